What follows belongs to an exercise in optimizing a design on an open flow for small area, a short achievable clock period and few clock cycles per item; a production flow would make more cautious choices.
RTL that was checked went through simulation tests only; none was proved equivalent to the original.
The runs stand in the order in which they began. Some may have run side by side, so a run need not build on the results above it, and the first need not be the original design.
Not every run is shown, and edits may drop behaviour that the tests do not exercise.
Function not checked in run 2: the RTL went through the layout flow alone.

### design/flow/run.sh
#!/bin/bash
# synth_recipe.tcl (not shown) runs the flow's synth.tcl, then flattens the netlist and writes it again
# the make line also repeats each setting of config.mk as NAME=value (left out here)
make -C /OpenROAD-flow-scripts/flow DESIGN_CONFIG=/design/flow/config.mk WORK_HOME=/design/flow/orfs CLKGATE_MAP_FILE= SYNTH_SCRIPT=/design/flow/synth_recipe.tcl finish
### design/flow/config.mk
export PLATFORM = sky130hd
export DESIGN_NAME = bitcoin_hash
export DESIGN_NICKNAME = bitcoin_hash
export VERILOG_FILES = /design/flow/design.v
export SDC_FILE = /design/flow/constraint.sdc
export NUM_CORES = 4
export LEC_CHECK = 0
export CAP_MARGIN = 20
export CORE_MARGIN = 2
export CORE_UTILIZATION = 40
export PLACE_DENSITY = 0.6
export SLEW_MARGIN = 20
### design/flow/constraint.sdc
create_clock -name core_clock -period 12.0 [get_ports {clk}]
set_input_delay 2.4000 -clock core_clock [delete_from_list [all_inputs] [get_ports {clk}]]
set_output_delay 2.4000 -clock core_clock [all_outputs]
set_load 0.01 [all_outputs]
### design/flow/design.v
module bitcoin_hash (input logic clk, reset_n, start, 
                     input logic [15:0] message_addr, output_addr, 
							output logic done, mem_we, 
							output logic [15:0] mem_addr, 
							output logic [31:0] mem_write_data, 
							input logic [31:0] mem_read_data); 
  localparam logic [2047:0] sha256_k = { 
     32'h428a2f98, 32'h71374491, 32'hb5c0fbcf, 32'he9b5dba5, 32'h3956c25b, 32'h59f111f1, 32'h923f82a4, 32'hab1c5ed5, 
	  32'hd807aa98, 32'h12835b01, 32'h243185be, 32'h550c7dc3, 32'h72be5d74, 32'h80deb1fe, 32'h9bdc06a7, 32'hc19bf174, 
	  32'he49b69c1, 32'hefbe4786, 32'h0fc19dc6, 32'h240ca1cc, 32'h2de92c6f, 32'h4a7484aa, 32'h5cb0a9dc, 32'h76f988da, 
	  32'h983e5152, 32'ha831c66d, 32'hb00327c8, 32'hbf597fc7, 32'hc6e00bf3, 32'hd5a79147, 32'h06ca6351, 32'h14292967, 
	  32'h27b70a85, 32'h2e1b2138, 32'h4d2c6dfc, 32'h53380d13, 32'h650a7354, 32'h766a0abb, 32'h81c2c92e, 32'h92722c85, 
	  32'ha2bfe8a1, 32'ha81a664b, 32'hc24b8b70, 32'hc76c51a3, 32'hd192e819, 32'hd6990624, 32'hf40e3585, 32'h106aa070, 
	  32'h19a4c116, 32'h1e376c08, 32'h2748774c, 32'h34b0bcb5, 32'h391c0cb3, 32'h4ed8aa4a, 32'h5b9cca4f, 32'h682e6ff3, 
	  32'h748f82ee, 32'h78a5636f, 32'h84c87814, 32'h8cc70208, 32'h90befffa, 32'ha4506ceb, 32'hbef9a3f7, 32'hc67178f2 
  }; 
  function logic [255:0] sha256_op(input logic [31:0] a, b, c, d, e, f, g, h, w,
                                   input logic [7:0] t);
    logic [31:0] S1, S0, ch, maj, t1, t2;  
  begin
      S1 = rrot(e, 6) ^ rrot(e, 11) ^ rrot(e, 25);
      ch = (e & f) ^ ((~e) & g);
      t1 = h + S1 + ch + sha256_k[(6'd63 - t[5:0])*32 +: 32] + w;
      S0 = rrot(a, 2) ^ rrot(a, 13) ^ rrot(a, 22);
      maj = (a & b) ^ (a & c) ^ (b & c);
      t2 = S0 + maj;
      sha256_op = {t1 + t2, a, b, c, d + t1, e, f, g};
  end
  endfunction
  function logic [31:0] rrot (input logic [31:0] x,
                              input logic [7:0] r);
  begin
    rrot = (x >> r) | (x << (32-r));
  end
  endfunction
  enum logic [3:0] {IDLE=4'b0000, READ0=4'b0001, READ1=4'b0010, COMPUTEFIRSTBLOCK=4'b0011, FIRSTBLOCKCONT=4'b0100, FIRSTBLOCKRESULTS=4'b0101, 
					     READSECOND0=4'b0110, READSECOND1=4'b0111, READSECOND2=4'b1000, SHAUNDER16=4'b1001, SHAOVER16=4'b1010, 
						  FIRSTHASH=4'b1011, WRITE=4'b1100, FINISH=4'b1101} state;
  logic [31:0] w[0:15];
  logic [31:0] H[0:7];
  logic [31:0] end1, end2, end3;
  logic [31:0] nonce;
  logic [31:0] a, b, c, d, e, f, g, h;
  logic [31:0] wtxnew;
  logic [7:0] rc, wc, t, i;
  logic [1:0] isSecond;
	function logic [31:0] wtnew(input logic [31:0] w0, w1, w9, w14);
	  logic [31:0] s0, s1; 
	begin
	  s0 = rrot(w1,7)^rrot(w1,18)^(w1>>3); 
	  s1 = rrot(w14,17)^rrot(w14,19)^(w14>>10); 
	  wtnew = w0 + s0 + w9 + s1; 
	end
	endfunction
  always_ff @(posedge clk)
  begin
    if (!reset_n) begin
		state <= IDLE;
		done <= 0;
		mem_we <= 0;
    end else begin
      mem_we <= 0;
      case (state)
        IDLE:
          if (start) begin
				{H[0], H[1], H[2], H[3], H[4], H[5], H[6], H[7]} <= {32'h6a09e667, 32'hbb67ae85, 32'h3c6ef372, 32'ha54ff53a, 32'h510e527f, 32'h9b05688c, 32'h1f83d9ab, 32'h5be0cd19};
			   mem_addr <= message_addr; 
				mem_we <= 0;
				rc <= 1;
				wc <= 0;
				isSecond <= 0;
				done <= 0;
            state <= READ0;
          end
        READ0: begin
			 mem_addr <= message_addr + rc; 
			 rc <= rc + 1; 
		    state <= READ1;
		  end
		  READ1: begin
		    w[15] <= mem_read_data; 
			 mem_addr <= message_addr + rc; 
			 rc <= rc + 1; 
			 t = 0;
			 a <= H[0]; b <= H[1]; c <= H[2]; d <= H[3]; e <= H[4]; f <= H[5]; g <= H[6]; h <= H[7];
		    state <= COMPUTEFIRSTBLOCK;
		  end
		  COMPUTEFIRSTBLOCK: begin
		    {a, b, c, d, e, f, g, h} <= sha256_op(a, b, c, d, e, f, g, h, w[15], t); 
			 for( i = 0; i < 15; i++ ) w[i] <= w[i+1];
			 if (t < 15 ) w[15] <= mem_read_data;
			 else w[15] <= wtnew(w[0], w[1], w[9], w[14]); 
			 if( rc < 16 ) begin 
			   mem_addr <= message_addr + rc; 
			   rc <= rc + 1; 
			 end
			 t = t + 1;
			 if( t > 62 ) state <= FIRSTBLOCKCONT;
		  end
		  FIRSTBLOCKCONT: begin
		    {a, b, c, d, e, f, g, h} <= sha256_op(a, b, c, d, e, f, g, h, w[15], t);
			 mem_addr <= message_addr + rc;
			 rc <= rc + 1;
			 state <= FIRSTBLOCKRESULTS;
		  end
		  FIRSTBLOCKRESULTS: begin
		    H[0] <= H[0] + a; H[1] <= H[1] + b; H[2] <= H[2] + c; H[3] <= H[3] + d; H[4] <= H[4] + e; H[5] <= H[5] + f; H[6] <= H[6] + g; H[7] <= H[7] + h;
			 t = 0;
			 mem_addr <= message_addr + rc; 
			 rc <= rc + 1;
			 state <= READSECOND0;
		  end
		  READSECOND0: begin
		    a <= H[0]; b <= H[1]; c <= H[2]; d <= H[3]; e <= H[4]; f <= H[5]; g <= H[6]; h <= H[7];
		    mem_addr <= message_addr + rc; 
			 end1 <= mem_read_data;
			 rc <= rc + 1;
			 w[0] <= mem_read_data;
			 state <= READSECOND1;
		  end
		  READSECOND1: begin
		    mem_addr <= message_addr + rc;
			 end2 <= mem_read_data;
			 w[1] <= mem_read_data; 
			 state <= READSECOND2;
		  end
		  READSECOND2: begin
		    end3 <= mem_read_data;
			 w[2] <= mem_read_data;
			 nonce <= 0;
			 w[3] <= 0;
			 w[4] <= 32'h80000000;
			 for (i = 5; i < 15; i++) w[i] <= 32'h00000000;
			 w[15] <= 32'd640;
			 state <= SHAUNDER16;
		  end
		  SHAUNDER16: begin
		    {a, b, c, d, e, f, g, h} <= sha256_op(a, b, c, d, e, f, g, h, w[t], t); 
			 t = t + 1;
			 if( t > 15 ) state <= SHAOVER16;
		  end
		  SHAOVER16: begin  
			 for (i = 0; i < 15; i++) w[i] <= w[i+1];
			 wtxnew = wtnew(w[0], w[1], w[9], w[14]);
			 w[15] <= wtxnew; 
			 {a, b, c, d, e, f, g, h} <= sha256_op(a, b, c, d, e, f, g, h, wtxnew, t);
			 t = t + 1;
			 if( t > 63 ) begin 
			   state <= FIRSTHASH;
				if( isSecond == 1 ) state <= WRITE;
			 end
		  end
		  FIRSTHASH: begin
		    w[0] <= H[0] + a; w[1] <= H[1] + b; w[2] <= H[2] + c; w[3] <= H[3] + d; w[4] <= H[4] + e; w[5] <= H[5] + f; w[6] <= H[6] + g; w[7] <= H[7] + h;
			 w[8] <= 32'h80000000;
			 for (i = 9; i < 15; i++) w[i] <= 32'h00000000;
			 w[15] <= 32'd256;
			 {a,b,c,d,e,f,g,h} <= {32'h6a09e667, 32'hbb67ae85, 32'h3c6ef372, 32'ha54ff53a, 32'h510e527f, 32'h9b05688c, 32'h1f83d9ab, 32'h5be0cd19};
			 t = 0; 
			 isSecond <= 1;
			 state <= SHAUNDER16;
		  end
		  WRITE: begin
			mem_we <= 1;
		   mem_addr <= output_addr + wc;
			wc <= wc + 1;
			mem_write_data <= a + 32'h6a09e667;
			if( nonce == 15 ) state <= FINISH;
			else state <= SHAUNDER16;
			a <= H[0]; b <= H[1]; c <= H[2]; d <= H[3]; e <= H[4]; f <= H[5]; g <= H[6]; h <= H[7];
			w[0] <= end1; w[1] <= end2; w[2] <= end3; 
			w[3] <= nonce + 1;
			w[4] <= 32'h80000000;
			for (i = 5; i < 15; i++) w[i] <= 32'h00000000;
			w[15] <= 32'd640;
			isSecond <= 0;
			nonce <= nonce + 1;
			t = 0;
		  end
		  FINISH: begin
			done <= 1;
			state <= IDLE;
		  end
      endcase
    end
  end
endmodule
==> flow_summary_export.csv, run 1 <==
group,metric,value,unit
sta,finalCritPeriodShare,90.29,%
critical_path,cpPeakStageDelay,620,ps
run,max-cap-violations,0,
final_layout,fillers,18765,
cts,postCtsHoldBufs,0,
yosys,syn_inst,7780,
critical_path,cp-end-kind,"flop",
final_layout,drive_gt1_share,6.541,%
global_route,grt_max_degree,138,
yosys,yosys_warnings,3,
global_route,met1_usage,46.14,%
cts,clkSinkCount,1231,
floorplan,start_util,40.26,%
yosys,seq_area_frac_synth,45.35,%
final_layout,nNetsFinal,8486,
outcome,status,"finished clean",
place,hpwlAfterDp,296000,um
yosys,synth_edf_count,1225,
sta,relSlewSlack,1.115,%
floorplan,core_area,202100,um^2
floorplan,fp.dieH,455.0,um
route,viasPerCell,6.520,
yosys,synth_top_area_share,45.21,%
yosys,syn-num-nets,8481,
cts,ctsResizeCount,0,
min_path,hp-class,"reg2reg",
yosys,synthArstFlopShare,0,%
critical_path,path_class,"reg2reg",
yosys,synth_seq_cells,1231,
final_layout,design_area,90920,um^2
sta,fin_skew,65.61,ps
route,drtPass1Iterations,11,
floorplan,pin_count,117,
sta,rsz0062_at_grt,"no",
global_route,grtUsageTotal,36.56,%
global_route,grt_pass1_wl,525200,um
critical_path,path_depth,44,
route,remaining_drc_errors,0,
route,vias,69054,
cts,clk_latency,850,ps
critical_path,critPathBufInv,4,
sta,worstMarginPinSlew,1483,ps
yosys,synth_ff_type,"edfxtp_1",
cts,cts_setup_buffers,0,
yosys,yosys-top-cells-area,"edfxtp_1, ha_1, xnor2_1",
floorplan,dieWidth,455.0,um
sta,fmax,92.29,MHz
cts,cts-root-buf,"clkbuf_16",
global_route,grt_pass1_vias,65089,
route,ant_nets,0,
place,portBuffers,116,
route,drt_wl_total,387900,um
cts,cts.htree.levels,4,
sta,setup_viol,0,
yosys,syn_area,81370,um^2
critical_path,critPathArrivalTime,11380,ps
global_route,grt_use_met3,11.40,%
route,drt_iter0_markers,10632,
sta,final.setup.tns,0,ps
yosys,synth_cell_types,87,
sta,hold_viol_final,0,
place,place_area,86090,um^2
global_route,gr-total-overflow,0,
final_layout,fin_util,44.98,%
place,dp_cells,10308,
sta,fin_crit,10840,ps
critical_path,required,12540,ps
cts,clk_pin_slew,70,ps
cts,tritoncts,"done",
sta,slew_violations,0,
yosys,avgSynthCellArea,10.46,um^2
final_layout,syn2layout_area_growth,11.73,%
place,gp_congestion,1.077,
critical_path,crit_path_start_kind,"flop",
final_layout,final_cell_count_no_fill,10591,
global_route,grtUsageMet2,53.77,%
cts,numCtsBuffers,147,
critical_path,crit_top_cell,"a21oi_1",
yosys,yosysTopAreaCell,"edfxtp_1",
floorplan,rows,165,
floorplan,die-area,207100,um^2
global_route,grt_antenna_before_repair,32,
critical_path,r2r_cells,44,
critical_path,slowest_stage,"edfxtp_1",
critical_path,cp_max_fo,13,
critical_path,crit_family,"compound AO/OA/AOI/OAI gates",
min_path,worstHoldPathCells,2,
global_route,grt_busiest_layer,"met2",
cts,cts_buffer_depth,3,
route,wire_per_inst,36.63,um
==> worst paths after layout <==
path / start / end / slack [ps]
worst max-delay path: t[0]$_SDFFCE_PN0P_ / e[30]$_DFFE_PP_ / 1160
worst min-delay path: done$_SDFFE_PN0P_ / done$_SDFFE_PN0P_ / 540
worst max register to register: t[0]$_SDFFCE_PN0P_ / e[30]$_DFFE_PP_ / 1160
worst min register to register: done$_SDFFE_PN0P_ / done$_SDFFE_PN0P_ / 540
==> worst reg2reg max path, delay by kind of cell, from the launching register on <==
kind	cells	cell delay (ps)
buf+inv	4	870
xor+xnor	3	570
flops	1	620
compound gates	22	4540
fa+ha+maj	6	2570
simple gates	9	1390
==> cells in the final DEF, fill, tap and decap left out, types with 222 or more instances in the layout <==
master | netlist | routed
edfxtp_1 | 1225 | 1225
nand2_1 | 585 | 581
o21ai_0 | 577 | 574
xnor2_1 | 513 | 513
a21oi_1 | 505 | 499
ha_1 | 494 | 494
nor2_1 | 443 | 433
inv_1 | 382 | 381
and3_1 | 263 | 261
xor2_1 | 240 | 239
a21o_1 | 223 | 222
==> kinds of logic after synthesis <==
logic type / share of synthesized area, %
xor+xnor: 8.152
buf+inv: 3.892
flops: 45.35
compound gates: 19.43
fa+ha+maj: 11.42
simple gates: 10.74
mux: 1.007
==> area by class of cell <==
class / count / area [um^2] / area share, %
Timing Repair Buffer: 315 / 2755 / 3.030
Sequential cell: 1231 / 36910 / 40.59
Antenna cell: 15 / 37.54 / 0.04129
Inverter: 384 / 1441 / 1.585
Clock inverter: 101 / 1011 / 1.112
Multi-Input combinational cell: 5706 / 41650 / 45.81
Tap cell: 2672 / 3343 / 3.677
Clock buffer: 167 / 3775 / 4.152
==> synth_stat cells, drive strengths merged (15+ instances only) <==
cell type	instances
a211o	15
a211oi	35
a21boi	26
a21o	223
a21oi	507
a221o	21
a221oi	47
a222oi	105
a22o	132
a22oi	153
a31oi	59
and2	17
and3	263
buf	42
clkbuf	417
edfxtp	1225
fa	140
ha	494
inv	382
maj3	31
mux2i	56
nand2	585
nand2b	77
nand3	147
nand4	57
nor2	443
nor2b	60
nor3	111
nor4	16
o211ai	35
o21a	53
o21ai	586
o21bai	82
o221ai	26
o22a	106
o22ai	32
o311ai	15
o31ai	22
or3	26
xnor2	514
xor2	240
==> sequential cells by signal, summed over array words and instances (netlist names), 4 cells and up <==
signal	count
h	32
H	256
state	4
d	32
mem_addr	16
w	512
rc	8
mem_write_data	32
end2	32
f	32
c	32
t	8
end1	32
a	32
nonce	32
end3	32
g	32
b	32
wc	8
e	32
==> metal layers <==
metal / vias to the layer above / wire length, um
met2: 4571 / 163600
met3: 985 / 46940
met4: 26 / 31620
met5: - / 280
met1: 34365 / 145500
li1: 29107 / -
==> metrics by stage <==
step	hold slack, ps	setup WS, ps
final	538.2	1165
after global routing	558.6	270.9
after global placement	522.6	1359
after floorplan	517.8	530.3
after CTS	537.6	1353
after detailed placement	525.3	1416
Testbench counts, summed over its fixed seeds: cycles 34,432, jobs 16.
Power of run 1 is left out: the tool's default activity adds up to more than one toggle a clock period on the data nets, which glitch-free logic cannot reach.
==> inputs of run 2 (changes only) <==
==> design/flow/design.v (replaced) <==
module bitcoin_hash (input logic clk, reset_n, start,
                     input logic [15:0] message_addr, output_addr,
                     output logic done, mem_we,
                     output logic [15:0] mem_addr,
                     output logic [31:0] mem_write_data,
                     input logic [31:0] mem_read_data);
  localparam logic [31:0] IV0 = 32'h6a09e667, IV1 = 32'hbb67ae85,
                          IV2 = 32'h3c6ef372, IV3 = 32'ha54ff53a,
                          IV4 = 32'h510e527f, IV5 = 32'h9b05688c,
                          IV6 = 32'h1f83d9ab, IV7 = 32'h5be0cd19;
  localparam logic [2047:0] KTAB = {
    32'h428a2f98, 32'h71374491, 32'hb5c0fbcf, 32'he9b5dba5, 32'h3956c25b, 32'h59f111f1, 32'h923f82a4, 32'hab1c5ed5,
    32'hd807aa98, 32'h12835b01, 32'h243185be, 32'h550c7dc3, 32'h72be5d74, 32'h80deb1fe, 32'h9bdc06a7, 32'hc19bf174,
    32'he49b69c1, 32'hefbe4786, 32'h0fc19dc6, 32'h240ca1cc, 32'h2de92c6f, 32'h4a7484aa, 32'h5cb0a9dc, 32'h76f988da,
    32'h983e5152, 32'ha831c66d, 32'hb00327c8, 32'hbf597fc7, 32'hc6e00bf3, 32'hd5a79147, 32'h06ca6351, 32'h14292967,
    32'h27b70a85, 32'h2e1b2138, 32'h4d2c6dfc, 32'h53380d13, 32'h650a7354, 32'h766a0abb, 32'h81c2c92e, 32'h92722c85,
    32'ha2bfe8a1, 32'ha81a664b, 32'hc24b8b70, 32'hc76c51a3, 32'hd192e819, 32'hd6990624, 32'hf40e3585, 32'h106aa070,
    32'h19a4c116, 32'h1e376c08, 32'h2748774c, 32'h34b0bcb5, 32'h391c0cb3, 32'h4ed8aa4a, 32'h5b9cca4f, 32'h682e6ff3,
    32'h748f82ee, 32'h78a5636f, 32'h84c87814, 32'h8cc70208, 32'h90befffa, 32'ha4506ceb, 32'hbef9a3f7, 32'hc67178f2
  };
  function automatic logic [31:0] rotr(input logic [31:0] x, input int r);
    rotr = (x >> r) | (x << (32 - r));
  endfunction
  function automatic logic [63:0] csa(input logic [31:0] x, y, z);
    logic [31:0] s, c;
    s = x ^ y ^ z;
    c = (x & y) | (x & z) | (y & z);
    csa = {c[30:0], 1'b0, s};
  endfunction
  localparam logic [3:0] IDLE = 4'd0, FILL = 4'd1, LD1 = 4'd2, B1 = 4'd3, FF1 = 4'd4,
                         LD2F = 4'd5, B2 = 4'd6, LD3 = 4'd7, B3 = 4'd8, LD2N = 4'd9,
                         OUTX = 4'd10, OUTY = 4'd11;
  logic [3:0]  ph;
  logic [5:0]  t;
  logic [3:0]  n;
  logic [31:0] a, b, c, d, e, f, g, hkw;
  logic [31:0] W [0:15];
  logic [31:0] ma [0:3];
  logic [31:0] me [0:3];
  wire rnd  = (ph == B1) | (ph == B2) | (ph == B3);
  wire ldiv = (ph == LD1) | (ph == LD3);
  wire ldm  = (ph == LD2F) | (ph == LD2N);
  wire [31:0] S1 = rotr(e, 6) ^ rotr(e, 11) ^ rotr(e, 25);
  wire [31:0] S0 = rotr(a, 2) ^ rotr(a, 13) ^ rotr(a, 22);
  wire [31:0] ch = (e & f) ^ (~e & g);
  wire [31:0] mj = (a & b) | (c & (a | b));
  wire [63:0] pa1 = csa(hkw, ch, mj);
  wire [63:0] pa2 = csa(pa1[31:0], pa1[63:32], S1);
  wire [63:0] pa3 = csa(pa2[31:0], pa2[63:32], S0);
  wire [31:0] a_new = pa3[31:0] + pa3[63:32];
  wire [63:0] pe1 = csa(hkw, ch, d);
  wire [63:0] pe2 = csa(pe1[31:0], pe1[63:32], S1);
  wire [31:0] e_new = pe2[31:0] + pe2[63:32];
  wire [5:0]  kidx = t + 6'd1;
  wire [31:0] kw   = KTAB[(6'd63 - kidx) * 32 +: 32];
  wire [31:0] hx   = ldm ? me[3] : ldiv ? IV7 : g;
  wire [31:0] hy   = (ph == LD3) ? a : W[1];
  wire [31:0] hz   = (ph == LD3) ? ma[3] : 32'd0;
  wire [63:0] ph1  = csa(hx, kw, hy);
  wire [63:0] ph2  = csa(ph1[31:0], ph1[63:32], hz);
  wire [31:0] hkw_new = ph2[31:0] + ph2[63:32];
  wire [31:0] s0w = rotr(W[1], 7) ^ rotr(W[1], 18) ^ (W[1] >> 3);
  wire [31:0] s1w = rotr(W[14], 17) ^ rotr(W[14], 19) ^ (W[14] >> 10);
  wire [63:0] pw1 = csa(W[0], W[9], s0w);
  wire [63:0] pw2 = csa(pw1[31:0], pw1[63:32], s1w);
  wire [31:0] w_new = pw2[31:0] + pw2[63:32];
  wire        useM = (ph == B2) | (ph == LD3);
  wire [1:0]  k    = rnd ? (2'd0 - t[1:0]) : 2'd0;
  logic [31:0] iva, ive;
  always_comb begin
    case (k)
      2'd0: begin iva = IV0; ive = IV4; end
      2'd1: begin iva = IV1; ive = IV5; end
      2'd2: begin iva = IV2; ive = IV6; end
      default: begin iva = IV3; ive = IV7; end
    endcase
  end
  wire [31:0] fa = (useM ? ma[3] : iva) + a;
  wire [31:0] fe = (useM ? me[3] : ive) + e;
  wire ffw  = (t >= 6'd61);
  wire rot  = (rnd & ffw & (ph != B3)) | (ph == FF1) | (ph == LD3);
  wire rld  = (ph == B1) | (ph == FF1);
  wire        inj1 = (ph == B1) & (t >= 6'd50);
  wire        inj3 = (ph == B3) & (t >= 6'd49);
  wire [4:0]  j    = inj1 ? {1'b0, t[3:0]} - 5'd2 : inj3 ? {1'b0, t[3:0]} - 5'd1 :
                     (ph == FF1) ? 5'd14 : 5'd15;
  wire        inj  = inj1 | inj3 | (ph == FF1) | ldm;
  wire [3:0]  nn   = (ph == B1) ? 4'd0 : n + 4'd1;
  wire        c3   = ((ph == B2) & (t >= 6'd57)) | (ph == LD3);
  logic [31:0] w15;
  always_comb begin
    if ((ph == FILL) | (ph == LD1) | (inj & (j < 5'd3))) w15 = mem_read_data;
    else if (inj) begin
      if (j == 5'd3) w15 = {28'd0, nn};
      else if (j == 5'd4) w15 = 32'h80000000;
      else if (j == 5'd15) w15 = 32'd640;
      else w15 = 32'd0;
    end else if (c3) begin
      if (ph == LD3) w15 = 32'd256;
      else if (t == 6'd57) w15 = 32'h80000000;
      else w15 = 32'd0;
    end else w15 = w_new;
  end
  wire        wr_next = (ph == LD2N) | (ph == OUTX) | ((ph == B3) & (t == 6'd63));
  logic [4:0] off;
  always_comb begin
    if (ph == IDLE) off = 5'd0;
    else if (ph == FILL) off = {1'b0, t[3:0]} + 5'd1;
    else if (ph == B1) off = t[4:0] - 5'd0;       
    else off = t[4:0] + 5'd1;                     
  end
  wire [15:0] abase = wr_next ? output_addr : message_addr;
  wire [15:0] aoff  = wr_next ? {12'd0, (ph == OUTX) ? 4'd15 : n} : {11'd0, off};
  integer i;
  always_ff @(posedge clk) begin
    if (ldiv) begin
      a <= IV0; b <= IV1; c <= IV2; d <= IV3; e <= IV4; f <= IV5; g <= IV6;
    end else if (ldm) begin
      a <= ma[0]; b <= ma[1]; c <= ma[2]; d <= ma[3];
      e <= me[0]; f <= me[1]; g <= me[2];
    end else begin
      a <= a_new; b <= a; c <= b; d <= c;
      e <= e_new; f <= e; g <= f;
    end
    hkw <= hkw_new;
    for (i = 0; i < 15; i = i + 1) W[i] <= W[i+1];
    W[15] <= w15;
    if (ph == B2 && t == 6'd61) begin W[6] <= fa; W[10] <= fe; end
    if (ph == B2 && t == 6'd62) begin W[4] <= fa; W[8]  <= fe; end
    if (ph == B2 && t == 6'd63) begin W[2] <= fa; W[6]  <= fe; end
    if (ph == LD3)              begin W[0] <= fa; W[4]  <= fe; end
    if (rot) begin
      ma[1] <= ma[0]; ma[2] <= ma[1]; ma[3] <= ma[2];
      me[1] <= me[0]; me[2] <= me[1]; me[3] <= me[2];
      ma[0] <= rld ? fa : ma[3];
      me[0] <= rld ? fe : me[3];
    end
    mem_write_data <= fa;
    mem_addr <= abase + aoff;
    if (!reset_n) begin
      ph <= IDLE;
      done <= 1'b0;
      mem_we <= 1'b0;
    end else begin
      mem_we <= 1'b0;
      case (ph)
        IDLE: if (start) begin
          done <= 1'b0;
          ph <= FILL;
          t <= 6'd0;
          n <= 4'd0;
        end
        FILL: begin
          t <= t + 6'd1;
          if (t == 6'd15) begin ph <= LD1; t <= 6'd63; end
        end
        LD1: begin ph <= B1; t <= 6'd0; end
        B1: if (t == 6'd63) ph <= FF1; else t <= t + 6'd1;
        FF1: ph <= LD2F;
        LD2F: begin ph <= B2; t <= 6'd0; end
        B2: if (t == 6'd63) ph <= LD3; else t <= t + 6'd1;
        LD3: begin ph <= B3; t <= 6'd0; end
        B3: if (t == 6'd63) ph <= (n == 4'd15) ? OUTX : LD2N; else t <= t + 6'd1;
        LD2N: begin ph <= B2; t <= 6'd0; n <= n + 4'd1; mem_we <= 1'b1; end
        OUTX: begin ph <= OUTY; mem_we <= 1'b1; end
        OUTY: begin ph <= IDLE; done <= 1'b1; end
        default: ph <= IDLE;
      endcase
    end
  end
endmodule
==> run 2 against run 1 <==
- non-clock buffer count down 87
- register-to-register slack better by 2200 ps
- core utilization up 0.37 points
- cell count down 26%
- routed wire length down 47%
==> flow_summary_export.csv, run 2 <==
group,metric,value,unit
outcome,status,"finished clean",
yosys,yosys_warnings,4,
critical_path,crit_top_cell,"o21ai_0",
critical_path,crit_path_start_kind,"flop",
sta,worstMarginPinSlew,1233,ps
route,viasPerCell,5.551,
min_path,worstHoldPathCells,0,
critical_path,crit_family,"compound AO/OA/AOI/OAI gates",
yosys,synth_cell_types,84,
min_path,min_from,"W[12][26]$_DFF_P_",
place,hpwlAfterDp,155900,um
cts,postCtsHoldBufs,0,
critical_path,critPathArrivalTime,9230,ps
cts,cts.htree.levels,3,
run,max-cap-violations,0,
floorplan,rows,137,
global_route,grtUsageTotal,28.64,%
critical_path,cp-end-kind,"flop",
route,ant_nets,0,
floorplan,dieWidth,377.9,um
yosys,avgSynthCellArea,9.537,um^2
yosys,synth_ff_type,"dfxtp_1",
critical_path,path_class,"reg2reg",
min_path,hp-class,"reg2reg",
yosys,yosysTopAreaCell,"dfxtp_1",
critical_path,r2r-end,"hkw[30]$_DFF_P_",
yosys,synth_top_area_share,29.43,%
critical_path,regToRegStartpoint,"t[0]$_DFFE_PP_",
route,wire_per_inst,26.26,um
final_layout,reg_top3,"W (512), ma (128), me (128)",
cts,ctsResizeCount,0,
cts,cts-root-buf,"clkbuf_16",
critical_path,rrSetupSlack,3360,ps
floorplan,start_util,40.17,%
cts,numCtsBuffers,112,
sta,setup_viol,0,
cts,clkSinkCount,1088,
sta,hold_viol_final,0,
place,gp_congestion,0.9644,
floorplan,pin_count,117,
sta,rsz0062_at_grt,"no",
yosys,syn_area,55910,um^2
sta,finalCritPeriodShare,71.98,%
sta,final.setup.tns,0,ps
critical_path,cpPeakStageDelay,840,ps
sta,fmax,115.8,MHz
floorplan,core_area,139200,um^2
final_layout,largest_reg_flops,512,
final_layout,nNetsFinal,6437,
yosys,synth_most_common_cell,"nand2_1",
cts,tritoncts,"done",
global_route,grt_antenna_before_repair,13,
cts,clk_pin_slew,60,ps
yosys,synthArstFlopShare,0,%
yosys,seq_area_frac_synth,43.72,%
yosys,synth_common_cells,"nand2_1, dfxtp_1, inv_1",
min_path,hold_path_end,"W[11][26]$_DFF_P_",
final_layout,syn2layout_area_growth,12.90,%
yosys,syn_inst,5863,
place,portBuffers,116,
sta,slew_violations,0,
sta,relSlewSlack,17.22,%
final_layout,drive_gt1_share,6.488,%
critical_path,r2r_cells,25,
yosys,syn-num-nets,6429,
final_layout,mostFrequentLayoutCell,"nand2_1",
sta,fin_skew,96.85,ps
floorplan,die-area,142800,um^2
route,drt_iter0_markers,4967,
final_layout,top_register,"W",
global_route,gr-total-overflow,0,
critical_path,cp_max_fo,61,
sta,fin_crit,8638,ps
yosys,synth_edf_count,266,
yosys,yosys-top-cells-area,"dfxtp_1, edfxtp_1, fa_1",
cts,clk_latency,760,ps
yosys,synth_seq_cells,1088,
global_route,grt_max_degree,153,
cts,cts_buffer_depth,3,
cts,cts_setup_buffers,0,
final_layout,final_cell_mix,"nand2_1, dfxtp_1, inv_1",
final_layout,fillers,13467,
global_route,grt_pass1_vias,41452,
route,vias,43536,
route,drt_wl_total,205900,um
critical_path,critPathBufInv,4,
route,drtPass1Iterations,6,
critical_path,slowest_stage,"a2111oi_0",
route,remaining_drc_errors,0,
floorplan,fp.dieH,377.9,um
global_route,grt_pass1_wl,295900,um
critical_path,required,12590,ps
==> run 2: cell count changes in the layout (fill, tap and decap cells not counted), moves of 105 or more <==
cell	change
xnor2_1	-187
o21ai_0	-241
and3_1	-229
a22oi_1	-125
a21o_1	-110
nor2_1	-198
a22o_1	-121
nand2_1	+420
dfxtp_1	+816
xor2_1	-130
fa_1	+141
edfxtp_1	-959
a222oi_1	-105
ha_1	-276
==> run 2: layer usage <==
metal | GRT usage, % | up-vias | routed length, um
met2 | 44.32 | 1812 | 91420
li1 | - | 19876 | -
met3 | 4.603 | 353 | 16270
met1 | 40.11 | 21491 | 89510
met5 | 0 | - | 26
met4 | 10.94 | 4 | 8696
==> run 2: per-stage QoR <==
step	hold slack (ps)	util (%)	instance area [um^2]	std cells	setup slack [ps]
floorplan	309.6	-	55930	5863	1361
global placement	309.7	42.53	59200	7632	3640
detailed placement	312.1	42.54	59210	7633	3593
CTS	295.2	45.35	63120	7841	3504
global route	319.3	45.35	63120	7841	2812
finish	304.9	45.36	63130	7843	3362
==> run 2: cell families (layout without fill, tap and decap cells) <==
family | after synthesis | count (layout) | synth area share [%]
compound gates | 1342 | 1342 | 15.07
xor+xnor | 448 | 448 | 7.017
fa+ha+maj | 529 | 529 | 15.48
buf+inv | 740 | 842 | 5.039
flops | 1088 | 1088 | 43.72
mux | 51 | 51 | 1.025
other cells | 0 | 2 | 0
simple gates | 1665 | 1665 | 12.65
==> run 2: final cells by class <==
| cell class | count | area [um^2] | area share [%] |
|---|---|---|---|
| multi-input cells | 4035 | 28890 | 45.76 |
| clock buffers | 158 | 3278 | 5.193 |
| well taps | 1876 | 2347 | 3.718 |
| flip-flops and latches | 1088 | 24440 | 38.72 |
| clock inverters | 50 | 628.1 | 0.9949 |
| repair buffers | 228 | 2014 | 3.191 |
| diodes | 2 | 5.005 | 0.007928 |
| inverters | 406 | 1524 | 2.414 |
==> run 2: worst register-to-register path, delay by kind of cell (launching register included) <==
family	cells	cell delay, ps
compound gates	10	3470
xor+xnor	2	390
fa+ha+maj	3	1210
buf+inv	4	1910
flops	1	320
simple gates	6	1210
==> run 2: worst max-delay path by stage <==
stage,to,depth (start not counted),startpoint
floorplan,ma[0][0]$_DFFE_PP_,7,t[0]$_DFFE_PP_
global placement,hkw[30]$_DFF_P_,25,t[0]$_DFFE_PP_
detailed placement,hkw[30]$_DFF_P_,25,t[0]$_DFFE_PP_
CTS,hkw[30]$_DFF_P_,25,t[0]$_DFFE_PP_
global route,hkw[30]$_DFF_P_,24,t[0]$_DFFE_PP_
finish,hkw[30]$_DFF_P_,25,t[0]$_DFFE_PP_
Power of run 2 is left out for the same reason.
==> inputs of run 3 (changes only) <==
--- a/design/flow/design.v
+++ b/design/flow/design.v
@@ -53,4 +53,4 @@
   wire [31:0] e_new = pe2[31:0] + pe2[63:32];
-  wire [5:0]  kidx = t + 6'd1;
-  wire [31:0] kw   = KTAB[(6'd63 - kidx) * 32 +: 32];
+  wire [2047:0] KNEXT = {KTAB[2015:0], KTAB[2047:2016]};
+  wire [31:0] kw   = KNEXT[(6'd63 - t) * 32 +: 32];
   wire [31:0] hx   = ldm ? me[3] : ldiv ? IV7 : g;
==> run 3 against run 2 <==
- first-iteration DRC count shrank 8.4%
- synthesized area shrank 0.15%
- die area shrank 0.14%
- flip-flop and latch count is the same
- core utilization is essentially flat
- synthesized cell count shrank 0.75%
- sequential share of layout area grew 0.071 points
- highest routed layer unchanged
- via count shrank 0.51%
- worst hold slack lost 9.9 ps
- routed wire length shrank 0.85%
- cell area shrank 0.18%
==> flow_summary_export.csv, run 3 <==
group,metric,value,unit
sta,fin_skew,86.68,ps
final_layout,multiInputGateArea,28770,um^2
cts,clk_pin_slew,60,ps
yosys,yosysTopAreaCell,"dfxtp_1",
floorplan,fp.dieH,377.6,um
global_route,grt_pass1_vias,41338,
yosys,synth_common_cells,"nand2_1, dfxtp_1, inv_1",
cts,cts_setup_buffers,0,
yosys,synth_edf_count,266,
route,wire_per_inst,26.14,um
yosys,syn_inst,5819,
route,drt_wl_total,204200,um
route,drtPass1Iterations,6,
critical_path,required,12590,ps
final_layout,syn2layout_area_growth,12.86,%
sta,setup_viol,0,
critical_path,worstPathCellList,"buf_4 -> clkinv_1 -> ha_1 -> inv_1 -> nor2_1 -> a21oi_1 -> o21ai_0 -> a211oi_1 -> a21oi_1 -> o21ai_0 -> fa_1 -> fa_1 -> inv_1 -> ha_1 -> a21oi_1 -> o21ai_0 -> a311oi_1 -> o32a_1 -> a21oi_1 -> o41ai_1 -> nor2b_1 -> o21a_1 -> o21a_1 -> o311ai_0",
cts,cts-root-buf,"clkbuf_16",
sta,final.setup.tns,0,ps
yosys,avgSynthCellArea,9.595,um^2
floorplan,start_util,40.16,%
critical_path,crit_top_cell,"a21oi_1",
global_route,grt_pass1_wl,293100,um
cts,cts.htree.levels,3,
place,hpwlAfterDp,155300,um
floorplan,pin_count,117,
yosys,seq_area_frac_synth,43.78,%
final_layout,seqCellArea,24440,um^2
outcome,status,"finished clean",
route,remaining_drc_errors,0,
route,ant_nets,0,
critical_path,slowest_stage,"ha_1",
critical_path,crit_path_start_kind,"flop",
floorplan,core_area,139000,um^2
min_path,hp-class,"reg2reg",
sta,rsz0062_at_grt,"no",
sta,hold_viol_final,0,
final_layout,drive_gt1_share,6.393,%
route,vias,43316,
global_route,gr-total-overflow,0,
final_layout,reg_top3,"W (512), ma (128), me (128)",
sta,worstMarginPinSlew,1216,ps
global_route,grtUsageTotal,28.45,%
final_layout,mostFrequentLayoutCell,"nand2_1",
yosys,synth_seq_cells,1088,
yosys,synth_ff_type,"dfxtp_1",
yosys,synth_top_area_share,29.47,%
place,gp_congestion,0.9932,
sta,fmax,133.7,MHz
critical_path,critPathArrivalTime,8070,ps
yosys,synthArstFlopShare,0,%
cts,ctsResizeCount,0,
min_path,worstHoldPathCells,0,
floorplan,die-area,142600,um^2
critical_path,path_class,"reg2reg",
yosys,yosys_warnings,4,
final_layout,final_cell_count_no_fill,7810,
cts,tritoncts,"done",
final_layout,largest_reg_flops,512,
final_layout,top_register,"W",
yosys,yosys-top-cells-area,"dfxtp_1, edfxtp_1, fa_1",
yosys,synth_cell_types,89,
sta,finalCritPeriodShare,62.33,%
cts,clkSinkCount,1088,
critical_path,cp_max_fo,19,
final_layout,final_cell_mix,"nand2_1, dfxtp_1, inv_1",
cts,cts_buffer_depth,3,
global_route,grt_max_degree,161,
critical_path,cp-end-kind,"flop",
critical_path,r2r_cells,24,
final_layout,fillers,13243,
floorplan,dieWidth,377.6,um
final_layout,nNetsFinal,6408,
cts,clk_latency,780,ps
sta,relSlewSlack,17.88,%
run,max-cap-violations,0,
place,portBuffers,116,
sta,fin_crit,7480,ps
route,drt_iter0_markers,4551,
floorplan,rows,137,
yosys,syn-num-nets,6398,
yosys,synth_most_common_cell,"nand2_1",
place,dp_cells,7587,
global_route,grt_antenna_before_repair,17,
cts,postCtsHoldBufs,0,
sta,slew_violations,0,
route,viasPerCell,5.546,
cts,numCtsBuffers,116,
critical_path,cpPeakStageDelay,830,ps
yosys,syn_area,55830,um^2
[run 3: cell types whose count changed in the layout (fill, tap and decap cells not counted), sizes merged, moves of 12 or more]
cell   change
nor2      +26
ha        +13
xnor2     -17
a21o      -26
nand2     -30
a21oi     -24
o21a      +12
[run 3: worst max-delay path, delay by kind of cell, from the launching register on]
kind	cells	cell delay (ps)
AO/OA/AOI/OAI	14	3240
adder cells (fa/ha/maj)	4	2250
buffers and inverters	4	940
flip-flops	1	320
AND/OR/NAND/NOR	2	540
[run 3: layout make-up]
class,instances,area share (%)
Clock buffer,164,5.298
Tap cell,1876,3.725
Antenna cell,6,0.02383
Timing Repair Buffer,218,3.098
Clock inverter,53,1.038
Sequential cell,1088,38.79
Inverter,397,2.365
Multi-Input combinational cell,4008,45.66
[run 3: path summary, 6_finish.rpt]
kind         slack [ps]               from          endpoint
max                4520     t[1]$_DFFE_PP_   hkw[30]$_DFF_P_
min                 290  W[10][22]$_DFF_P_  W[9][22]$_DFF_P_
max reg2reg        4520     t[1]$_DFFE_PP_   hkw[30]$_DFF_P_
min reg2reg         290  W[10][22]$_DFF_P_  W[9][22]$_DFF_P_
[run 3: routing by layer]
layer | share of wire (%) | wire (um) | vias to the layer above | GRT usage, %
met5 | 0.014 | 29 | - | 0
met4 | 4.8 | 9701 | 4 | 12.36
met3 | 9.2 | 18710 | 342 | 5.331
met2 | 44 | 90020 | 1971 | 43.70
met1 | 42 | 85720 | 21242 | 39.04
li1 | - | - | 19757 | -
[run 3: per-stage QoR]
stage                     worst slack [ps]  instance area (um^2)  utilization (%)  hold slack [ps]
after global routing                  4070                 63000            45.32            295.3
after global placement                4739                 58990            42.43            309.6
after CTS                             4631                 63000            45.32            298.2
after floorplan                       1923                 55850                -            309.6
after detailed placement              4730                 59010            42.45            312.1
final                                 4520                 63010            45.33            295.0
[run 3: cell families (layout without fill, tap and decap cells)]
family                     after synthesis  count (layout)  share of synthesized area (%)
buffers and inverters                  723             832                          4.930
AOI/OAI and AO/OA                     1304            1304                          14.69
DFF                                   1088            1088                          43.78
adders and majority gates              542             542                          15.79
xor gates and xnor gates               440             440                          6.902
other                                    0               6                              0
muxes                                   57              57                          1.228
and+or+nand+nor                       1665            1665                          12.68
Testbench counts for the RTL of run 3, summed over its fixed seeds: cycles 34,640, jobs 16.
Power of run 3 is left out for the same reason.
==> inputs of run 4 (changes only) <==
--- a/design/flow/config.mk
+++ b/design/flow/config.mk
@@ -11,2 +11,3 @@
 export PLACE_DENSITY = 0.6
+export SETUP_SLACK_MARGIN = 5
 export SLEW_MARGIN = 20
==> run 4 against run 3 <==
- still clean on timing, DRC and antenna
- flip-flop and latch count did not move
- clock skew rose by 19 ps
- global-route usage fell by 0.094 points
- synthesized cell count unchanged
- cell count about the same
- die area is the same
- core utilization is 0.087 points higher
- first-iteration DRC count rose by 3.8%
- register-to-register slack better by 800 ps
- critical path type unchanged
==> flow_summary_export.csv, run 4 <==
group,metric,value,unit
cts,postCtsHoldBufs,0,
route,vias,43337,
outcome,status,"finished clean",
yosys,synth_top_area_share,29.47,%
sta,finalCritPeriodShare,55.62,%
sta,rsz0062_at_grt,"no",
critical_path,required,12570,ps
route,drt_iter0_markers,4723,
route,remaining_drc_errors,0,
yosys,synth_seq_cells,1088,
yosys,seq_area_frac_synth,43.78,%
yosys,synth_top_family_by_area,"adder cells",
sta,slew_violations,0,
yosys,synthArstFlopShare,0,%
global_route,grt_pass1_wl,294000,um
critical_path,rrSetupSlack,5330,ps
floorplan,core_area,139000,um^2
final_layout,final_cell_mix,"nand2_1, dfxtp_1, inv_1",
final_layout,syn2layout_area_growth,13.08,%
yosys,synth_xor_area_share,6.902,%
sta,relSlewSlack,12.40,%
floorplan,start_util,40.16,%
cts,cts-root-buf,"clkbuf_16",
global_route,grt_pass1_vias,41790,
cts,cts.htree.levels,3,
yosys,synth_edf_count,266,
cts,numCtsBuffers,113,
yosys,synth_common_cells,"nand2_1, dfxtp_1, inv_1",
global_route,grtUsageTotal,28.36,%
yosys,synth_cell_types,89,
yosys,synthSimpleGateAreaFrac,12.68,%
yosys,syn-num-nets,6398,
cts,tritoncts,"done",
floorplan,dieWidth,377.6,um
yosys,synth-compound-area-share,14.69,%
place,dp_cells,7586,
sta,worstMarginPinSlew,1305,ps
floorplan,die-area,142600,um^2
yosys,synth_mux_area_share,1.228,%
sta,hold_viol_final,0,
cts,clk_latency,790,ps
critical_path,path_class,"reg2reg",
critical_path,cp-end-kind,"flop",
yosys,synth_ff_type,"dfxtp_1",
critical_path,critPathArrivalTime,7240,ps
floorplan,fp.dieH,377.6,um
yosys,yosys_warnings,4,
place,gp_congestion,0.9707,
sta,fin_skew,105.8,ps
yosys,syn_area,55830,um^2
route,ant_nets,0,
sta,setup_viol,0,
final_layout,drive_gt1_share,6.814,%
sta,final.setup.tns,0,ps
route,drt_wl_total,204100,um
sta,fmax,149.8,MHz
yosys,synthAdderAreaFrac,15.79,%
global_route,gr-total-overflow,0,
route,viasPerCell,5.550,
min_path,hp-class,"reg2reg",
place,place_area,59060,um^2
global_route,grt_max_degree,176,
yosys,yosysTopAreaCell,"dfxtp_1",
cts,clkSinkCount,1088,
place,portBuffers,116,
yosys,yosys-top-cells-area,"dfxtp_1, edfxtp_1, fa_1",
final_layout,design_area,63140,um^2
final_layout,nNetsFinal,6411,
cts,cts_buffer_depth,3,
global_route,grt_antenna_before_repair,17,
critical_path,crit_path_start_kind,"flop",
final_layout,final_cell_count_no_fill,7809,
final_layout,top_register,"W",
route,drtPass1Iterations,6,
yosys,synth_most_common_cell,"nand2_1",
critical_path,cp_max_fo,22,
final_layout,reg_top3,"W (512), ma (128), me (128)",
floorplan,rows,137,
cts,clk_pin_slew,60,ps
yosys,avgSynthCellArea,9.595,um^2
place,hpwlAfterDp,153900,um
sta,fin_crit,6675,ps
run,max-cap-violations,0,
floorplan,pin_count,117,
final_layout,largest_reg_flops,512,
route,wire_per_inst,26.14,um
final_layout,mostFrequentLayoutCell,"nand2_1",
yosys,syn_inst,5819,
[run 4: cell counts after synthesis]
Identical to the previous run, type by type.
[run 4: worst max-delay path: stages, from the launching register on]
cell and delay [ps]:
edfxtp_1 320, buf_4 320, ha_1 520, inv_1 250, ha_1 390, nor2_1 210
mux2i_1 100, nor2_1 100, a311oi_1 70, a21oi_2 410, fa_1 510, fa_1 500
inv_1 40, ha_1 350, and3_1 210, and3_1 190, a211oi_2 380, o32a_1 310
a21oi_1 130, o41ai_2 350, nor2b_1 90, o21a_1 210, o21a_1 180, o311ai_0 350
[run 4: area by class of cell]
class | instances | area [um^2]
clock inverters | 54 | 716.9
repair buffers | 224 | 2038
fillers | 13285 | 75880
flip-flops and latches | 1088 | 24440
multi-input cells | 4008 | 28860
diodes | 4 | 10.01
clock buffers | 158 | 3217
inverters | 397 | 1504
well taps | 1876 | 2347
[run 4: final timing paths]
| check | startpoint | end | cells past startpoint |
|---|---|---|---|
| hold / removal | W[13][1]$_DFF_P_ | W[12][1]$_DFF_P_ | 0 |
| hold reg to reg | W[13][1]$_DFF_P_ | W[12][1]$_DFF_P_ | 0 |
| setup / recovery | t[0]$_DFFE_PP_ | hkw[30]$_DFF_P_ | 23 |
| setup reg to reg | t[0]$_DFFE_PP_ | hkw[30]$_DFF_P_ | 23 |
[run 4: cell families (layout without fill, tap and decap cells)]
group           Yosys count  count (layout)
simple gates           1665            1665
compound gates         1304            1304
flops                  1088            1088
buf+inv                 723             833
fa+ha+maj               542             542
xor+xnor                440             440
mux                      57              57
other cells               0               4
[run 4: routing by layer]
metal  part of all wire, %  global-route usage (%)  wire (um)
met5                0.0064                       0         13
met4                   4.7                   11.87       9628
met3                   8.2                   4.434      16830
met2                    44                   43.43      89280
met1                    43                   39.76      88360
[run 4: what timing repair did]
item                       in CTS  in global routing
cloned                          0                  1
buffers inserted                0                  6
setup endpoints to repair       1                  7
hold endpoints to repair        0                  0
resized for setup               5                 13
[run 4: stage by stage]
step | utilization [%] | hold WS, ps | worst slack, ps
2_1_floorplan | - | 309.6 | 2106
3_3_place_gp | 42.48 | 309.7 | 5080
3_5_place_dp | 42.48 | 312.1 | 4996
4_1_cts | 45.33 | 272.7 | 5001
5_1_grt | 45.41 | 296.0 | 5000
6_report | 45.42 | 285.1 | 5325
Power of run 4 is left out for the same reason.
==> inputs of run 5 (changes only) <==
--- a/design/flow/design.v
+++ b/design/flow/design.v
@@ -39,5 +39,8 @@
   logic [31:0] me [0:3];
+  logic f_ldiv, f_ldm, f_ld3, f_useM;
+  logic [1:0] f_k;
+  logic [31:0] kr;    
   wire rnd  = (ph == B1) | (ph == B2) | (ph == B3);
-  wire ldiv = (ph == LD1) | (ph == LD3);
-  wire ldm  = (ph == LD2F) | (ph == LD2N);
+  wire ldiv = f_ldiv;
+  wire ldm  = f_ldm;
   wire [31:0] S1 = rotr(e, 6) ^ rotr(e, 11) ^ rotr(e, 25);
@@ -53,10 +56,7 @@
   wire [31:0] e_new = pe2[31:0] + pe2[63:32];
-  wire [2047:0] KNEXT = {KTAB[2015:0], KTAB[2047:2016]};
-  wire [31:0] kw   = KNEXT[(6'd63 - t) * 32 +: 32];
-  wire [31:0] hx   = ldm ? me[3] : ldiv ? IV7 : g;
-  wire [31:0] hy   = (ph == LD3) ? a : W[1];
-  wire [31:0] hz   = (ph == LD3) ? ma[3] : 32'd0;
-  wire [63:0] ph1  = csa(hx, kw, hy);
-  wire [63:0] ph2  = csa(ph1[31:0], ph1[63:32], hz);
-  wire [31:0] hkw_new = ph2[31:0] + ph2[63:32];
+  localparam logic [2047:0] KNEXT = {KTAB[2015:0], KTAB[2047:2016]};
+  wire [31:0] hx   = ldm ? me[3] : f_ld3 ? (IV7 + 32'h428a2f98) : ldiv ? IV7 : g;
+  wire [31:0] hy   = f_ld3 ? a : W[1];
+  wire [63:0] ph1  = csa(hx, kr, hy);
+  wire [31:0] hkw_new = ph1[31:0] + ph1[63:32];
   wire [31:0] s0w = rotr(W[1], 7) ^ rotr(W[1], 18) ^ (W[1] >> 3);
@@ -66,4 +66,4 @@
   wire [31:0] w_new = pw2[31:0] + pw2[63:32];
-  wire        useM = (ph == B2) | (ph == LD3);
-  wire [1:0]  k    = rnd ? (2'd0 - t[1:0]) : 2'd0;
+  wire        useM = f_useM;
+  wire [1:0]  k    = f_k;
   logic [31:0] iva, ive;
@@ -113,2 +113,22 @@
   wire [15:0] aoff  = wr_next ? {12'd0, (ph == OUTX) ? 4'd15 : n} : {11'd0, off};
+  logic [3:0] ph_nx;
+  logic [5:0] t_nx;
+  always_comb begin
+    ph_nx = ph; t_nx = t;
+    case (ph)
+      IDLE: if (start) begin ph_nx = FILL; t_nx = 6'd0; end
+      FILL: if (t == 6'd15) begin ph_nx = LD1; t_nx = 6'd63; end else t_nx = t + 6'd1;
+      LD1:  begin ph_nx = B1; t_nx = 6'd0; end
+      B1:   if (t == 6'd63) ph_nx = FF1; else t_nx = t + 6'd1;
+      FF1:  ph_nx = LD2F;
+      LD2F: begin ph_nx = B2; t_nx = 6'd0; end
+      B2:   if (t == 6'd63) ph_nx = LD3; else t_nx = t + 6'd1;
+      LD3:  begin ph_nx = B3; t_nx = 6'd0; end
+      B3:   if (t == 6'd63) ph_nx = (n == 4'd15) ? OUTX : LD2N; else t_nx = t + 6'd1;
+      LD2N: begin ph_nx = B2; t_nx = 6'd0; end
+      OUTX: ph_nx = OUTY;
+      OUTY: ph_nx = IDLE;
+      default: ph_nx = IDLE;
+    endcase
+  end
   integer i;
@@ -144,27 +164,16 @@
     end else begin
-      mem_we <= 1'b0;
-      case (ph)
-        IDLE: if (start) begin
-          done <= 1'b0;
-          ph <= FILL;
-          t <= 6'd0;
-          n <= 4'd0;
-        end
-        FILL: begin
-          t <= t + 6'd1;
-          if (t == 6'd15) begin ph <= LD1; t <= 6'd63; end
-        end
-        LD1: begin ph <= B1; t <= 6'd0; end
-        B1: if (t == 6'd63) ph <= FF1; else t <= t + 6'd1;
-        FF1: ph <= LD2F;
-        LD2F: begin ph <= B2; t <= 6'd0; end
-        B2: if (t == 6'd63) ph <= LD3; else t <= t + 6'd1;
-        LD3: begin ph <= B3; t <= 6'd0; end
-        B3: if (t == 6'd63) ph <= (n == 4'd15) ? OUTX : LD2N; else t <= t + 6'd1;
-        LD2N: begin ph <= B2; t <= 6'd0; n <= n + 4'd1; mem_we <= 1'b1; end
-        OUTX: begin ph <= OUTY; mem_we <= 1'b1; end
-        OUTY: begin ph <= IDLE; done <= 1'b1; end
-        default: ph <= IDLE;
-      endcase
+      ph <= ph_nx;
+      mem_we <= (ph == LD2N) | (ph == OUTX);
+      if (ph == IDLE && start) done <= 1'b0;
+      if (ph == OUTY) done <= 1'b1;
     end
+    t <= t_nx;
+    if (ph == IDLE) n <= 4'd0;
+    else if (ph == LD2N) n <= n + 4'd1;
+    f_ldiv <= (ph_nx == LD1) | (ph_nx == LD3);
+    f_ldm  <= (ph_nx == LD2F) | (ph_nx == LD2N);
+    f_ld3  <= (ph_nx == LD3);
+    f_useM <= (ph_nx == B2) | (ph_nx == LD3);
+    f_k    <= ((ph_nx == B1) | (ph_nx == B2) | (ph_nx == B3)) ? (2'd0 - t_nx[1:0]) : 2'd0;
+    kr     <= (ph_nx == LD3) ? ma[2] : KNEXT[(6'd63 - t_nx) * 32 +: 32];
   end
==> design/flow/flow/run.sh (new file) <==
#!/bin/bash
# Standard ORFS layout (standard.sh), with the timing repair asked to
# overshoot the clock constraint so the achieved period is as short as it can be.
set -euo pipefail
bash standard.sh SETUP_SLACK_MARGIN=8 finish > flow_make.log 2>&1
==> design/flow/standard.sh (new file) <==
#!/bin/bash
# synth_recipe.tcl (not shown) runs the flow's synth.tcl, then flattens the netlist and writes it again
# the make line also repeats each setting of config.mk as NAME=value (left out here)
make -C /OpenROAD-flow-scripts/flow DESIGN_CONFIG=/design/flow/config.mk WORK_HOME=/design/flow/orfs CLKGATE_MAP_FILE= SYNTH_SCRIPT=/design/flow/synth_recipe.tcl "${@:-finish}"
--- a/design/flow/config.mk
+++ b/design/flow/config.mk
@@ -11,3 +11,2 @@
 export PLACE_DENSITY = 0.6
-export SETUP_SLACK_MARGIN = 5
 export SLEW_MARGIN = 20
removed: design/flow/run.sh
==> run 5 against run 4 <==
- highest routed layer unchanged
- die area is 1.1% higher
- clock-buffer cell count up 4
- sequential share of layout area down 3.9 points
- still clean
- global-route usage increased by 1.2 points
- fmax grew 38%
- first-iteration DRC count rose by 3.6%
- core utilization rose by 6.6 points
- setup slack better by 1800 ps
- flip-flop and latch count increased by 38
- critical endpoint is now a[29]$_SDFF_PP1_
==> flow_summary_export.csv, run 5 <==
group,metric,value,unit
outcome,status,"finished clean",
run,max-cap-violations,0,
cts,numCtsBuffers,121,
yosys,synthArstFlopShare,0,%
final_layout,drive_gt1_share,24.43,%
final_layout,syn2layout_area_growth,28.89,%
critical_path,cp_max_fo,4,
sta,fmax,206.8,MHz
floorplan,rows,137,
cts,tritoncts,"done",
place,hpwlAfterDp,153000,um
yosys,synth_ff_type,"dfxtp_1",
sta,relSlewSlack,10.90,%
place,portBuffers,116,
final_layout,mostFrequentLayoutCell,"dfxtp_1",
global_route,grt_antenna_before_repair,16,
cts,clk_pin_slew,70,ps
floorplan,core_area,139700,um^2
route,ant_nets,0,
final_layout,nNetsFinal,6643,
critical_path,crit_path_start_kind,"flop",
critical_path,slowest_stage,"fa_1",
route,wire_per_inst,27.23,um
critical_path,worstPathCellList,"mux2_4 -> buf_4 -> fa_1 -> inv_1 -> fa_1 -> inv_2 -> fa_1 -> inv_2 -> fa_2 -> nor2b_2 -> o21ai_2 -> a21boi_2 -> o31a_1 -> o21ai_4 -> nand2_4 -> a221o_1 -> a21oi_4 -> nor4b_1 -> or3_1",
min_path,hp-class,"reg2reg",
yosys,yosys-top-cells-area,"dfxtp_1, edfxtp_1, fa_1",
yosys,synth_seq_cells,1126,
final_layout,seqCellArea,25340,um^2
sta,rsz0062_at_grt,"yes",
cts,clkSinkCount,1126,
floorplan,fp.dieH,379.6,um
yosys,yosys_warnings,4,
cts,clk_latency,780,ps
sta,hold_viol_final,0,
floorplan,start_util,40.39,%
sta,worstMarginPinSlew,1323,ps
global_route,met1_usage,38.82,%
route,vias,45743,
place,gp_congestion,0.9938,
cts,cts.htree.levels,3,
yosys,seq_area_frac_synth,44.49,%
final_layout,top_register,"W",
final_layout,multiInputGateArea,32860,um^2
global_route,grt_max_degree,128,
critical_path,cpPeakStageDelay,540,ps
route,drt_iter0_markers,4895,
yosys,syn-num-nets,6268,
yosys,yosysTopAreaCell,"dfxtp_1",
cts,cts-root-buf,"clkbuf_16",
yosys,synth_top_area_share,30.86,%
route,viasPerCell,5.654,
sta,final.setup.tns,0,ps
global_route,grtUsageTotal,29.52,%
route,drtPass1Iterations,5,
route,remaining_drc_errors,0,
critical_path,required,12630,ps
global_route,grt_busiest_layer,"met2",
final_layout,fillers,12323,
global_route,grt_pass1_vias,44298,
sta,fin_skew,53.59,ps
global_route,grtUsageMet2,45.83,%
critical_path,path_class,"reg2reg",
cts,cts_buffer_depth,3,
final_layout,reg_top3,"W (512), ma (128), me (128)",
yosys,synth_edf_count,256,
global_route,grt_use_met3,5.447,%
floorplan,pin_count,117,
global_route,grt_pass1_wl,311900,um
yosys,synth_cell_types,95,
critical_path,cp-end-kind,"flop",
sta,slew_violations,0,
critical_path,critPathArrivalTime,5470,ps
sta,finalCritPeriodShare,40.29,%
critical_path,r2r_cells,19,
final_layout,largest_reg_flops,512,
yosys,syn_inst,5732,
yosys,syn_area,56430,um^2
min_path,worstHoldPathCells,0,
floorplan,die-area,144100,um^2
yosys,avgSynthCellArea,9.845,um^2
floorplan,dieWidth,379.6,um
critical_path,crit_top_cell,"fa_1",
yosys,synth_common_cells,"dfxtp_1, nand2_1, inv_1",
sta,setup_viol,0,
yosys,synth_most_common_cell,"dfxtp_1",
route,drt_wl_total,220300,um
final_layout,final_cell_mix,"dfxtp_1, nand2_1, inv_1",
sta,fin_crit,4835,ps
global_route,gr-total-overflow,0,
[run 5: layout make-up]
type	count	area share, %
Timing Repair inverter	1	0.01204
Tap cell	1876	3.227
Antenna cell	4	0.01376
Sequential cell	1126	34.84
Multi-Input combinational cell	3825	45.19
Clock inverter	64	1.086
Inverter	436	2.334
Timing Repair Buffer	596	8.590
Clock buffer	162	4.710
[run 5: path summary, 6_finish.rpt]
check | from | end | slack, ps
max reg2reg | e[2]$_SDFF_PP1_ | a[29]$_SDFF_PP1_ | 7170
max | e[2]$_SDFF_PP1_ | a[29]$_SDFF_PP1_ | 7170
min | W[12][30]$_DFF_P_ | W[11][30]$_DFF_P_ | 320
min reg2reg | W[12][30]$_DFF_P_ | W[11][30]$_DFF_P_ | 320
[run 5: cells by family after synthesis]
kind of cell | after synthesis | share of synthesized area [%]
AND/OR/NAND/NOR | 1321 | 10.09
adder cells (fa/ha/maj) | 499 | 14.27
XOR/XNOR | 418 | 6.488
buffers and inverters | 782 | 5.321
flip-flops | 1126 | 44.49
multiplexers | 260 | 4.725
AO/OA/AOI/OAI | 1326 | 14.62
[run 5: per-stage QoR]
stage	setup WS [ps]	util (%)	std cells	hold WS, ps	area [um^2]
after floorplan	2387	-	5732	309.6	57400
after global placement	5726	42.83	7449	309.6	59830
after detailed placement	5700	42.85	7449	312.1	59860
after CTS	7185	49.85	7941	313.7	69640
after global routing	7052	52.05	8086	321.2	72720
final	7165	52.06	8090	319.9	72730
[run 5: worst max-delay path: cells and delay by family, from the launching register on]
| family | cells | cell delay [ps] |
|---|---|---|
| buffers and inverters | 4 | 310 |
| AOI/OAI and AO/OA | 6 | 1070 |
| muxes | 1 | 310 |
| and+or+nand+nor | 4 | 770 |
| DFF | 1 | 360 |
| adders and majority gates | 4 | 1910 |
[run 5: routing by layer]
layer / share of wire [%] / vias to the layer above
met5: 0.019 / -
met4: 6.9 / 6
met3: 8.8 / 539
met2: 44 / 2212
met1: 40 / 22655
li1: - / 20331
[run 5: what timing repair did]
action | 4_1_cts | 5_1_grt
hold endpoints to repair | 0 | 0
gates resized for setup | 761 | 471
setup buffers | 248 | 139
pin swaps | 240 | 318
endpoints found under the setup margin | 407 | 242
gates cloned | 18 | 6
hold buffers | 0 | 0
Testbench counts for the RTL of run 5, summed over its fixed seeds: cycles 34,640, jobs 16.
Power of run 5 is left out for the same reason.
==> inputs of run 6 (changes only) <==
==> design/flow/design.v (replaced) <==
module bitcoin_hash (input logic clk, reset_n, start,
                     input logic [15:0] message_addr, output_addr,
                     output logic done, mem_we,
                     output logic [15:0] mem_addr,
                     output logic [31:0] mem_write_data,
                     input logic [31:0] mem_read_data);
  localparam logic [31:0] IV0 = 32'h6a09e667, IV1 = 32'hbb67ae85,
                          IV2 = 32'h3c6ef372, IV3 = 32'ha54ff53a,
                          IV4 = 32'h510e527f, IV5 = 32'h9b05688c,
                          IV6 = 32'h1f83d9ab, IV7 = 32'h5be0cd19;
  localparam logic [31:0] K0  = 32'h428a2f98;
  localparam logic [2047:0] KTAB = {
    32'h428a2f98, 32'h71374491, 32'hb5c0fbcf, 32'he9b5dba5, 32'h3956c25b, 32'h59f111f1, 32'h923f82a4, 32'hab1c5ed5,
    32'hd807aa98, 32'h12835b01, 32'h243185be, 32'h550c7dc3, 32'h72be5d74, 32'h80deb1fe, 32'h9bdc06a7, 32'hc19bf174,
    32'he49b69c1, 32'hefbe4786, 32'h0fc19dc6, 32'h240ca1cc, 32'h2de92c6f, 32'h4a7484aa, 32'h5cb0a9dc, 32'h76f988da,
    32'h983e5152, 32'ha831c66d, 32'hb00327c8, 32'hbf597fc7, 32'hc6e00bf3, 32'hd5a79147, 32'h06ca6351, 32'h14292967,
    32'h27b70a85, 32'h2e1b2138, 32'h4d2c6dfc, 32'h53380d13, 32'h650a7354, 32'h766a0abb, 32'h81c2c92e, 32'h92722c85,
    32'ha2bfe8a1, 32'ha81a664b, 32'hc24b8b70, 32'hc76c51a3, 32'hd192e819, 32'hd6990624, 32'hf40e3585, 32'h106aa070,
    32'h19a4c116, 32'h1e376c08, 32'h2748774c, 32'h34b0bcb5, 32'h391c0cb3, 32'h4ed8aa4a, 32'h5b9cca4f, 32'h682e6ff3,
    32'h748f82ee, 32'h78a5636f, 32'h84c87814, 32'h8cc70208, 32'h90befffa, 32'ha4506ceb, 32'hbef9a3f7, 32'hc67178f2
  };
  localparam logic [2047:0] KNEXT = {KTAB[2015:0], KTAB[2047:2016]};
  function automatic logic [31:0] rotr(input logic [31:0] x, input int r);
    rotr = (x >> r) | (x << (32 - r));
  endfunction
  function automatic logic [63:0] csa(input logic [31:0] x, y, z);
    logic [31:0] s, c;
    s = x ^ y ^ z;
    c = (x & y) | (x & z) | (y & z);
    csa = {c[30:0], 1'b0, s};
  endfunction
  localparam logic [3:0] IDLE = 4'd0, FILL = 4'd1, LD1 = 4'd2, B1 = 4'd3, FF1 = 4'd4,
                         LD2F = 4'd5, B2 = 4'd6, LD3 = 4'd7, B3 = 4'd8, LD2N = 4'd9,
                         OUTX = 4'd10, OUTY = 4'd11;
  logic [3:0]  ph;
  logic [5:0]  t;
  logic [3:0]  n;
  logic [31:0] a, b, c, d, e, f, g, hkw;
  logic [31:0] W [0:15];
  logic [31:0] ra1 [0:1];    
  logic [31:0] ra2 [0:1];    
  logic [31:0] re1 [0:1];    
  logic [31:0] re2 [0:1];    
  logic [31:0] kr;           
  logic f_ldiv, f_ldm, f_ld3, f_useM, f_r1, f_rld1, f_rld2;
  logic f_wmem, f_wsch, f_fw61, f_fw62, f_fw63;
  logic [1:0]  f_k;
  logic [31:0] cw;           
  logic [3:0] ph_nx;
  logic [5:0] t_nx;
  always_comb begin
    ph_nx = ph; t_nx = t;
    case (ph)
      IDLE: if (start) begin ph_nx = FILL; t_nx = 6'd0; end
      FILL: if (t == 6'd15) begin ph_nx = LD1; t_nx = 6'd63; end else t_nx = t + 6'd1;
      LD1:  begin ph_nx = B1; t_nx = 6'd0; end
      B1:   if (t == 6'd63) ph_nx = FF1; else t_nx = t + 6'd1;
      FF1:  ph_nx = LD2F;
      LD2F: begin ph_nx = B2; t_nx = 6'd0; end
      B2:   if (t == 6'd63) ph_nx = LD3; else t_nx = t + 6'd1;
      LD3:  begin ph_nx = B3; t_nx = 6'd0; end
      B3:   if (t == 6'd63) ph_nx = (n == 4'd15) ? OUTX : LD2N; else t_nx = t + 6'd1;
      LD2N: begin ph_nx = B2; t_nx = 6'd0; end
      OUTX: ph_nx = OUTY;
      OUTY: ph_nx = IDLE;
      default: ph_nx = IDLE;
    endcase
  end
  wire nrnd  = (ph_nx == B1) | (ph_nx == B2) | (ph_nx == B3);
  wire ff_hi = (t_nx >= 6'd61);
  wire       ninj1 = (ph_nx == B1) & (t_nx >= 6'd50);
  wire       ninj3 = (ph_nx == B3) & (t_nx >= 6'd49);
  wire       ninj  = ninj1 | ninj3 | (ph_nx == FF1) | (ph_nx == LD2F) | (ph_nx == LD2N);
  wire [4:0] nj    = ninj1 ? {1'b0, t_nx[3:0]} - 5'd2 : ninj3 ? {1'b0, t_nx[3:0]} - 5'd1 :
                     (ph_nx == FF1) ? 5'd14 : 5'd15;
  wire [3:0] nn    = (ph_nx == B1) ? 4'd0 : n + 4'd1;
  wire       nc3   = ((ph_nx == B2) & (t_nx >= 6'd57)) | (ph_nx == LD3);
  logic [31:0] ncw;
  always_comb begin
    ncw = 32'd0;
    if (ninj) begin
      if (nj == 5'd3) ncw = {28'd0, nn};
      else if (nj == 5'd4) ncw = 32'h80000000;
      else if (nj == 5'd15) ncw = 32'd640;
    end else if (nc3) begin
      if (ph_nx == LD3) ncw = 32'd256;
      else if (t_nx == 6'd57) ncw = 32'h80000000;
    end
  end
  wire [31:0] S1 = rotr(e, 6) ^ rotr(e, 11) ^ rotr(e, 25);
  wire [31:0] S0 = rotr(a, 2) ^ rotr(a, 13) ^ rotr(a, 22);
  wire [31:0] ch = (e & f) ^ (~e & g);
  wire [31:0] mj = (a & b) | (c & (a | b));
  wire [63:0] pa1 = csa(hkw, ch, mj);
  wire [63:0] pa2 = csa(pa1[31:0], pa1[63:32], S1);
  wire [63:0] pa3 = csa(pa2[31:0], pa2[63:32], S0);
  wire [31:0] a_new = pa3[31:0] + pa3[63:32];
  wire [63:0] pe1 = csa(hkw, ch, d);
  wire [63:0] pe2 = csa(pe1[31:0], pe1[63:32], S1);
  wire [31:0] e_new = pe2[31:0] + pe2[63:32];
  wire [31:0] hx = f_ldm ? re1[1] : f_ldiv ? (IV7 + K0) : g;
  wire [31:0] hy = f_ld3 ? a : W[1];
  wire [63:0] ph1 = csa(hx, kr, hy);
  wire [31:0] hkw_new = ph1[31:0] + ph1[63:32];
  wire [31:0] s0w = rotr(W[1], 7) ^ rotr(W[1], 18) ^ (W[1] >> 3);
  wire [31:0] s1w = rotr(W[14], 17) ^ rotr(W[14], 19) ^ (W[14] >> 10);
  wire [63:0] pw1 = csa(W[0], W[9], s0w);
  wire [63:0] pw2 = csa(pw1[31:0], pw1[63:32], s1w);
  wire [31:0] w_new = pw2[31:0] + pw2[63:32];
  wire [31:0] w15 = f_wmem ? mem_read_data : f_wsch ? w_new : cw;
  logic [31:0] iva, ive;
  always_comb begin
    case (f_k)
      2'd0: begin iva = IV0; ive = IV4; end
      2'd1: begin iva = IV1; ive = IV5; end
      2'd2: begin iva = IV2; ive = IV6; end
      default: begin iva = IV3; ive = IV7; end
    endcase
  end
  wire [31:0] fa = (f_useM ? (f_r1 ? ra1[1] : ra2[1]) : iva) + a;
  wire [31:0] fe = (f_useM ? (f_r1 ? re1[1] : re2[1]) : ive) + e;
  wire        wr_next = (ph == LD2N) | (ph == OUTX) | ((ph == B3) & (t == 6'd63));
  logic [4:0] off;
  always_comb begin
    if (ph == IDLE) off = 5'd0;
    else if (ph == FILL) off = {1'b0, t[3:0]} + 5'd1;
    else if (ph == B1) off = t[4:0];              
    else off = t[4:0] + 5'd1;                     
  end
  wire [15:0] abase = wr_next ? output_addr : message_addr;
  wire [15:0] aoff  = wr_next ? {12'd0, (ph == OUTX) ? 4'd15 : n} : {11'd0, off};
  wire        ld = f_ldiv | f_ldm;
  wire [31:0] la = f_ldiv ? IV0 : ra2[0];
  wire [31:0] lb = f_ldiv ? IV1 : ra2[1];
  wire [31:0] lc = f_ldiv ? IV2 : ra1[0];
  wire [31:0] ld_ = f_ldiv ? IV3 : ra1[1];
  wire [31:0] le = f_ldiv ? IV4 : re2[0];
  wire [31:0] lf = f_ldiv ? IV5 : re2[1];
  wire [31:0] lg = f_ldiv ? IV6 : re1[0];
  integer i;
  always_ff @(posedge clk) begin
    if (ld) begin
      a <= la; b <= lb; c <= lc; d <= ld_; e <= le; f <= lf; g <= lg;
    end else begin
      a <= a_new; b <= a; c <= b; d <= c;
      e <= e_new; f <= e; g <= f;
    end
    hkw <= hkw_new;
    for (i = 0; i < 15; i = i + 1) W[i] <= W[i+1];
    W[15] <= w15;
    if (f_fw61) begin W[6] <= fa; W[10] <= fe; end
    if (f_fw62) begin W[4] <= fa; W[8]  <= fe; end
    if (f_fw63) begin W[2] <= fa; W[6]  <= fe; end
    if (f_ld3)  begin W[0] <= fa; W[4]  <= fe; end
    ra1[1] <= ra1[0]; ra1[0] <= f_rld1 ? fa : ra1[1];
    re1[1] <= re1[0]; re1[0] <= f_rld1 ? fe : re1[1];
    ra2[1] <= ra2[0]; ra2[0] <= f_rld2 ? fa : ra2[1];
    re2[1] <= re2[0]; re2[0] <= f_rld2 ? fe : re2[1];
    mem_write_data <= fa;
    mem_addr <= abase + aoff;
    if (!reset_n) begin
      ph <= IDLE;
      done <= 1'b0;
      mem_we <= 1'b0;
    end else begin
      ph <= ph_nx;
      mem_we <= (ph == LD2N) | (ph == OUTX);
      if (ph == IDLE && start) done <= 1'b0;
      if (ph == OUTY) done <= 1'b1;
    end
    t <= t_nx;
    if (ph == IDLE) n <= 4'd0;
    else if (ph == LD2N) n <= n + 4'd1;
    f_ldiv <= (ph_nx == LD1) | (ph_nx == LD3);
    f_ldm  <= (ph_nx == LD2F) | (ph_nx == LD2N);
    f_ld3  <= (ph_nx == LD3);
    f_useM <= (ph_nx == B2) | (ph_nx == LD3);
    f_r1   <= (t_nx == 6'd61) | (t_nx == 6'd62);
    f_k    <= nrnd ? (2'd0 - t_nx[1:0]) : 2'd0;
    f_rld1 <= (ph_nx == B1) & ((t_nx == 6'd61) | (t_nx == 6'd62));
    f_rld2 <= ((ph_nx == B1) & (t_nx == 6'd63)) | (ph_nx == FF1);
    f_fw61 <= (ph_nx == B2) & (t_nx == 6'd61);
    f_fw62 <= (ph_nx == B2) & (t_nx == 6'd62);
    f_fw63 <= (ph_nx == B2) & (t_nx == 6'd63);
    f_wmem <= (ph_nx == FILL) | (ph_nx == LD1) | (ninj & (nj < 5'd3));
    f_wsch <= ~ninj & ~nc3;
    cw     <= ncw;
    kr     <= (ph_nx == LD3) ? ra2[0] : (ph_nx == LD1) ? 32'd0 : KNEXT[(6'd63 - t_nx) * 32 +: 32];
  end
endmodule
==> run 6 against run 5 <==
- still clean on timing, DRC and antenna
- critical path depth decreased by 3
- synthesized area fell by 0.60%
- non-clock buffer count increased by 2
- flip-flop and latch count grew 15
- register-to-register slack got worse by 80 ps
- worst hold slack lost 25 ps
- critical path type unchanged
==> flow_summary_export.csv, run 6 <==
group,metric,value,unit
yosys,synth_top_area_share,40.72,%
cts,clkSinkCount,1141,
yosys,syn-num-nets,6216,
sta,final.setup.tns,0,ps
route,vias,45568,
critical_path,crit_path_start_kind,"flop",
place,place_area,59740,um^2
min_path,hp-class,"reg2reg",
final_layout,top_register,"W",
final_layout,largest_reg_flops,512,
yosys,synthArstFlopShare,0,%
cts,cts_buffer_depth,3,
cts,clk_latency,780,ps
critical_path,critPathArrivalTime,5590,ps
global_route,grtUsageTotal,30.34,%
route,remaining_drc_errors,0,
final_layout,fin_util,52.04,%
cts,tritoncts,"done",
yosys,synth_top_family_by_area,"compound AO/OA/AOI/OAI gates",
cts,cts-root-buf,"clkbuf_16",
floorplan,start_util,40.25,%
sta,finalCritPeriodShare,40.97,%
route,drt_wl_total,224700,um
yosys,syn_area,56090,um^2
final_layout,design_area,72520,um^2
cts,clk_pin_slew,70,ps
sta,relSlewSlack,6.331,%
critical_path,cp-end-kind,"flop",
yosys,synth_xor_area_share,6.355,%
final_layout,nNetsFinal,6625,
global_route,grt_pass1_wl,313700,um
global_route,gr-total-overflow,0,
yosys,yosysTopAreaCell,"dfxtp_1",
yosys,synth_most_common_cell,"dfxtp_1",
outcome,status,"finished clean",
yosys,avgSynthCellArea,9.879,um^2
floorplan,core_area,139400,um^2
yosys,synth_edf_count,0,
final_layout,syn2layout_area_growth,29.28,%
yosys,yosys_warnings,6,
global_route,grt_pass1_vias,43706,
place,gp_congestion,1.015,
final_layout,drive_gt1_share,26.72,%
critical_path,path_class,"reg2reg",
yosys,synth_ff_type,"dfxtp_1",
final_layout,final_cell_mix,"dfxtp_1, nand2_1, inv_1",
yosys,synth_seq_cells,1141,
floorplan,fp.dieH,378.5,um
place,hpwlAfterDp,157800,um
yosys,synthAdderAreaFrac,14.40,%
place,portBuffers,116,
sta,fmax,203.4,MHz
yosys,synth_mux_area_share,9.698,%
route,ant_nets,0,
global_route,grt_max_degree,91,
cts,postCtsHoldBufs,0,
route,drt_iter0_markers,4299,
route,drtPass1Iterations,5,
sta,hold_viol_final,0,
yosys,synth-compound-area-share,14.57,%
sta,slew_violations,0,
critical_path,rrSetupSlack,7080,ps
floorplan,rows,137,
run,max-cap-violations,0,
sta,worstMarginPinSlew,1393,ps
sta,fin_crit,4916,ps
cts,cts.htree.levels,3,
yosys,yosys-top-cells-area,"dfxtp_1, fa_1, mux2i_1",
cts,numCtsBuffers,119,
global_route,grt_antenna_before_repair,10,
route,viasPerCell,5.648,
sta,setup_viol,0,
floorplan,pin_count,117,
critical_path,cp_max_fo,5,
floorplan,die-area,143200,um^2
sta,fin_skew,72.73,ps
yosys,synth_common_cells,"dfxtp_1, nand2_1, inv_1",
route,wire_per_inst,27.85,um
yosys,syn_inst,5678,
final_layout,mostFrequentLayoutCell,"dfxtp_1",
sta,rsz0062_at_grt,"yes",
floorplan,dieWidth,378.5,um
yosys,synthSimpleGateAreaFrac,9.368,%
critical_path,required,12670,ps
yosys,seq_area_frac_synth,40.72,%
yosys,synth_cell_types,101,
[run 6: cell count changes after synthesis, moves of 24 or more]
cell / previous run / this run
dfxtp_1: 870 / 1141
edfxtp_1: 256 / 0
nand2_1: 666 / 418
mux2_2: 51 / 228
o21ai_0: 382 / 223
mux2i_1: 209 / 287
a21o_1: 84 / 131
clkbuf_1: 264 / 226
inv_1: 430 / 392
nor3_1: 41 / 75
o21ai_1: 40 / 7
nor2b_1: 30 / 54
[run 6: cells by family (layout without fill, tap and decap cells)]
group | after synthesis | count (layout)
AOI/OAI and AO/OA | 1247 | 1248
xor gates and xnor gates | 407 | 407
adders and majority gates | 501 | 501
buffers and inverters | 710 | 1220
DFF | 1141 | 1141
muxes | 515 | 515
other | 0 | 3
and+or+nand+nor | 1157 | 1157
[run 6: per-layer routing]
metal	vias up	track usage, %	wire (um)	share of wire [%]
li1	20375	-	-	-
met1	22491	41.55	94880	42
met2	2159	44.62	94560	42
met3	537	5.228	19380	8.6
met4	6	18.09	15780	7.0
met5	-	0	46	0.020
[run 6: worst paths after layout]
kind	from	end	depth (start not counted)
max reg2reg	e[2]$_DFF_P_	a[28]$_DFF_P_	16
min reg2reg	W[4][10]$_DFF_P_	W[3][10]$_DFF_P_	0
max	e[2]$_DFF_P_	a[28]$_DFF_P_	16
min	W[4][10]$_DFF_P_	W[3][10]$_DFF_P_	0
[run 6: what timing repair did]
action / in CTS / in global routing
gates cloned: 17 / 8
setup buffers: 234 / 134
hold endpoints to repair: 0 / 0
resized for setup: 664 / 392
pin swaps: 204 / 237
setup endpoints to repair: 478 / 278
[run 6: cell type report]
class / instances / area (um^2)
fill: 12318 / 66840
clock buffer: 162 / 3390
antenna: 3 / 7.507
multi-input combinational: 3828 / 34810
sequential: 1141 / 23030
clock inverter: 61 / 957.2
tap: 1876 / 2347
timing repair buffer: 598 / 6370
inverter: 399 / 1602
[run 6: worst max-delay path, cell delays in order (launching register included)]
cell and delay (ps):
dfxtp_4 360, mux2_4 320, fa_1 490, inv_1 50, fa_1 500, inv_2 40
fa_2 560, ha_4 220, a211oi_4 300, o21ai_4 130, a2111oi_4 430, o31ai_4 150
a221o_2 470, a21oi_4 270, o31a_1 210, nor3_1 50, a211o_1 250
[run 6: metrics by stage]
| step | setup WS [ps] | cells | hold slack, ps |
|---|---|---|---|
| after CTS | 7131 | 7923 | 286.5 |
| after floorplan | 7380 | 5678 | 309.6 |
| after detailed placement | 5860 | 7449 | 312.1 |
| after global routing | 6994 | 8066 | 297.9 |
| final | 7084 | 8068 | 295.0 |
| after global placement | 5818 | 7448 | 309.5 |
Testbench counts for the RTL of run 6, summed over its fixed seeds: cycles 34,640, jobs 16.
Power of run 6 is left out for the same reason.
==> inputs of run 7 (changes only) <==
--- a/design/flow/config.mk
+++ b/design/flow/config.mk
@@ -7,2 +7,3 @@
 export LEC_CHECK = 0
+export ABC_AREA = 1
 export CAP_MARGIN = 20
@@ -10,2 +11,4 @@
 export CORE_UTILIZATION = 40
+export CTS_BUF_LIST = sky130_fd_sc_hd__clkbuf_8
+export CTS_CLUSTER_SIZE = 30
 export PLACE_DENSITY = 0.6
==> run 7 against run 6 <==
- still clean on timing, DRC and antenna
- flip-flop and latch count did not move
- worst hold slack got worse by 8.2 ps
- clock skew is 7.6 ps higher
- non-clock buffer count shrank 299
- via count increased by 10%
- synthesized area about the same
- core utilization fell by 3.7 points
- register-to-register slack gained 600 ps
- clock-buffer cell count increased by 75
- first-iteration DRC count grew 27%
- critical endpoint is now a[29]$_DFF_P_
==> flow_summary_export.csv, run 7 <==
group,metric,value,unit
global_route,grt_max_degree,77,
min_path,min_from,"W[12][8]$_DFF_P_",
critical_path,required,12880,ps
cts,numCtsBuffers,190,
min_path,hold_path_end,"W[11][8]$_DFF_P_",
floorplan,die-area,143100,um^2
floorplan,fp.dieH,378.3,um
yosys,syn-num-nets,7478,
yosys,synth_common_cells,"nand2_1, dfxtp_1, inv_1",
global_route,grt_pass1_vias,47769,
yosys,synth_ff_type,"dfxtp_1",
route,drt_iter0_markers,5454,
cts,cts.htree.levels,4,
sta,fmax,231.6,MHz
global_route,grt_antenna_before_repair,15,
yosys,synthArstFlopShare,0,%
place,hpwlAfterDp,186000,um
place,gp_congestion,1.029,
yosys,synth_most_common_cell,"nand2_1",
route,remaining_drc_errors,0,
route,dr_wl_met3,22890,um
outcome,status,"finished clean",
critical_path,regToRegStartpoint,"a[1]$_DFF_P_",
critical_path,path_class,"reg2reg",
yosys,synth_cell_types,61,
yosys,syn_inst,6940,
yosys,yosysTopAreaCell,"dfxtp_1",
cts,cts-root-buf,"clkbuf_8",
cts,clkSinkCount,1141,
route,wire_per_inst,26.39,um
sta,finalCritPeriodShare,35.98,%
floorplan,pin_count,117,
cts,tritoncts,"done",
yosys,synth_edf_count,0,
critical_path,r2r-end,"a[29]$_DFF_P_",
critical_path,rrSetupSlack,7680,ps
cts,clk_latency,990,ps
final_layout,top_register,"W",
yosys,synth_seq_cells,1141,
floorplan,dieWidth,378.3,um
route,ant_nets,0,
final_layout,syn2layout_area_growth,20.30,%
critical_path,cp-end-kind,"flop",
yosys,yosys-top-cells-area,"dfxtp_1, nand2_1, fa_1",
critical_path,critPathArrivalTime,5200,ps
final_layout,final_cell_mix,"nand2_1, dfxtp_1, inv_1",
yosys,seq_area_frac_synth,40.75,%
yosys,avgSynthCellArea,8.076,um^2
cts,cts_buffer_depth,3,
sta,holdWs,286.8,ps
cts,clk_pin_slew,70,ps
final_layout,drive_gt1_share,15.18,%
floorplan,core_area,139400,um^2
sta,slew_violations,0,
route,top_layer,"met5",
route,met2WireLength,103600,um
floorplan,start_util,40.22,%
sta,hold_viol_final,0,
min_path,worstHoldPathCells,0,
cts,postCtsHoldBufs,0,
sta,fin_crit,4318,ps
route,viasPerCell,5.456,
final_layout,mostFrequentLayoutCell,"nand2_1",
sta,setup_viol,0,
sta,worstMarginPinSlew,1017,ps
route,drtPass1Iterations,6,
min_path,hp-class,"reg2reg",
final_layout,largest_reg_flops,512,
global_route,grtUsageTotal,33.36,%
final_layout,nNetsFinal,7718,
sta,final.setup.tns,0,ps
route,wl_met1,101700,um
yosys,syn_area,56050,um^2
route,drt_wl_total,243200,um
sta,rsz0062_at_grt,"yes",
global_route,grt_pass1_wl,341300,um
route,vias,50268,
yosys,yosys_warnings,6,
critical_path,cp_max_fo,4,
run,max-cap-violations,0,
critical_path,r2r_cells,20,
floorplan,rows,137,
yosys,synth_top_area_share,40.75,%
place,portBuffers,116,
sta,fin_skew,80.29,ps
critical_path,crit_path_start_kind,"flop",
sta,relSlewSlack,32.22,%
global_route,gr-total-overflow,0,
## run 7: cell count changes after synthesis, sizes merged, moves of 103 or more
cell,previous run,this run
nor2,334,457
inv,397,927
xnor2,311,150
mux2,228,0
xor2,96,199
mux2i,287,3
nand2,419,1434
nand3,92,257
a21o,132,26
o21ai,233,737
## run 7: cell type report
class / count / area [um^2]
multi-input cells: 4615 / 31250
diodes: 6 / 15.01
repair buffers: 299 / 2962
clock inverters: 107 / 949.7
clock buffers: 237 / 3262
flip-flops and latches: 1141 / 23060
fillers: 13565 / 71940
inverters: 932 / 3561
repair inverters: 1 / 8.758
well taps: 1876 / 2347
## run 7: logic make-up after synthesis
family	Yosys count	share of synthesized area (%)
AO/OA/AOI/OAI	1488	14.72
XOR/XNOR	349	5.454
adder cells (fa/ha/maj)	482	14.07
buffers and inverters	1184	8.046
AND/OR/NAND/NOR	2293	16.90
multiplexers	3	0.05358
flip-flops	1141	40.75
## run 7: timing repair
action                     in CTS  in global routing
gates cloned                    5                  0
buffers inserted               72                 43
pin swaps                      53                 60
gates resized for setup       675                286
setup endpoints to repair     477                284
## run 7: worst max-delay path, cell delays in order (launching register included)
cell     delay, ps
dfxtp_4        340
maj3_2         340
fa_1           520
inv_1           50
fa_1           490
inv_2           40
fa_1           480
ha_2           200
inv_2           40
fa_2           370
nor2_4         140
nand2_2         70
nand2_4         90
a21oi_4         90
o21ai_4        210
inv_2           90
o21ai_4        180
nand4_1        160
nand3_1        120
nand2_1         50
o21ai_1        140
## run 7: worst max-delay path by stage
stage                     depth (start not counted)               end    startpoint  slack, ps
after global routing                             20     a[29]$_DFF_P_  a[1]$_DFF_P_       7590
final                                            20     a[29]$_DFF_P_  a[1]$_DFF_P_       7680
after CTS                                        20     a[29]$_DFF_P_  a[1]$_DFF_P_       7740
after floorplan                                  17  cw[9]$_SDFF_PP0_         start       7770
after global placement                           13    kr[25]$_DFF_P_         start       6070
after detailed placement                         13    kr[25]$_DFF_P_         start       6110
## run 7: through the flow
| stage | utilization (%) | cells | area, um^2 | worst slack [ps] |
|---|---|---|---|---|
| floorplan | - | 6940 | 56170 | 7772 |
| global placement | 42.46 | 8743 | 59170 | 6072 |
| detailed placement | 42.47 | 8744 | 59180 | 6108 |
| CTS | 47.37 | 9165 | 66020 | 7736 |
| global route | 48.37 | 9209 | 67410 | 7590 |
| finish | 48.38 | 9214 | 67420 | 7682 |
## run 7: metal layers
metal  vias to the layer above  track usage (%)
met5                         -                0
met4                         4            17.64
met3                       521            6.408
met2                      2664            50.22
met1                     24258            45.19
li1                      22821                -
Power of run 7 is left out for the same reason.
==> inputs of run 8 (changes only) <==
==> design/flow/flow/run.sh (replaced) <==
#!/bin/bash
# Standard ORFS layout (standard.sh) with two changes to how it is made:
#  - timing repair is asked to overshoot the clock constraint (setup margin 8 ns),
#    so the achieved period comes out as short as the repair can make it;
#  - clock tree: sink clusters of up to 30 flip-flops, clkbuf_8 buffers, no dummy loads.
set -euo pipefail
bash standard.sh SETUP_SLACK_MARGIN=8 \
  "CTS_ARGS=-sink_clustering_enable -repair_clock_nets -sink_clustering_size 30 -buf_list sky130_fd_sc_hd__clkbuf_8 -dont_use_dummy_load" \
  finish > flow_make.log 2>&1
--- a/design/flow/config.mk
+++ b/design/flow/config.mk
@@ -11,4 +11,2 @@
 export CORE_UTILIZATION = 40
-export CTS_BUF_LIST = sky130_fd_sc_hd__clkbuf_8
-export CTS_CLUSTER_SIZE = 30
 export PLACE_DENSITY = 0.6
==> run 8 against run 7 <==
- global-route usage shrank 0.25 points
- register-to-register slack gained 20 ps
- cell area shrank 2.3%
- highest routed layer unchanged
==> flow_summary_export.csv, run 8 <==
group,metric,value,unit
yosys,syn-num-nets,7478,
min_path,hp-class,"reg2reg",
global_route,grt_pass1_vias,47387,
floorplan,die-area,143100,um^2
sta,fmax,232.8,MHz
critical_path,cpPeakStageDelay,550,ps
cts,cts.htree.levels,4,
sta,fin_skew,131.2,ps
yosys,syn_inst,6940,
route,drt_iter0_markers,5299,
global_route,gr-total-overflow,0,
cts,cts_buffer_depth,3,
place,dp_slack,6108,ps
critical_path,worstPathCellList,"maj3_2 -> fa_1 -> inv_1 -> fa_1 -> inv_2 -> fa_1 -> ha_2 -> inv_2 -> fa_2 -> nor2_4 -> nand2_2 -> nand2_4 -> a21oi_4 -> o21ai_4 -> inv_2 -> o21ai_4 -> buf_4 -> a21oi_2 -> o21ai_2 -> nand2_1",
route,vias,49621,
global_route,grt_max_degree,77,
sta,relSlewSlack,35.96,%
sta,fin_crit,4295,ps
final_layout,largest_reg_flops,512,
critical_path,cp_max_fo,4,
cts,clk_latency,970,ps
cts,clkSinkCount,1141,
sta,slew_violations,0,
cts,tritoncts,"done",
critical_path,required,12780,ps
yosys,avgSynthCellArea,8.076,um^2
critical_path,crit_path_start_kind,"flop",
floorplan,pin_count,117,
sta,setup_slack,7705,ps
critical_path,critPathBufInv,5,
final_layout,top_register,"W",
sta,rsz0062_at_grt,"yes",
final_layout,syn2layout_area_growth,17.52,%
final_layout,fin_util,47.26,%
route,viasPerCell,5.473,
floorplan,rows,137,
place,gp_congestion,1.029,
place,hpwlAfterDp,186000,um
sta,worstMarginPinSlew,960.5,ps
route,drt_wl_total,242000,um
critical_path,slowest_stage,"fa_1",
critical_path,cp-end-kind,"flop",
cts,clk_pin_slew,60,ps
sta,setup_viol,0,
final_layout,drive_gt1_share,14.14,%
floorplan,dieWidth,378.3,um
final_layout,nNetsFinal,7726,
cts,cts-root-buf,"clkbuf_8",
yosys,yosys_warnings,6,
route,wire_per_inst,26.69,um
global_route,grtUsageTotal,33.11,%
global_route,grt_pass1_wl,338500,um
yosys,synth_ff_type,"dfxtp_1",
critical_path,path_class,"reg2reg",
yosys,synth_cell_types,61,
yosys,seq_area_frac_synth,40.75,%
route,remaining_drc_errors,0,
floorplan,start_util,40.22,%
sta,finalCritPeriodShare,35.79,%
yosys,synth_most_common_cell,"nand2_1",
yosys,yosysTopAreaCell,"dfxtp_1",
floorplan,core_area,139400,um^2
critical_path,crit_family,"adder cells",
yosys,synthArstFlopShare,0,%
outcome,status,"finished clean",
critical_path,critPathArrivalTime,5070,ps
yosys,synth_seq_cells,1141,
cts,postCtsHoldBufs,0,
place,portBuffers,116,
route,drtPass1Iterations,6,
final_layout,final_cell_mix,"nand2_1, dfxtp_1, inv_1",
yosys,synth_top_area_share,40.75,%
global_route,grt_antenna_before_repair,14,
route,ant_nets,0,
yosys,yosys-top-cells-area,"dfxtp_1, nand2_1, fa_1",
floorplan,fp.dieH,378.3,um
run,max-cap-violations,0,
sta,hold_viol_final,0,
final_layout,mostFrequentLayoutCell,"nand2_1",
yosys,synth_edf_count,0,
sta,final.setup.tns,0,ps
cts,numCtsBuffers,190,
yosys,syn_area,56050,um^2
yosys,synth_common_cells,"nand2_1, dfxtp_1, inv_1",
==> run 8: cell types whose count changed in the layout (fill, tap and decap cells not counted), moves of 11 or more <==
cell / delta
clkbuf_8: -45
clkinv_2: -17
inv_1: -57
o21ai_1: -13
o21ai_2: +11
==> run 8: timing repair <==
| item | in CTS | in global routing |
|---|---|---|
| gates cloned | 5 | 2 |
| pin swaps | 54 | 84 |
| buffers inserted | 60 | 61 |
| setup endpoints to repair | 481 | 268 |
| resized for setup | 642 | 284 |
==> run 8: metrics by stage <==
step	cells	area [um^2]	hold slack (ps)
3_3_place_gp	8743	59170	309.6
3_5_place_dp	8744	59180	312.1
5_1_grt	9063	65850	241.9
6_report	9067	65860	242.2
4_1_cts	8999	64280	238.1
2_1_floorplan	6940	56170	309.6
==> run 8: final cells by class <==
| type | instances | area [um^2] |
|---|---|---|
| fill | 13697 | 73500 |
| multi-input combinational | 4615 | 31260 |
| sequential | 1141 | 23050 |
| inverter | 932 | 3566 |
| timing repair buffer | 307 | 3008 |
| clock buffer | 190 | 2615 |
| tap | 1876 | 2347 |
| antenna | 5 | 12.51 |
| timing repair inverter | 1 | 8.758 |
==> run 8: final timing paths <==
path                            cells after the start          endpoint  slack [ps]              from
worst min register to register                      0  W[14][8]$_DFF_P_         240  W[15][8]$_DFF_P_
worst max-delay path                               20     a[13]$_DFF_P_        7700      a[1]$_DFF_P_
worst min-delay path                                0  W[14][8]$_DFF_P_         240  W[15][8]$_DFF_P_
worst max register to register                     20     a[13]$_DFF_P_        7700      a[1]$_DFF_P_
==> run 8: layer usage <==
layer | wire length (um) | share of wire, % | GRT usage [%]
met3 | 22610 | 9.3 | 6.744
met4 | 15170 | 6.3 | 17.71
met1 | 101200 | 42 | 44.67
met5 | 76 | 0.031 | 0
met2 | 102900 | 43 | 49.66
==> run 8: cells by family after synthesis <==
group,synth area share [%]
and+or+nand+nor,16.90
AOI/OAI and AO/OA,14.72
buffers and inverters,8.046
DFF,40.75
adders and majority gates,14.07
xor gates and xnor gates,5.454
muxes,0.05358
Power of run 8 is left out for the same reason.
==> inputs of run 9 (changes only) <==
--- a/design/flow/config.mk
+++ b/design/flow/config.mk
@@ -10,4 +10,4 @@
 export CORE_MARGIN = 2
-export CORE_UTILIZATION = 40
-export PLACE_DENSITY = 0.6
+export CORE_UTILIZATION = 55
+export PLACE_DENSITY = 0.7
 export SLEW_MARGIN = 20
==> run 9 against run 8 <==
- first-iteration DRC count grew 29%
- synthesized cell count stayed put
- flip-flop and latch count unchanged
- synthesized area did not move
- die area down 27%
- via count up 3.7%
==> flow_summary_export.csv, run 9 <==
group,metric,value,unit
yosys,synth_xor_area_share,5.454,%
yosys,synth_top_area_share,40.75,%
critical_path,crit_path_start_kind,"flop",
final_layout,mostFrequentLayoutCell,"nand2_1",
global_route,gr-total-overflow,0,
yosys,synth_cell_types,61,
critical_path,rrSetupSlack,7750,ps
yosys,syn-num-nets,7478,
cts,clk_latency,910,ps
critical_path,required,12770,ps
global_route,grt_pass1_vias,48500,
yosys,yosysTopAreaCell,"dfxtp_1",
final_layout,drive_gt1_share,13.67,%
sta,worstMarginPinSlew,1139,ps
cts,clkSinkCount,1141,
yosys,synth_most_common_cell,"nand2_1",
critical_path,r2r_cells,17,
route,viasPerCell,6.020,
final_layout,largest_reg_flops,512,
critical_path,crit_top_cell,"fa_1",
critical_path,regToRegStartpoint,"a[12]$_DFF_P_",
place,gp_congestion,1.085,
floorplan,core_area,101400,um^2
route,wire_per_inst,27.93,um
yosys,synth_seq_cells,1141,
yosys,syn_area,56050,um^2
yosys,synthArstFlopShare,0,%
yosys,synth_edf_count,0,
critical_path,cp-end-kind,"flop",
cts,cts.htree.levels,4,
sta,slew_violations,0,
floorplan,die-area,104500,um^2
yosys,synth_ff_type,"dfxtp_1",
yosys,synthSimpleGateAreaFrac,16.90,%
critical_path,crit_start,"a[12]$_DFF_P_",
yosys,yosys_warnings,6,
sta,setup_viol,0,
route,drtPass1Iterations,8,
floorplan,pin_count,117,
sta,rsz0062_at_grt,"yes",
critical_path,cp_max_fo,6,
critical_path,cpPeakStageDelay,540,ps
global_route,grt_pass1_wl,333000,um
floorplan,rows,117,
floorplan,start_util,55.25,%
cts,cts-root-buf,"clkbuf_8",
global_route,grt_max_degree,87,
sta,fmax,235.4,MHz
route,ant_nets,0,
floorplan,dieWidth,323.2,um
final_layout,fillers,8736,
yosys,synth_common_cells,"nand2_1, dfxtp_1, inv_1",
critical_path,crit_end,"a[31]$_DFF_P_",
sta,fin_skew,132.2,ps
place,portBuffers,116,
sta,fin_crit,4248,ps
critical_path,path_class,"reg2reg",
route,vias,51475,
cts,clk_pin_slew,60,ps
cts,tritoncts,"done",
critical_path,critPathArrivalTime,5020,ps
route,drt_iter0_markers,6848,
yosys,synth_mux_area_share,0.05358,%
yosys,syn_inst,6940,
yosys,seq_area_frac_synth,40.75,%
route,remaining_drc_errors,0,
yosys,synth-compound-area-share,14.72,%
run,max-cap-violations,0,
final_layout,syn2layout_area_growth,16.11,%
min_path,hp-class,"reg2reg",
final_layout,top_register,"W",
sta,finalCritPeriodShare,35.40,%
yosys,synth_top_family_by_area,"simple AND/OR/NAND/NOR gates",
critical_path,r2r-end,"a[31]$_DFF_P_",
yosys,synthAdderAreaFrac,14.07,%
floorplan,fp.dieH,323.2,um
final_layout,final_cell_mix,"nand2_1, dfxtp_1, inv_1",
global_route,grtUsageTotal,44.62,%
cts,numCtsBuffers,181,
cts,cts_buffer_depth,3,
final_layout,nNetsFinal,7711,
outcome,status,"finished clean",
route,drt_wl_total,238800,um
sta,relSlewSlack,23.83,%
sta,hold_viol_final,0,
yosys,yosys-top-cells-area,"dfxtp_1, nand2_1, fa_1",
sta,final.setup.tns,0,ps
critical_path,slowest_stage,"fa_1",
yosys,avgSynthCellArea,8.076,um^2
critical_path,worstPathCellList,"o21ai_2 -> o21ai_4 -> fa_1 -> inv_1 -> fa_1 -> inv_1 -> fa_1 -> ha_4 -> a21oi_1 -> o21ai_0 -> a21oi_2 -> o21ai_4 -> buf_4 -> buf_6 -> a21oi_4 -> xnor2_2 -> o21ai_1",
global_route,grt_antenna_before_repair,17,
place,hpwlAfterDp,178800,um
run 9: worst min-delay path by stage:
stage | from | endpoint | slack, ps | depth (start not counted)
floorplan | W[12][0]$_DFF_P_ | W[11][0]$_DFF_P_ | 310 | 0
global placement | W[6][21]$_DFF_P_ | W[5][21]$_DFF_P_ | 310 | 0
detailed placement | W[12][9]$_DFF_P_ | W[11][9]$_DFF_P_ | 310 | 0
CTS | W[4][8]$_DFF_P_ | W[3][8]$_DFF_P_ | 260 | 0
global route | W[4][8]$_DFF_P_ | W[3][8]$_DFF_P_ | 270 | 0
finish | re1[0][28]$_DFF_P_ | re1[1][28]$_DFF_P_ | 270 | 0
run 9: logic make-up after synthesis:
kind of cell | count (synthesis)
DFF | 1141
AOI/OAI and AO/OA | 1488
adders and majority gates | 482
and+or+nand+nor | 2293
xor gates and xnor gates | 349
buffers and inverters | 1184
muxes | 3
run 9: what timing repair did:
| action | in CTS | in global routing |
|---|---|---|
| setup endpoints to repair | 469 | 311 |
| pin swaps | 49 | 70 |
| resized for setup | 589 | 325 |
| hold buffers | 0 | 0 |
| buffers inserted | 68 | 56 |
| gates cloned | 4 | 6 |
run 9: layout make-up:
cell class              count  area, um^2  area share, %
clock buffers             181        2491          3.828
well taps                1368        1712          2.630
multi-input cells        4615       31220          47.97
inverters                 932        3580          5.501
repair inverters            4       30.03        0.04614
diodes                     12       30.03        0.04614
flip-flops and latches   1141       23070          35.45
repair buffers            298        2945          4.526
run 9: worst max-delay path, delay by kind of cell (launching register included):
kind	cells	cell delay [ps]
adders and majority gates	4	1830
AOI/OAI and AO/OA	8	1380
buffers and inverters	4	380
DFF	1	410
xor gates and xnor gates	1	190
run 9: routing by layer:
metal	up-vias	routed length [um]	global-route usage, %
met1	24343	89330	57.11
met2	3491	100200	66.20
li1	22687	-	-
met4	6	21620	32.61
met3	948	27620	10.19
met5	-	46	0
run 9: through the flow:
step	setup WS [ps]	cells	cell area (um^2)	hold WS, ps	utilization, %
finish	7752	8551	65080	274.8	64.15
global route	7643	8541	65050	268.4	64.12
CTS	7880	8477	63280	265.0	62.37
detailed placement	6411	8224	58460	312.1	57.63
global placement	6442	8223	58450	309.7	57.61
floorplan	7772	6940	56170	309.6	-
Power of run 9 is left out for the same reason.
==> inputs of run 10 (changes only) <==
==> design/flow/flow/run.sh (replaced) <==
#!/bin/bash
# Standard ORFS layout (standard.sh) with three changes to how it is made:
#  - no full-adder extraction in synthesis (ADDER_MAP_FILE empty): the carry-save
#    adders are left to ABC's gate mapping;
#  - timing repair is asked to overshoot the clock constraint (setup margin 8 ns),
#    so the achieved period comes out as short as the repair can make it;
#  - clock tree: sink clusters of up to 30 flip-flops, clkbuf_8 buffers, no dummy loads.
set -euo pipefail
bash standard.sh ADDER_MAP_FILE= SETUP_SLACK_MARGIN=8 \
  "CTS_ARGS=-sink_clustering_enable -repair_clock_nets -sink_clustering_size 30 -buf_list sky130_fd_sc_hd__clkbuf_8 -dont_use_dummy_load" \
  finish > flow_make.log 2>&1
==> run 10 against run 9 <==
- via count rose by 30%
- core utilization fell by 2.7 points
- flip-flop and latch count did not move
- synthesized cell count rose by 37%
- die area rose by 10%
- clock skew fell by 20 ps
- first-iteration DRC count rose by 34%
- cell area rose by 4.9%
- worst hold slack improved by 16 ps
- synthesized area rose by 10%
- sequential share of layout area fell by 1.9 points
- highest routed layer unchanged
- routed wire length rose by 18%
==> flow_summary_export.csv, run 10 <==
group,metric,value,unit
route,remaining_drc_errors,0,
global_route,grt_max_degree,82,
critical_path,crit_path_start_kind,"flop",
sta,hold_viol_final,0,
global_route,grt_antenna_before_repair,18,
final_layout,final_cell_count_no_fill,11207,
cts,clkSinkCount,1141,
yosys,syn_inst,9512,
floorplan,dieWidth,339.3,um
outcome,status,"finished clean",
yosys,synth_top_area_share,36.95,%
sta,fmax,249.9,MHz
yosys,syn-num-nets,9579,
sta,slew_violations,0,
cts,numCtsBuffers,179,
place,gp_congestion,1.082,
floorplan,die-area,115100,um^2
yosys,avgSynthCellArea,6.499,um^2
yosys,synth_edf_count,0,
cts,cts.htree.levels,4,
final_layout,multiInputGateArea,34070,um^2
sta,relSlewSlack,14.12,%
cts,cts_buffer_depth,3,
sta,fin_skew,111.8,ps
route,ant_nets,0,
final_layout,mostFrequentLayoutCell,"nand2_1",
route,viasPerCell,5.954,
route,wire_per_inst,25.07,um
sta,fin_crit,4002,ps
yosys,synth_ff_type,"dfxtp_1",
place,hpwlAfterDp,218100,um
sta,final.setup.tns,0,ps
sta,rsz0062_at_grt,"yes",
global_route,grt_use_met3,11.64,%
yosys,synth_cell_types,83,
yosys,yosys_warnings,6,
final_layout,nNetsFinal,9777,
sta,setup_slack,7998,ps
cts,clk_latency,900,ps
global_route,grtUsageMet2,71.34,%
floorplan,core_area,111100,um^2
final_layout,fillers,10180,
final_layout,final_cell_mix,"nand2_1, inv_1, dfxtp_1",
route,drt_iter0_markers,9173,
yosys,yosys-top-cells-area,"dfxtp_1, nand2_1, inv_1",
floorplan,pin_count,117,
route,vias,66727,
yosys,syn_area,61820,um^2
sta,worstMarginPinSlew,1284,ps
place,portBuffers,116,
critical_path,cp-end-kind,"flop",
floorplan,start_util,55.63,%
run,max-cap-violations,0,
global_route,gr-total-overflow,0,
cts,cts-root-buf,"clkbuf_8",
yosys,synth_common_cells,"nand2_1, dfxtp_1, inv_1",
yosys,synthArstFlopShare,0,%
yosys,seq_area_frac_synth,36.95,%
cts,clk_pin_slew,70,ps
yosys,yosysTopAreaCell,"dfxtp_1",
critical_path,crit_start,"f_r1$_DFF_P_",
critical_path,required,12680,ps
final_layout,largest_reg_flops,512,
final_layout,top_register,"W",
final_layout,drive_gt1_share,8.519,%
yosys,synth_most_common_cell,"nand2_1",
yosys,synth_seq_cells,1141,
global_route,met1_usage,55.52,%
sta,setup_viol,0,
route,drt_wl_total,281000,um
critical_path,regToRegStartpoint,"f_r1$_DFF_P_",
floorplan,rows,122,
critical_path,path_class,"reg2reg",
global_route,grtUsageTotal,46.78,%
cts,postCtsHoldBufs,0,
route,drtPass1Iterations,13,
min_path,hp-class,"reg2reg",
global_route,grt_busiest_layer,"met2",
place,dp_cells,10938,
global_route,grt_pass1_wl,397500,um
sta,finalCritPeriodShare,33.35,%
critical_path,cp_max_fo,37,
final_layout,syn2layout_area_growth,10.48,%
floorplan,fp.dieH,339.3,um
critical_path,critPathArrivalTime,4690,ps
global_route,grt_pass1_vias,61752,
final_layout,seqCellArea,22920,um^2
cts,tritoncts,"done",
place,dp_slack,5900,ps
min_path,min_from,"W[6][1]$_DFF_P_",
run 10: cell count changes after synthesis, moves of 207 or more:
cell     previous run  this run
inv_1             913      1120
fa_1              251         0
nand2_1          1415      3271
nand3_1           251       724
ha_1              220         0
nor2_1            438       667
run 10: timing repair:
action	CTS	global route
hold endpoints to repair	0	0
endpoints found under the setup margin	369	229
buffers inserted	28	44
resized for setup	172	159
pin swaps	10	19
cloned	4	3
run 10: cells by family after synthesis:
logic type | synth area share [%]
buffers and inverters | 9.038
multiplexers | 0.09716
adder cells (fa/ha/maj) | 0.01619
AO/OA/AOI/OAI | 13.60
flip-flops | 36.95
AND/OR/NAND/NOR | 34.22
XOR/XNOR | 6.076
run 10: critical path, cell delays in order, from the launching register on:
cell     delay [ps]
dfxtp_2         310
buf_6           190
inv_2            90
buf_6           350
nand2_1         140
a21oi_2         240
xor2_2          300
o21ai_0         310
a21o_1          270
nor2_4          320
nor2_1           90
nor2_2          180
inv_1           130
nand2_1         170
nand2_1          80
nand2_1         100
nand2_1         200
nand2_1         130
o21ai_0         150
run 10: area by class of cell:
class | count | area share (%)
antenna | 11 | 0.04031
clock buffer | 179 | 3.607
inverter | 1185 | 6.691
multi-input combinational | 6956 | 49.88
sequential | 1141 | 33.55
tap | 1488 | 2.726
timing repair buffer | 247 | 3.499
run 10: per-stage QoR:
step | hold slack, ps | utilization (%) | instance area (um^2)
floorplan | 309.6 | - | 61890
global placement | 309.5 | 57.79 | 64220
detailed placement | 312.1 | 57.79 | 64220
CTS | 291.2 | 60.60 | 67350
global route | 295.9 | 61.44 | 68270
finish | 290.9 | 61.46 | 68290
run 10: per-layer routing:
metal  share of wire (%)  up-vias
li1                    -    30568
met1                  36    30539
met2                  42     4447
met3                  12     1161
met4                  10       12
met5               0.025        -
run 10: worst paths after layout:
check | to | slack, ps | cells past startpoint
max | W[0][29]$_DFF_P_ | 8000 | 18
min | W[5][1]$_DFF_P_ | 290 | 0
max reg2reg | W[0][29]$_DFF_P_ | 8000 | 18
min reg2reg | W[5][1]$_DFF_P_ | 290 | 0
Power of run 10 is left out for the same reason.
==> inputs of run 11 (changes only) <==
==> design/flow/flow/run.sh (replaced) <==
#!/bin/bash
# Standard ORFS layout (standard.sh) with two changes to how it is made:
#  - timing repair is asked to overshoot the clock constraint (setup margin 8 ns),
#    so the achieved period comes out as short as the repair can make it;
#  - clock tree: sink clusters of up to 30 flip-flops, clkbuf_8 buffers, no dummy loads.
set -euo pipefail
bash standard.sh SETUP_SLACK_MARGIN=8 \
  "CTS_ARGS=-sink_clustering_enable -repair_clock_nets -sink_clustering_size 30 -buf_list sky130_fd_sc_hd__clkbuf_8 -dont_use_dummy_load" \
  finish > flow_make.log 2>&1
--- a/design/flow/config.mk
+++ b/design/flow/config.mk
@@ -10,4 +10,4 @@
 export CORE_MARGIN = 2
-export CORE_UTILIZATION = 55
-export PLACE_DENSITY = 0.7
+export CORE_UTILIZATION = 65
+export PLACE_DENSITY = 0.8
 export SLEW_MARGIN = 20
==> run 11 against run 10 <==
- synthesized cell count shrank 27%
- the run now fails in 5_1_grt
- synthesized area shrank 9.3%
==> flow_summary_export.csv, run 11 <==
group,metric,value,unit
yosys,synthArstFlopShare,0,%
cts,postCtsHoldBufs,0,
yosys,yosysTopAreaCell,"dfxtp_1",
yosys,synth_edf_count,0,
outcome,error_line,"[ERROR GRT-0232] Routing congestion too high. Check the congestion heatmap in the GUI.",
yosys,synth_ff_type,"dfxtp_1",
cts,cts-root-buf,"clkbuf_8",
yosys,synth_common_cells,"nand2_1, dfxtp_1, inv_1",
global_route,gr-total-overflow,34,
place,portBuffers,116,
floorplan,rows,107,
cts,numCtsBuffers,174,
yosys,syn_inst,6940,
yosys,yosys_warnings,6,
yosys,synth_cell_types,61,
yosys,synth_seq_cells,1141,
cts,clkSinkCount,1141,
yosys,synth_most_common_cell,"nand2_1",
floorplan,fp.dieH,297.6,um
yosys,yosys-top-cells-area,"dfxtp_1, nand2_1, fa_1",
global_route,grtUsageTotal,73.17,%
yosys,synth_top_area_share,40.75,%
floorplan,pin_count,117,
floorplan,dieWidth,297.6,um
sta,grt-worst-endpoint,"a[27]$_DFF_P_/D",
cts,cts_buffer_depth,3,
sta,worst_path_end_type,"sequential cell input",
cts,cts.htree.levels,4,
place,hpwlAfterDp,182400,um
outcome,haltStage,"5_1_grt",
floorplan,start_util,65.72,%
outcome,status,"did not finish",
yosys,syn_area,56050,um^2
yosys,seq_area_frac_synth,40.75,%
yosys,avgSynthCellArea,8.076,um^2
place,gp_congestion,1.094,
global_route,grt_max_degree,90,
yosys,syn-num-nets,7478,
-- run 11: cells by family after synthesis --
logic type / count (synthesis) / share of synthesized area (%)
adders and majority gates: 482 / 14.07
and+or+nand+nor: 2293 / 16.90
muxes: 3 / 0.05358
DFF: 1141 / 40.75
buffers and inverters: 1184 / 8.046
xor gates and xnor gates: 349 / 5.454
AOI/OAI and AO/OA: 1488 / 14.72
-- run 11: what timing repair did --
item	in CTS
pin swaps	48
resized for setup	596
gates cloned	8
setup endpoints to repair	455
buffers inserted	74
-- run 11: per-layer routing --
layer	GRT overflow	track usage, %
met1	0	72.82
met2	19	90.28
met3	1	57.29
met4	14	73.20
met5	0	27.87
-- run 11: worst max-delay path by stage --
stage | start | slack, ps | endpoint | cells after the start
4_1_cts | a[1]$_DFF_P_ | 7680 | a[29]$_DFF_P_ | 20
3_5_place_dp | start | 6280 | kr[25]$_DFF_P_ | 14
2_1_floorplan | start | 7770 | cw[9]$_SDFF_PP0_ | 17
3_3_place_gp | start | 6310 | kr[25]$_DFF_P_ | 14
-- run 11: stage by stage --
| step | cell area [um^2] | instances | worst slack (ps) | hold WS (ps) | util (%) |
|---|---|---|---|---|---|
| CTS | 63030 | 8258 | 7680 | 284.8 | 73.91 |
| detailed placement | 58200 | 8002 | 6281 | 312.1 | 68.24 |
| global placement | 58200 | 8002 | 6309 | 309.6 | 68.24 |
| floorplan | 56170 | 6940 | 7772 | 309.6 | - |
==> inputs of run 12 (changes only) <==
==> design/flow/flow/run.sh (replaced) <==
#!/bin/bash
# Standard ORFS layout (standard.sh) with two changes to how it is made:
#  - timing repair is asked to overshoot the clock constraint (setup margin 7.7 ns),
#    so the achieved period comes out as short as the repair can make it;
#  - clock tree: sink clusters of up to 30 flip-flops, clkbuf_8 buffers, no dummy loads.
set -euo pipefail
bash standard.sh SETUP_SLACK_MARGIN=7.7 \
  "CTS_ARGS=-sink_clustering_enable -repair_clock_nets -sink_clustering_size 30 -buf_list sky130_fd_sc_hd__clkbuf_8 -dont_use_dummy_load" \
  finish > flow_make.log 2>&1
--- a/design/flow/config.mk
+++ b/design/flow/config.mk
@@ -10,4 +10,4 @@
 export CORE_MARGIN = 2
-export CORE_UTILIZATION = 65
-export PLACE_DENSITY = 0.8
+export CORE_UTILIZATION = 55
+export PLACE_DENSITY = 0.7
 export SLEW_MARGIN = 20
==> run 12 against run 11 <==
- the run now finishes clean
- synthesized cell count unchanged
- synthesized area unchanged
==> flow_summary_export.csv, run 12 <==
group,metric,value,unit
min_path,hold_path_end,"W[11][3]$_DFF_P_",
cts,clkSinkCount,1141,
yosys,yosysTopAreaCell,"dfxtp_1",
final_layout,fin_util,61.91,%
yosys,synth_common_cells,"nand2_1, dfxtp_1, inv_1",
yosys,synth_ff_type,"dfxtp_1",
run,max-cap-violations,0,
global_route,grt_antenna_before_repair,23,
place,dp_cells,8225,
sta,hold_viol_final,0,
outcome,status,"finished clean",
min_path,min_from,"W[12][3]$_DFF_P_",
cts,cts.htree.levels,4,
critical_path,critPathArrivalTime,5060,ps
yosys,avgSynthCellArea,8.076,um^2
floorplan,die-area,104500,um^2
global_route,grt_pass1_wl,330200,um
critical_path,r2r-end,"W[8][12]$_DFF_P_",
sta,final.setup.tns,0,ps
sta,fmax,228.3,MHz
cts,numCtsBuffers,180,
global_route,grt_max_degree,117,
yosys,synthArstFlopShare,0,%
final_layout,final_cell_count_no_fill,8451,
final_layout,largest_reg_flops,512,
route,drt_wl_total,236000,um
critical_path,crit_start,"f_k[0]$_SDFF_PN0_",
cts,postCtsHoldBufs,0,
place,portBuffers,116,
place,gp_congestion,1.089,
critical_path,cp_max_fo,5,
yosys,synth_edf_count,0,
sta,fin_crit,4379,ps
route,vias,50492,
cts,clk_pin_slew,60,ps
floorplan,fp.dieH,323.2,um
critical_path,required,12690,ps
critical_path,crit_path_start_kind,"flop",
final_layout,syn2layout_area_growth,12.06,%
sta,slew_violations,0,
route,drt_iter0_markers,6158,
route,viasPerCell,5.975,
critical_path,cp-end-kind,"flop",
cts,cts-root-buf,"clkbuf_8",
yosys,yosys-top-cells-area,"dfxtp_1, nand2_1, fa_1",
floorplan,dieWidth,323.2,um
critical_path,regToRegStartpoint,"f_k[0]$_SDFF_PN0_",
yosys,seq_area_frac_synth,40.75,%
yosys,syn_inst,6940,
final_layout,nNetsFinal,7617,
critical_path,r2r_cells,15,
critical_path,path_class,"reg2reg",
min_path,hp-class,"reg2reg",
global_route,grt_pass1_vias,47904,
yosys,yosys_warnings,6,
global_route,gr-total-overflow,0,
final_layout,mostFrequentLayoutCell,"nand2_1",
yosys,syn-num-nets,7478,
floorplan,pin_count,117,
floorplan,start_util,55.25,%
floorplan,core_area,101400,um^2
route,remaining_drc_errors,0,
yosys,synth_top_area_share,40.75,%
route,drtPass1Iterations,9,
sta,fin_skew,152.8,ps
route,ant_nets,0,
yosys,syn_area,56050,um^2
sta,holdWs,224.6,ps
sta,relSlewSlack,21.65,%
place,hpwlAfterDp,181800,um
floorplan,rows,117,
cts,clk_latency,900,ps
min_path,worstHoldPathCells,0,
final_layout,drive_gt1_share,9.467,%
sta,setup_viol,0,
yosys,synth_cell_types,61,
cts,tritoncts,"done",
yosys,synth_seq_cells,1141,
yosys,synth_most_common_cell,"nand2_1",
sta,worstMarginPinSlew,1171,ps
critical_path,rrSetupSlack,7620,ps
route,wire_per_inst,27.92,um
sta,rsz0062_at_grt,"yes",
final_layout,top_register,"W",
cts,cts_buffer_depth,3,
global_route,grtUsageTotal,44.35,%
sta,finalCritPeriodShare,36.49,%
final_layout,fillers,8871,
final_layout,final_cell_mix,"nand2_1, dfxtp_1, inv_1",
==> run 12: stage by stage <==
step / setup WS [ps] / cell area [um^2]
after floorplan: 7657 / 56050
after global placement: 6417 / 58360
after detailed placement: 6363 / 58370
after CTS: 7585 / 61850
after global routing: 7518 / 62800
final: 7621 / 62810
==> run 12: logic make-up (layout without fill, tap and decap cells) <==
kind of cell,Yosys count,after routing,synth area share [%]
AND/OR/NAND/NOR,2293,2296,16.90
AO/OA/AOI/OAI,1488,1488,14.72
buffers and inverters,1184,1318,8.046
flip-flops,1141,1141,40.75
adder cells (fa/ha/maj),482,482,14.07
XOR/XNOR,349,349,5.454
multiplexers,3,3,0.05358
other,0,6,0
==> run 12: layout make-up <==
type	instances	area [um^2]	share of cell area, %
Multi-Input combinational cell	4618	30000	47.76
Antenna cell	6	15.01	0.02391
Inverter	932	3530	5.620
Clock buffer	180	2477	3.944
Timing Repair Buffer	206	2069	3.295
Tap cell	1368	1712	2.725
Sequential cell	1141	23010	36.63
==> run 12: worst max-delay path, stage by stage (launching register included) <==
cell and delay (ps):
dfxtp_1 350, ha_1 230, or2_2 420, nor2_4 360, buf_4 230, a21oi_1 110
ha_1 230, inv_1 60, o21ai_0 210, a31oi_1 460, nand2_1 90, a21oi_1 370
inv_1 220, or2_2 330, nand2_1 350, o21ai_0 180
==> run 12: what timing repair did <==
action,in CTS,in global routing
setup endpoints to repair,217,213
gates resized for setup,304,207
pin swaps,18,25
gates cloned,2,3
setup buffers,19,16
==> run 12: worst max-delay path by stage <==
stage / slack (ps) / endpoint / cells after the start
final: 7620 / W[8][12]$_DFF_P_ / 15
after global routing: 7520 / a[11]$_DFF_P_ / 19
after CTS: 7590 / kr[15]$_DFF_P_ / 17
after detailed placement: 6360 / kr[15]$_DFF_P_ / 16
after global placement: 6420 / kr[17]$_DFF_P_ / 15
after floorplan: 7660 / a[27]$_DFF_P_ / 22
==> run 12: routing by layer <==
metal  global-route usage (%)  part of all wire, %  vias to the layer above  routed length (um)
met5                        0                 0.13                        -                 296
met4                    31.99                  8.4                       22               19820
met3                    11.07                   11                      794               26930
met2                    66.97                   43                     3278              101100
met1                    55.29                   37                    23916               87880
li1                         -                    -                    22482                   -
Power of run 12 is left out for the same reason.
==> inputs of run 13 (changes only) <==
==> design/flow/flow/run.sh (replaced) <==
#!/bin/bash
# Standard ORFS layout (standard.sh) with three changes to how it is made:
#  - no full-adder extraction in synthesis (ADDER_MAP_FILE empty): the carry-save
#    adders are left to ABC's gate mapping;
#  - timing repair is asked to overshoot the clock constraint (setup margin 8.4 ns),
#    so the achieved period comes out as short as the repair can make it;
#  - clock tree: sink clusters of up to 30 flip-flops, clkbuf_8 buffers, no dummy loads.
set -euo pipefail
bash standard.sh ADDER_MAP_FILE= SETUP_SLACK_MARGIN=8.4 \
  "CTS_ARGS=-sink_clustering_enable -repair_clock_nets -sink_clustering_size 30 -buf_list sky130_fd_sc_hd__clkbuf_8 -dont_use_dummy_load" \
  finish > flow_make.log 2>&1
==> run 13 against run 12 <==
- worst hold slack improved by 56 ps
- flip-flop and latch count did not move
- die area rose by 10%
- synthesized cell count rose by 37%
- first-iteration DRC count rose by 58%
- largest cell class unchanged
- cell area rose by 15%
- critical endpoint is now mem_write_data[18]
- fmax rose by 16%
- core utilization rose by 2.8 points
==> flow_summary_export.csv, run 13 <==
group,metric,value,unit
outcome,status,"finished clean",
route,drtPass1Iterations,9,
yosys,synth_edf_count,0,
final_layout,top_register,"W",
sta,worstMarginPinSlew,1269,ps
yosys,yosysTopAreaCell,"dfxtp_1",
min_path,min_from,"re2[0][15]$_DFF_P_",
critical_path,required,9600,ps
cts,tritoncts,"done",
min_path,hp-class,"reg2reg",
sta,final.setup.tns,0,ps
final_layout,largest_reg_flops,512,
critical_path,crit_family,"flip-flops",
yosys,synth_cell_types,83,
final_layout,mostFrequentLayoutCell,"nand2_1",
cts,numCtsBuffers,179,
critical_path,r2r-end,"a[31]$_DFF_P_",
yosys,synth_most_common_cell,"nand2_1",
global_route,grt_pass1_vias,62261,
final_layout,final_cell_count_no_fill,11358,
cts,cts_buffer_depth,3,
final_layout,syn2layout_area_growth,16.41,%
route,drt_wl_total,290500,um
sta,rsz0062_at_grt,"yes",
yosys,syn_inst,9512,
global_route,grt_pass1_wl,403500,um
place,dp_cells,10939,
critical_path,slowest_stage,"dfxtp_4",
sta,finalCritPeriodShare,31.40,%
critical_path,cp-end-kind,"primary output",
critical_path,cpPeakStageDelay,360,ps
critical_path,crit_path_start_kind,"flop",
run,max-cap-violations,0,
floorplan,core_area,111100,um^2
cts,cts-root-buf,"clkbuf_8",
yosys,seq_area_frac_synth,36.95,%
cts,clkSinkCount,1141,
place,hpwlAfterDp,216000,um
floorplan,die-area,115100,um^2
yosys,yosys-top-cells-area,"dfxtp_1, nand2_1, inv_1",
critical_path,regToRegStartpoint,"a[31]$_DFF_P_",
yosys,avgSynthCellArea,6.499,um^2
cts,postCtsHoldBufs,0,
final_layout,final_cell_mix,"nand2_1, inv_1, dfxtp_1",
critical_path,path_depth,1,
place,portBuffers,116,
critical_path,r2r_cells,12,
route,vias,68374,
cts,cts.htree.levels,4,
route,ant_nets,0,
sta,fin_skew,114.8,ps
sta,setup_viol,0,
yosys,synth_common_cells,"nand2_1, dfxtp_1, inv_1",
yosys,synth_ff_type,"dfxtp_1",
yosys,synthArstFlopShare,0,%
sta,hold_viol_final,0,
route,drt_iter0_markers,9721,
route,viasPerCell,6.020,
yosys,synth_seq_cells,1141,
cts,clk_latency,910,ps
floorplan,rows,122,
global_route,grt_antenna_before_repair,21,
critical_path,path_class,"reg2out",
sta,relSlewSlack,15.14,%
sta,fmax,265.4,MHz
route,wire_per_inst,25.58,um
final_layout,fin_util,64.76,%
floorplan,fp.dieH,339.3,um
sta,slew_violations,0,
final_layout,fillers,9783,
global_route,gr-total-overflow,0,
critical_path,worstPathCellList,"buf_6",
cts,clk_pin_slew,60,ps
yosys,synth_top_area_share,36.95,%
final_layout,nNetsFinal,9925,
critical_path,critPathArrivalTime,1370,ps
critical_path,critPathBufInv,1,
min_path,worstHoldPathCells,0,
yosys,syn_area,61820,um^2
critical_path,cp_max_fo,1,
sta,fin_crit,3768,ps
final_layout,drive_gt1_share,14.03,%
floorplan,dieWidth,339.3,um
critical_path,crit_start,"mem_write_data[18]$_DFF_P_",
yosys,yosys_warnings,6,
floorplan,pin_count,117,
floorplan,start_util,55.63,%
global_route,grt_max_degree,97,
route,remaining_drc_errors,0,
yosys,syn-num-nets,9579,
critical_path,crit_end,"mem_write_data[18]",
critical_path,rrSetupSlack,8290,ps
place,gp_congestion,1.087,
global_route,grtUsageTotal,47.50,%
run 13: changes by cell type after synthesis, moves of 103 or more:
cell	previous run	this run
nor2_1	438	667
nand3_1	251	724
ha_1	220	0
inv_1	913	1120
o21ai_0	722	619
fa_1	251	0
nand2_1	1415	3271
run 13: worst min path at each step:
stage                         end  slack [ps]
2_1_floorplan    W[11][0]$_DFF_P_         310
3_5_place_dp    W[11][27]$_DFF_P_         310
4_1_cts        re2[1][15]$_DFF_P_         280
3_3_place_gp      W[3][9]$_DFF_P_         310
6_report       re2[1][15]$_DFF_P_         280
5_1_grt        re2[1][15]$_DFF_P_         290
run 13: layout make-up:
| type | count | area (um^2) | area share [%] |
|---|---|---|---|
| antenna | 14 | 35.03 | 0.04868 |
| clock buffer | 179 | 2464 | 3.424 |
| inverter | 1185 | 4686 | 6.512 |
| multi-input combinational | 6957 | 35740 | 49.66 |
| sequential | 1141 | 23060 | 32.05 |
| tap | 1488 | 1862 | 2.587 |
| timing repair buffer | 394 | 4114 | 5.717 |
run 13: kinds of logic (layout without fill, tap and decap cells):
| kind of cell | Yosys count | count (layout) | synth area share (%) |
|---|---|---|---|
| adder cells (fa/ha/maj) | 1 | 1 | 0.01619 |
| buffers and inverters | 1417 | 1758 | 9.038 |
| flip-flops | 1141 | 1141 | 36.95 |
| multiplexers | 6 | 6 | 0.09716 |
| AO/OA/AOI/OAI | 1467 | 1468 | 13.60 |
| AND/OR/NAND/NOR | 5058 | 5060 | 34.22 |
| other | 0 | 14 | 0 |
| XOR/XNOR | 422 | 422 | 6.076 |
run 13: metrics by stage:
stage | hold WS (ps) | worst slack, ps | area [um^2]
detailed placement | 312.1 | 5971 | 64310
finish | 281.0 | 8232 | 71960
floorplan | 309.6 | 7904 | 61980
global route | 289.6 | 8131 | 71930
global placement | 309.8 | 5961 | 64290
CTS | 275.0 | 8216 | 69470
run 13: timing repair:
item / 4_1_cts / 5_1_grt
setup endpoints to repair: 456 / 341
pin swaps: 75 / 80
setup buffers: 129 / 80
cloned: 10 / 7
gates resized for setup: 664 / 442
run 13: per-layer routing:
| metal | GRT usage [%] | vias up | part of all wire, % |
|---|---|---|---|
| li1 | - | 30854 | - |
| met1 | 55.80 | 31168 | 35 |
| met2 | 72.42 | 4913 | 42 |
| met3 | 12.74 | 1429 | 12 |
| met4 | 39.81 | 10 | 11 |
| met5 | 0 | - | 0.024 |
Power of run 13 is left out for the same reason.

port drivers added, routing unchanged:
The results above use ideal ports. As a check the final layouts listed here were re-extracted and re-timed, cells and wires unchanged. Step 1 assumes that a clkbuf_16 drives the clock port and a buf_2 every other input. Step 2 also shifts input and output timing later by t, the mid clock arrival at the registers, as if the neighbouring blocks saw the same clock. a / b / c = ideal / step 1 / step 2; a / b = the first two.
| run | shift t [ns] | slack for setup (ns) | worst setup path at the end | cell pins on the clock port's net |
|---|---|---|---|---|
| run 1 | 0.912 | 1.165 / 1.165 / 1.165 | register to register | 1 |
| run 2 | 0.788 | 3.362 / 3.362 / 3.362 | register to register | 1 |
| run 3 | 0.820 | 4.520 / 4.520 / 4.520 | register to register | 1 |
| run 4 | 0.811 | 5.325 / 5.325 / 5.325 | register to register | 1 |
| run 5 | 0.827 | 7.165 / 7.165 / 7.047 | input to register | 1 |
| run 6 | 0.830 | 7.084 / 7.084 / 6.970 | input to register | 1 |
| run 7 | 1.019 | 7.682 / 7.682 / 7.131 | input to register | 1 |
| run 8 | 0.969 | 7.705 / 7.705 / 7.146 | input to register | 1 |
| run 9 | 0.921 | 7.752 / 7.752 / 7.233 | input to register | 1 |
| run 10 | 0.916 | 7.998 / 7.971 / 7.119 | input to register | 1 |
| run 12 | 0.894 | 7.621 / 7.621 / 7.059 | input to register | 1 |
| run 13 | 0.936 | 8.232 / 8.150 / 7.308 | input to register | 1 |
After both steps every run listed still meets setup and hold. For run 13, which loses most, drivers alone change the setup slack by -0.082 ns; drivers and shift together by -0.924 ns.
